This is an optimization exercise on Yosys and OpenROAD, whose aim is a short achievable clock period and few clock cycles, not a production implementation. RTL that was checked went through simulation tests only; none was proved equivalent to the original. Runs are listed by start time; runs that overlapped did not see each other's results, and the first one shown may already differ from the original design. Some runs may be left out. An edit can pass the tests and still lose a function that they never use. No functional check of the RTL was part of runs 1, 2 and 5. Power and IR drop assume default switching activity.

==> design.v <==
module cpu (
  input  wire        clk,
  input  wire        rst,
  input  wire [15:0] rom_data,
  output reg  [11:0] contador,
  output wire        ram_we,
  output wire [7:0]  ram_waddr,
  output wire [7:0]  ram_wdata,
  output wire [5:0]  ram_rline,
  input  wire [31:0] ram_rdata,
  output reg         equal,
  output reg         halted,
  output reg         st_valid,
  output reg  [7:0]  st_addr,
  output reg  [7:0]  st_data
);
  localparam OP_LOAD  = 4'b0011;
  localparam OP_STORE = 4'b0100;
  localparam OP_ADD   = 4'b1001;
  localparam OP_SUB   = 4'b1010;
  localparam OP_OR    = 4'b0001;
  localparam OP_AND   = 4'b0010;
  localparam OP_EQUAL = 4'b0101;
  reg  [7:0] regA, regB;
  reg        x_valid;
  reg        x_load, x_store, x_add, x_sub, x_or, x_and;
  reg        x_r;
  reg  [7:0] x_ad;
  reg [31:0] x_line;
  wire [3:0] f_op = rom_data[15:12];
  wire [7:0] line_word = x_line[x_ad[1:0]*8 +: 8];
  wire       fwd       = st_valid && (st_addr == x_ad);
  wire [7:0] ld        = fwd ? st_data : line_word;
  wire [7:0] wdata   = x_r ? regB : regA;
  wire       x_st_go = x_valid & x_store;
  reg next_eq;
  always @(*) begin
    next_eq = (regA == regB);
    if (x_valid) begin
      if (x_load)
        next_eq = x_r ? (regA == ld) : (ld == regB);
      else if (x_add || x_sub)
        next_eq = (regB == 8'd0);
      else if (x_or)
        next_eq = ((regB & ~regA) == 8'd0);
      else if (x_and)
        next_eq = ((regA & ~regB) == 8'd0);
    end
  end
  wire f_is_eq  = ~halted & (f_op == OP_EQUAL);
  wire halt_now = f_is_eq & next_eq;
  assign ram_we    = x_st_go;
  assign ram_waddr = x_ad;
  assign ram_wdata = wdata;
  assign ram_rline = rom_data[7:2];
  always @(posedge clk) begin
    if (rst) begin
      contador <= 12'd0;
      halted   <= 1'b0;
      equal    <= 1'b0;
      x_valid  <= 1'b0;
      st_valid <= 1'b0;
      regA     <= 8'd0;
      regB     <= 8'd0;
    end else begin
      if (!halted && !halt_now)
        contador <= contador + 12'd1;
      if (f_is_eq)
        equal <= next_eq;
      if (halt_now)
        halted <= 1'b1;
      x_valid <= ~halted & ~halt_now;
      st_valid <= x_st_go;
      if (x_valid) begin
        if (x_load && !x_r) regA <= ld;
        if (x_load &&  x_r) regB <= ld;
        if (x_add) regB <= regA + regB;
        if (x_sub) regB <= regA - regB;
        if (x_or)  regB <= regA | regB;
        if (x_and) regB <= regA & regB;
      end
    end
  end
  always @(posedge clk) begin
    x_load  <= (f_op == OP_LOAD);
    x_store <= (f_op == OP_STORE);
    x_add   <= (f_op == OP_ADD);
    x_sub   <= (f_op == OP_SUB);
    x_or    <= (f_op == OP_OR);
    x_and   <= (f_op == OP_AND);
    x_r     <= rom_data[11];
    x_ad    <= rom_data[7:0];
    x_line  <= ram_rdata;
    st_addr <= x_ad;
    st_data <= wdata;
  end
endmodule
module ram (
  input  wire        clk,
  input  wire        rst_q,
  input  wire [15:0] carnet,
  input  wire        we,
  input  wire [7:0]  waddr,
  input  wire [7:0]  wdata,
  input  wire [5:0]  rline,
  output wire [31:0] rdata       
);
  reg [2047:0] mem;
  genvar i;
  generate
    for (i = 0; i < 256; i = i + 1) begin : g_word
      wire [7:0] init = (i == 0) ? {4'b0000, carnet[15:12]} :
                        (i == 1) ? {4'b0000, carnet[11:8]}  :
                        (i == 2) ? {4'b0000, carnet[7:4]}   :
                        (i == 3) ? {4'b0000, carnet[3:0]}   : 8'd0;
      always @(posedge clk) begin
        if (rst_q)
          mem[i*8 +: 8] <= init;
        else if (we && waddr == i)
          mem[i*8 +: 8] <= wdata;
      end
    end
  endgenerate
  assign rdata = mem[rline*32 +: 32];
endmodule
module cpu_sys (
  input  wire        clk,
  input  wire        rst,          
  input  wire [15:0] carnet,       
  input  wire [15:0] rom_data,     
  output wire [11:0] contador,     
  output wire        equal,        
  output wire        halted,       
  output wire        st_valid,     
  output wire [7:0]  st_addr,      
  output wire [7:0]  st_data       
);
  wire        ram_we;
  wire [7:0]  ram_waddr, ram_wdata;
  wire [5:0]  ram_rline;
  wire [31:0] ram_rdata;
  reg rst_q;
  always @(posedge clk) rst_q <= rst;
  cpu u_cpu (
    .clk(clk), .rst(rst), .rom_data(rom_data), .contador(contador),
    .ram_we(ram_we), .ram_waddr(ram_waddr), .ram_wdata(ram_wdata),
    .ram_rline(ram_rline), .ram_rdata(ram_rdata),
    .equal(equal), .halted(halted),
    .st_valid(st_valid), .st_addr(st_addr), .st_data(st_data)
  );
  ram u_ram (
    .clk(clk), .rst_q(rst_q), .carnet(carnet),
    .we(ram_we), .waddr(ram_waddr), .wdata(ram_wdata),
    .rline(ram_rline), .rdata(ram_rdata)
  );
endmodule
==> run.sh <==
#!/bin/bash
# synth_recipe.tcl (not shown) runs the flow's synth.tcl, then flattens the netlist and writes it again
# the make line also repeats each setting of config.mk as NAME=value (left out here)
make -C /OpenROAD-flow-scripts/flow DESIGN_CONFIG=/design/flow/config.mk WORK_HOME=/design/flow/orfs CLKGATE_MAP_FILE= SYNTH_SCRIPT=/design/flow/synth_recipe.tcl finish
==> config.mk <==
export PLATFORM = sky130hd
export DESIGN_NAME = cpu_sys
export DESIGN_NICKNAME = cpu_sys
export VERILOG_FILES = /design/flow/design.v
export SDC_FILE = /design/flow/constraint.sdc
export NUM_CORES = 4
export LEC_CHECK = 0
export CAP_MARGIN = 20
export CORE_MARGIN = 2
export CORE_UTILIZATION = 40
export PLACE_DENSITY = 0.6
export SLEW_MARGIN = 20
==> constraint.sdc <==
create_clock -name core_clock -period 5.0 [get_ports {clk}]
set_input_delay 1.0000 -clock core_clock [delete_from_list [all_inputs] [get_ports {clk}]]
set_output_delay 1.0000 -clock core_clock [all_outputs]
set_load 0.01 [all_outputs]
==> run summary, run 1 <==
* RSZ-0062 raised after global routing: false
* Final net count at roughly 8400
* Placer Congestion at 0.858
* Psw at 0.00789 W
* Final hold vios at 0
* Clock network power share at 0.464
* Mapped Area at 89000 sq um
* Final period util at 0.805
* Pin count of the biggest net entering global routing at 260
* Int Power at 0.0269 W
* Worst-path maximum fanout at 15
* Row count at 173
* Drt pass-1 iters at 5
* Reg power frac at 0.495
* Main synth FF type: dfxtp_1
* Seq cells post-synth at around 2100
* I/O pin cnt at 65
* Clock transition at path regs at 0.06 ns
* Main combinational cell family by area after synthesis: compound AO/OA/AOI/OAI gates
* Crit. End Element: flop
* Synth warnings at 3
* WS Path Type: reg -> reg
* Wire per inst at about 21 um
* Post-CTS setup buffers at 0
* Final Util at 0.454
* Slew Limit Fails at 0
* Vias at approximately 66000
* P per Cell Area at 346 nW/um^2
* Commonest cells post-synth: nor2_1 (2322), dfxtp_1 (2128), a211oi_1 (2042)
* Crit path DAT at about 4.8 ns
* Setup TNS Final at 0 ns
* CTS Root Cell: clkbuf_16
* First-pass GRT wire length at 384000 um
* Die area at 226000 sq um
* Synth top area cells: dfxtp_1 (48%), a211oi_1 (17%), mux4_2 (17%)
* Combinational fraction of design power at 0.041
* Initial antenna violation count at 11
* Layout area overhead at 13.0%
* Worst Skew at roughly 0.043 ns
* # H-tree levels at 4
* Top cell type's share of synthesized area at 0.479
* Max-cap viol count at 0
* Fmax at around 250 MHz
* Number of global-route vias before repair at 63100
* Die height at approximately 480 um
* Share of layout cells above drive strength 1 at 0.171
* Clk latency of the worst-skew pair at 0.87 ns
* Crit-path max cell delay at 0.65 ns
* Worst Path Required at 5.76 ns
* Post-synth EDFFs at 16
* Startpoint Class: flop
* Grt total ovfl at 0
* Post-Synth Simple-Gate Area at 0.109
* Sequential share of the synthesized area at 0.484
* WL final at 246000 um
* Buf+Inv Stages, Crit Path at 0
* Count leader, synth: nor2_1
* Buffers on Ports at a little over 60
* LEAKAGE at 30.9 nW
* Synth Net Count at 8664
* Net Sw Frac at 0.227
* Remaining antenna violation count after routing at 0
* CTS tree: yes
* Slew @ Worst Pin at 1.16 ns
* Worst path top cell family by delay: compound AO/OA/AOI/OAI gates
* Worst slew margin at 0.224
* Final Power at 0.0347 W
* Clk sink count at 2144
* Min-delay worst type: reg -> reg
* Tot GR Track Use at 0.215
* Peak VDD IR at 0.410 mV
* Ys async rst share at 0
* Post-synthesis xor/xnor area fraction at 0.00207
* Synth Area per Inst at 10.4 sq um
* CTS hold repair buffers at 0
* Core Box Area at 222000 sq um
* Cells after Synth at 8595
* HPWL after DPL at 153000 um
* Die Wd at 476 um
* Status: finished clean
* Final setup viols at 0
* Crit-path slowest cell: nand3_1
* Critical Path, Cell by Cell: xnor2_1 -> and3_1 -> nand3_1 -> o2111a_1 -> a2111oi_4 -> a31o_4 -> a21oi_2 -> nand2_1 -> mux2_2
* Final Critical Period at 4.02 ns
* Vias/cell at 5.71
* Cell taking the most area after synthesis: dfxtp_1
* Synth Area in Adders at 0.00509
* Clock buffer depth at 3
* Complex-gate fraction of the synthesized area at 0.182
* Cts bufs inserted at 220
* DRC violations left at 0
* Initial core utilization at 0.401
* Resized Gates After CTS at 0
* Post-synthesis cell type count at 60
* Post-synthesis mux area share at 0.175
* DRT iter0 DRCs at 5756
==> per-layer routing <==
| metal | GRT usage | part of all wire | up-vias |
|---|---|---|---|
| li1 | - | - | 31200 |
| met1 | 0.302 | 0.45 | 32200 |
| met2 | 0.345 | 0.47 | 1811 |
| met3 | 0.0288 | 0.052 | 334 |
| met4 | 0.0656 | 0.028 | 2 |
| met5 | 0 | 0.000061 | - |
==> placed cells by master (no fill, tap or decap), types with 33 or more instances in the layout <==
master | netlist | routed
a211oi_1 | 2042 | 2042
a21oi_1 | 43 | 43
buf_12 | 0 | 47
buf_4 | 0 | 324
clkbuf_1 | 846 | 67
clkbuf_16 | 0 | 221
clkbuf_8 | 0 | 49
clkdlybuf4s50_1 | 0 | 55
clkinv_2 | 0 | 34
dfxtp_1 | 2128 | 2127
ha_1 | 33 | 33
inv_1 | 56 | 56
mux4_2 | 667 | 667
nand2_1 | 72 | 72
nor2_1 | 2322 | 2308
==> final timing paths <==
kind / startpoint / slack (ns) / to / cells after the start
setup / recovery: u_cpu.x_ad[6]$_DFF_P_ / 0.98 / u_cpu.contador[7]$_SDFFE_PP0P_ / 9
hold / removal: u_cpu.x_ad[7]$_DFF_P_ / 0.47 / u_cpu.st_addr[7]$_DFF_P_ / 0
setup reg to reg: u_cpu.x_ad[6]$_DFF_P_ / 0.98 / u_cpu.contador[7]$_SDFFE_PP0P_ / 9
hold reg to reg: u_cpu.x_ad[7]$_DFF_P_ / 0.47 / u_cpu.st_addr[7]$_DFF_P_ / 0
==> cell type report <==
class	count	area [sq um]
Inverter	56	210
Timing Repair Buffer	434	4020
Antenna cell	6	15.0
Clock inverter	61	642
Clock buffer	337	6460
Tap cell	2975	3720
Fill cell	20300	121000
Sequential cell	2144	43100
Multi-Input combinational cell	5464	42400
==> flip-flops by register name, indices dropped and copies added, names as in the netlist <==
register / count
u_cpu.x_add: 1
u_ram.mem: 2048
u_cpu.st_valid: 1
u_cpu.halted: 1
u_cpu.st_data: 8
rst_q: 1
u_cpu.regB: 8
u_cpu.equal: 1
u_cpu.x_sub: 1
u_cpu.x_line: 32
u_cpu.x_and: 1
u_cpu.x_valid: 1
u_cpu.x_load: 1
u_cpu.contador: 12
u_cpu.x_ad: 8
u_cpu.st_addr: 8
u_cpu.x_or: 1
u_cpu.x_r: 1
u_cpu.x_store: 1
u_cpu.regA: 8
==> through the flow <==
stage          instances  hold WS [ns]  cell area, sq um  worst slack (ns)
2_1_floorplan       8595         0.326             89000              1.37
3_3_place_gp       11100         0.452             93300              1.03
3_5_place_dp       11100         0.457             93300              1.00
4_1_cts            11500         0.467            100000             0.985
5_1_grt            11500         0.484            101000             0.678
6_report           11500         0.475            101000             0.975
==> power by group through the flow <==
stage / combinational, W / clock, W / sequential (W)
floorplan: 0.000969 / 0 / 0.0175
global placement: 0.00141 / 0 / 0.0176
finish: 0.00142 / 0.0161 / 0.0172
detailed placement: 0.00142 / 0 / 0.0176
CTS: 0.00143 / 0.0164 / 0.0172
global route: 0.00151 / 0.0171 / 0.0172
==> cell families after synthesis <==
logic type                 after synthesis
adders and majority gates               35
and+or+nand+nor                       2520
DFF                                   2144
xor gates and xnor gates                21
muxes                                  716
buffers and inverters                  987
AOI/OAI and AO/OA                     2172
==> inputs of run 2 (changes only) <==
--- a/config.mk
+++ b/config.mk
@@ -5,8 +5,10 @@
 export SDC_FILE = /design/flow/constraint.sdc
 export NUM_CORES = 4
 export LEC_CHECK = 0
+export ABC_CLOCK_PERIOD_IN_PS = 2400
 export CAP_MARGIN = 20
 export CORE_MARGIN = 2
 export CORE_UTILIZATION = 40
 export PLACE_DENSITY = 0.6
+export SETUP_SLACK_MARGIN = 2.6
 export SLEW_MARGIN = 20
==> run 2 against run 1 <==
Compared with the run above: combinational power is 27% higher; setup slack better by 1.1 ns; still clean on timing, DRC and antenna; sequential power barely moved; largest cell class is now multi-input combinational cells; critical endpoint is now u_cpu.contador[10]$_SDFFE_PP0P_; hold slack got worse by 0.050 ns; total power up 1.2%; synthesized area is the same; die area unchanged; critical path depth is 1 higher; count of clock-buffer cells in the layout is 4 lower; highest routed layer unchanged.
==> run summary, run 2 <==
* Worst Skew at 0.0287 ns (-0.0146 ns)
* CTS tree: yes
* Peak VDD IR at 0.317 mV (-23%)
* Cells after Synth at 8595 (unchanged)
* Synth Area per Inst at 10.4 sq um (unchanged)
* Final hold vios at 0 (unchanged)
* Layout area overhead at 18.2%
* Synth Net Count at 8664 (unchanged)
* Final Util at 0.475 (+0.0210)
* Setup WS pre-CTS at 0.837 ns (-0.167 ns)
* Commonest cells post-synth: nor2_1 (2322), dfxtp_1 (2128), a211oi_1 (2042)
* Crit path DAT at 3.71 ns (-1.07 ns)
* Clock transition at path regs at 0.06 ns (about the same)
* I/O pin cnt at 65 (unchanged)
* Setup TNS Final at 0 ns (unchanged)
* Grt total ovfl at 0 (unchanged)
* Worst r2r dst: u_cpu.contador[10]$_SDFFE_PP0P_
* Area post-placement at 93200 sq um (-0.10%)
* Vias/cell at 5.74 (+0.50%)
* Crit path to: u_cpu.contador[10]$_SDFFE_PP0P_
* Clk latency of the worst-skew pair at 0.86 ns (about the same)
* Commonest non-fill, non-tap cell in the layout: nor2_1
* Final period util at 0.594 (-0.211)
* Buffers on Ports at 61 (unchanged)
* Pin count of the biggest net entering global routing at 230 (-12%)
* First-pass GRT wire length at 391000 um (+1.9%)
* Crit. End Element: flop
* Final Critical Period at 2.97 ns (-1.06 ns)
* P per Cell Area at 334 nW/um^2 (-3.3%)
* Post-synth EDFFs at 16 (unchanged)
* RSZ-0062 raised after global routing: true
* CTS Root Cell: clkbuf_16
* Initial antenna violation count at 5 (-6)
* Row count at 173 (unchanged)
* Slew Limit Fails at 0 (unchanged)
* LEAKAGE at 33.0 nW (+6.7%)
* FF-to-FF setup slack at 2.03 ns (+1.06 ns)
* HP Start: u_cpu.x_ad[6]$_DFF_P_
* Remaining antenna violation count after routing at 0 (unchanged)
* Status: finished clean
* Drt pass-1 iters at 6 (+1)
* Count leader, synth: nor2_1
* Initial core utilization at 0.401 (unchanged)
* Ys async rst share at 0 (unchanged)
* Synth warnings at 3 (unchanged)
* Synth top area cells: dfxtp_1 (48%), a211oi_1 (17%), mux4_2 (17%)
* R2R depth at 10 (+1)
* Setup ws final at 2.03 ns (+1.06 ns)
* Startpoint Class: flop
* Worst hold slack at 0.425 ns (-0.0498 ns)
* Tot GR Track Use at 0.221 (+0.00592)
* Clock buffer depth at 3 (unchanged)
* Die Wd at 476 um (unchanged)
* Wire per inst at 22.2 um (+3.5%)
* Cts bufs inserted at 214 (-2.7%)
* Clk sink count at 2144 (unchanged)
* Critical R2R Launch: u_cpu.x_ad[0]$_DFF_P_
* Sequential share of the synthesized area at 0.484 (unchanged)
* Worst-path maximum fanout at 5 (-10)
* DRT iter0 DRCs at 6600 (+15%)
* Fin area at 105000 sq um (+4.6%)
* Largest regs: u_ram.mem x2048, u_cpu.x_line x32, u_cpu.contador x12
* Die area at 226000 sq um (unchanged)
* Vias at 67000 (+2.1%)
* Share of layout cells above drive strength 1 at 0.219 (+0.0478)
* Mapped Area at 89000 sq um (unchanged)
* Min-delay worst type: reg -> reg
* Slew @ Worst Pin at 1.10 ns (-0.0596 ns)
* Number of global-route vias before repair at 63700 (+0.96%)
* # H-tree levels at 4 (unchanged)
* Top cell type's share of synthesized area at 0.479 (unchanged)
* HPWL after DPL at 153000 um (-0.37%)
* Final setup viols at 0 (unchanged)
* Main synth FF type: dfxtp_1
* Number of fill cells at 19900 (-1.9%)
* WL final at 259000 um (+5.2%)
* Core Box Area at 222000 sq um (unchanged)
* DRC violations left at 0 (unchanged)
* Worst slew margin at 0.265 (+0.0416)
* Post-synthesis cell type count at 60 (unchanged)
* WS Path Type: reg -> reg
* Die height at 476 um (unchanged)
* Seq cells post-synth at 2144 (unchanged)
* Register ranked first by flip-flop count: u_ram.mem
* Most frequent cells in the layout: nor2_1 (2242), dfxtp_1 (2075), a211oi_1 (2038), mux4_2 (667), buf_4 (357)
* Worst Path Required at 5.75 ns (about the same)
* Cell taking the most area after synthesis: dfxtp_1
* Crit path from: u_cpu.x_ad[0]$_DFF_P_
* Max-cap viol count at 0 (unchanged)
* Final net count at 8573 (+2.2%)
* Fmax at 337 MHz (+36%)
* Max reg flops at 2048 (unchanged)
* Placer Congestion at 0.852 (-0.65%)
run 2: changes by cell type in the layout (fill, tap and decap cells not counted), moves of 17 or more:
cell             change
buf_6               +58
dfxtp_1             -52
buf_4               +33
dfxtp_4             +26
dfxtp_2             +26
nor2_1              -66
o21ai_0             -17
buf_16              +49
buf_12              +38
nor2_4              +63
nand2_1             -19
clkdlybuf4s50_1     -31
run 2: worst min-delay path by stage:
| stage | endpoint | depth (start not counted) |
|---|---|---|
| 2_1_floorplan | u_cpu.st_addr[4]$_DFF_P_ | 0 |
| 3_3_place_gp | u_cpu.st_addr[6]$_DFF_P_ | 0 |
| 3_5_place_dp | u_cpu.st_addr[7]$_DFF_P_ | 0 |
| 4_1_cts | u_cpu.st_addr[7]$_DFF_P_ | 0 |
| 5_1_grt | u_cpu.st_addr[6]$_DFF_P_ | 0 |
| 6_report | u_cpu.st_addr[6]$_DFF_P_ | 0 |
run 2: logic make-up (layout without fill, tap and decap cells):
group,after synthesis,after routing,synth area share
flops,2144,2144,0.484
buf+inv,987,1072,0.0422
fa+ha+maj,35,35,0.00509
other cells,0,3,0
xor+xnor,21,21,0.00207
mux,716,716,0.175
simple gates,2520,2522,0.109
compound gates,2172,2176,0.182
run 2: report_power, final:
group | internal (W) | switching (W)
Combinational | 0.000673 | 0.00112
Clock | 0.00931 | 0.00687
Sequential | 0.0171 | 0.0000503
Total | 0.0271 | 0.00804
run 2: final cells by class:
class                           instances  area, sq um  share of cell area
Tap cell                             2975         3720              0.0354
Clock inverter                         65          724             0.00689
Multi-Input combinational cell       5470        43700               0.415
Sequential cell                      2144        43200               0.411
Timing Repair Buffer                  618         7220              0.0686
Inverter                               56          210             0.00200
Clock buffer                          333         6400              0.0608
Antenna cell                            3         7.51           0.0000714
run 2: what timing repair did:
action                     4_1_cts  5_1_grt
gates resized for setup        504      204
setup endpoints to repair     2154     1367
pin swaps                       31       53
cloned                          31       10
hold buffers                     0        0
buffers inserted                96       82
run 2: stage by stage:
stage,cells,total power [W]
floorplan,8595,0.0186
global placement,11000,0.0190
detailed placement,11000,0.0190
CTS,11600,0.0353
global route,11700,0.0362
finish,11700,0.0352
run 2: routing by layer:
metal,routed length (um),up-vias,share of wire,GRT usage
li1,-,31700,-,-
met2,120000,2034,0.46,0.349
met3,15700,396,0.060,0.0317
met4,8130,4,0.031,0.0688
met5,33,-,0.00013,0
met1,116000,32800,0.45,0.313
run 2: critical path, cell delays in order, from the launching register on:
cell and delay, ns:
dfxtp_4 0.39, buf_12 0.14, mux4_2 0.57, and2_4 0.18, o32ai_4 0.10, o211a_1 0.21
a31oi_1 0.06, a31o_4 0.31, a2111oi_4 0.36, and3_4 0.24, mux2_4 0.29
==> inputs of run 3 (changes only) <==
--- a/design.v
+++ b/design.v
@@ -22,75 +22,96 @@
   localparam OP_AND   = 4'b0010;
   localparam OP_EQUAL = 4'b0101;
   reg  [7:0] regA, regB;
-  reg        x_valid;
-  reg        x_load, x_store, x_add, x_sub, x_or, x_and;
+  reg        x_lA, x_lB, x_store, x_add, x_sub, x_or, x_and, x_keep;
   reg        x_r;
   reg  [7:0] x_ad;
   reg [31:0] x_line;
-  wire [3:0] f_op = rom_data[15:12];
-  wire [7:0] line_word = x_line[x_ad[1:0]*8 +: 8];
-  wire       fwd       = st_valid && (st_addr == x_ad);
-  wire [7:0] ld        = fwd ? st_data : line_word;
-  wire [7:0] wdata   = x_r ? regB : regA;
-  wire       x_st_go = x_valid & x_store;
-  reg next_eq;
-  always @(*) begin
-    next_eq = (regA == regB);
-    if (x_valid) begin
-      if (x_load)
-        next_eq = x_r ? (regA == ld) : (ld == regB);
-      else if (x_add || x_sub)
-        next_eq = (regB == 8'd0);
-      else if (x_or)
-        next_eq = ((regB & ~regA) == 8'd0);
-      else if (x_and)
-        next_eq = ((regA & ~regB) == 8'd0);
-    end
-  end
-  wire f_is_eq  = ~halted & (f_op == OP_EQUAL);
-  wire halt_now = f_is_eq & next_eq;
-  assign ram_we    = x_st_go;
+  reg  [4:0] x_src;       
+  reg  [7:0] x_fdata;
+  wire [3:0] f_op  = rom_data[15:12];
+  wire       f_r   = rom_data[11];
+  wire [7:0] f_ad  = rom_data[7:0];
+  wire       f_ok  = ~halted;
+  wire       f_load  = (f_op == OP_LOAD);
+  wire       f_store = (f_op == OP_STORE);
+  wire       f_add   = (f_op == OP_ADD);
+  wire       f_sub   = (f_op == OP_SUB);
+  wire       f_or    = (f_op == OP_OR);
+  wire       f_and   = (f_op == OP_AND);
+  wire       f_equal = (f_op == OP_EQUAL);
+  wire [7:0] wdata = x_r ? regB : regA;
+  wire       f_fwd = x_store && (x_ad == f_ad);
+  wire [7:0] w0 = x_line[7:0];
+  wire [7:0] w1 = x_line[15:8];
+  wire [7:0] w2 = x_line[23:16];
+  wire [7:0] w3 = x_line[31:24];
+  wire [7:0] ld = ({8{x_src[0]}} & w0) | ({8{x_src[1]}} & w1) |
+                  ({8{x_src[2]}} & w2) | ({8{x_src[3]}} & w3) |
+                  ({8{x_src[4]}} & x_fdata);
+  wire [4:0] eqA = {x_fdata == regA, w3 == regA, w2 == regA, w1 == regA, w0 == regA};
+  wire [4:0] eqB = {x_fdata == regB, w3 == regB, w2 == regB, w1 == regB, w0 == regB};
+  wire next_eq = (x_lA    & |(x_src & eqB)) |
+                 (x_lB    & |(x_src & eqA)) |
+                 ((x_add | x_sub) & (regB == 8'd0)) |
+                 (x_or    & ((regB & ~regA) == 8'd0)) |
+                 (x_and   & ((regA & ~regB) == 8'd0)) |
+                 (x_keep  & (regA == regB));
+  wire f_eq_ok  = f_ok & f_equal;
+  wire halt_now = f_eq_ok & next_eq;
+  wire [7:0] sum  = regA + regB;
+  wire [7:0] diff = regA - regB;
+  wire       x_holdB = ~(x_lB | x_add | x_sub | x_or | x_and);
+  assign ram_we    = x_store;
   assign ram_waddr = x_ad;
   assign ram_wdata = wdata;
-  assign ram_rline = rom_data[7:2];
+  assign ram_rline = f_ad[7:2];
   always @(posedge clk) begin
     if (rst) begin
       contador <= 12'd0;
       halted   <= 1'b0;
       equal    <= 1'b0;
-      x_valid  <= 1'b0;
+      x_lA     <= 1'b0;
+      x_lB     <= 1'b0;
+      x_store  <= 1'b0;
+      x_add    <= 1'b0;
+      x_sub    <= 1'b0;
+      x_or     <= 1'b0;
+      x_and    <= 1'b0;
+      x_keep   <= 1'b1;
       st_valid <= 1'b0;
       regA     <= 8'd0;
       regB     <= 8'd0;
     end else begin
       if (!halted && !halt_now)
         contador <= contador + 12'd1;
-      if (f_is_eq)
+      if (f_eq_ok)
         equal <= next_eq;
       if (halt_now)
         halted <= 1'b1;
-      x_valid <= ~halted & ~halt_now;
-      st_valid <= x_st_go;
-      if (x_valid) begin
-        if (x_load && !x_r) regA <= ld;
-        if (x_load &&  x_r) regB <= ld;
-        if (x_add) regB <= regA + regB;
-        if (x_sub) regB <= regA - regB;
-        if (x_or)  regB <= regA | regB;
-        if (x_and) regB <= regA & regB;
-      end
+      x_lA    <= f_ok & f_load & ~f_r;
+      x_lB    <= f_ok & f_load &  f_r;
+      x_store <= f_ok & f_store;
+      x_add   <= f_ok & f_add;
+      x_sub   <= f_ok & f_sub;
+      x_or    <= f_ok & f_or;
+      x_and   <= f_ok & f_and;
+      x_keep  <= ~(f_ok & (f_load | f_add | f_sub | f_or | f_and));
+      st_valid <= x_store;
+      if (x_lA) regA <= ld;
+      regB <= ({8{x_lB}}  & ld)   |
+              ({8{x_add}} & sum)  |
+              ({8{x_sub}} & diff) |
+              ({8{x_or}}  & (regA | regB)) |
+              ({8{x_and}} & (regA & regB)) |
+              ({8{x_holdB}} & regB);
     end
   end
   always @(posedge clk) begin
-    x_load  <= (f_op == OP_LOAD);
-    x_store <= (f_op == OP_STORE);
-    x_add   <= (f_op == OP_ADD);
-    x_sub   <= (f_op == OP_SUB);
-    x_or    <= (f_op == OP_OR);
-    x_and   <= (f_op == OP_AND);
-    x_r     <= rom_data[11];
-    x_ad    <= rom_data[7:0];
+    x_r     <= f_r;
+    x_ad    <= f_ad;
     x_line  <= ram_rdata;
+    x_src   <= f_fwd ? 5'b10000 : {1'b0, 4'b0001 << f_ad[1:0]};
+    x_fdata <= wdata;
     st_addr <= x_ad;
     st_data <= wdata;
   end
@@ -106,7 +127,7 @@
   output wire [31:0] rdata       
 );
   reg [2047:0] mem;
-  genvar i;
+  genvar i, j;
   generate
     for (i = 0; i < 256; i = i + 1) begin : g_word
       wire [7:0] init = (i == 0) ? {4'b0000, carnet[15:12]} :
@@ -121,7 +142,23 @@
       end
     end
   endgenerate
-  assign rdata = mem[rline*32 +: 32];
+  wire [7:0] hi = 8'd1 << rline[5:3];
+  wire [7:0] lo = 8'd1 << rline[2:0];
+  wire [31:0] grp [0:7];
+  wire [31:0] acc [0:8];
+  assign acc[0] = 32'd0;
+  generate
+    for (i = 0; i < 8; i = i + 1) begin : g_hi
+      wire [31:0] part [0:8];
+      assign part[0] = 32'd0;
+      for (j = 0; j < 8; j = j + 1) begin : g_lo
+        assign part[j+1] = part[j] | ({32{lo[j]}} & mem[(i*8+j)*32 +: 32]);
+      end
+      assign grp[i]   = part[8];
+      assign acc[i+1] = acc[i] | ({32{hi[i]}} & grp[i]);
+    end
+  endgenerate
+  assign rdata = acc[8];
 endmodule
 module cpu_sys (
   input  wire        clk,
--- a/config.mk
+++ b/config.mk
@@ -5,10 +5,10 @@
 export SDC_FILE = /design/flow/constraint.sdc
 export NUM_CORES = 4
 export LEC_CHECK = 0
-export ABC_CLOCK_PERIOD_IN_PS = 2400
+export ABC_CLOCK_PERIOD_IN_PS = 2000
 export CAP_MARGIN = 20
 export CORE_MARGIN = 2
 export CORE_UTILIZATION = 40
 export PLACE_DENSITY = 0.6
-export SETUP_SLACK_MARGIN = 2.6
+export SETUP_SLACK_MARGIN = 3.0
 export SLEW_MARGIN = 20
==> run 3 against run 2 <==
Compared with the run above: still clean; setup slack better by 0.50 ns; clock power is 4% higher; synthesized area is 3.5% lower; core utilization grew 5.4 points; sequential share of layout area fell by 2.7 points; routed wire length up 40%; critical path type unchanged.
==> run summary, run 3 <==
* Final setup viols at 0 (unchanged)
* Die height at 467 um (-1.7%)
* # H-tree levels at 4 (unchanged)
* Final period util at 0.494 (-0.0996)
* Tot GR Track Use at 0.287 (+0.0656)
* Main synth FF type: dfxtp_1
* Number of fill cells at 18500 (-7.2%)
* Register ranked first by flip-flop count: u_ram.mem
* HPWL after DPL at 174000 um (+14%)
* Commonest cells post-synth: nor2_1 (2206), dfxtp_1 (2134), a211oi_1 (2017)
* Peak VDD IR at 0.407 mV (+29%)
* Area of the multi-input gates at 43200 sq um (-1.0%)
* CTS tree: yes
* Startpoint Class: flop
* Met3 Use GR at 0.0500 (+0.0183)
* WS Path Type: reg -> reg
* Initial core utilization at 0.401 (about the same)
* Clock buffer depth at 3 (unchanged)
* Worst Skew at 0.0387 ns (+0.0100 ns)
* Layout area overhead at 31.7%
* Synth Net Count at 9594 (+11%)
* Core Box Area at 214000 sq um (-3.5%)
* Vias/cell at 6.34 (+10%)
* Mapped Area at 85900 sq um (-3.5%)
* Worst slew margin at 0.203 (-0.0620)
* Area post-placement at 89400 sq um (-4.0%)
* Die Wd at 467 um (-1.7%)
* Initial antenna violation count at 7 (+2)
* Wire per inst at 28.2 um (+27%)
* Synth warnings at 3 (unchanged)
* Synth Area per Inst at 9.02 sq um (-13%)
* Count leader, synth: nor2_1
* Reg area at 43400 sq um (+0.43%)
* Buffers on Ports at 61 (unchanged)
* Max reg flops at 2048 (unchanged)
* RSZ-0062 raised after global routing: true
* CTS hold repair buffers at 0 (unchanged)
* Clk latency of the worst-skew pair at 0.88 ns (+0.02 ns)
* First-pass GRT wire length at 479000 um (+23%)
* Commonest non-fill, non-tap cell in the layout: nor2_1
* I/O pin cnt at 65 (unchanged)
* Slew @ Worst Pin at 1.20 ns (+0.0930 ns)
* Worst Path Required at 5.80 ns (+0.05 ns)
* WL final at 363000 um (+40%)
* Cts bufs inserted at 218 (+1.9%)
* Status: finished clean
* Share of layout cells above drive strength 1 at 0.233 (+0.0136)
* Ys async rst share at 0 (unchanged)
* LEAKAGE at 35.8 nW (+8.6%)
* Met2 global-route usage at 0.446 (+0.0976)
* Top cell type's share of synthesized area at 0.497 (+0.0186)
* Layer with the highest usage: met2
* P per Cell Area at 317 nW/um^2 (-5.2%)
* DRT iter0 DRCs at 11000 (+66%)
* Worst hold slack at 0.375 ns (-0.0499 ns)
* Cell taking the most area after synthesis: dfxtp_1
* Slew Limit Fails at 0 (unchanged)
* Grt total ovfl at 0 (unchanged)
* Cells after Synth at 9525 (+11%)
* Fmax at 405 MHz (+20%)
* Number of global-route vias before repair at 72200 (+13%)
* Met1 GRT Util at 0.382 (+0.0697)
* Crit. End Element: flop
* Post-synthesis cell type count at 61 (+1.7%)
* Final net count at 9923 (+16%)
* Die area at 218000 sq um (-3.4%)
* Pin count of the biggest net entering global routing at 226 (-1.7%)
* Row count at 170 (-1.7%)
* CTS Root Cell: clkbuf_16
* Post-synth EDFFs at 16 (unchanged)
* Remaining antenna violation count after routing at 0 (unchanged)
* DRC violations left at 0 (unchanged)
* Synth top area cells: dfxtp_1 (50%), a211oi_1 (18%), nor2_1 (9.6%)
* Largest regs: u_ram.mem x2048, u_cpu.x_line x32, u_cpu.contador x12
* Vias at 81600 (+22%)
* Clk sink count at 2150 (+0.28%)
* Setup TNS Final at 0 ns (unchanged)
* Fin area at 113000 sq um (+7.5%)
* Placer Congestion at 0.894 (+4.9%)
* Min-delay worst type: in -> reg
* Worst-path maximum fanout at 13 (+8)
* Final Critical Period at 2.47 ns (-0.498 ns)
* Most frequent cells in the layout: nor2_1 (2109), dfxtp_1 (2064), a211oi_1 (1939), a22oi_1 (661), buf_4 (449)
* Final hold vios at 0 (unchanged)
* Drt pass-1 iters at 7 (+1)
* Sequential share of the synthesized area at 0.503 (+0.0188)
* Max-cap viol count at 0 (unchanged)
* Seq cells post-synth at 2150 (+0.28%)
* Clock transition at path regs at 0.07 ns (about the same)
* Crit path DAT at 3.27 ns (-0.44 ns)
-- run 3: worst paths after layout --
kind                                 start                        endpoint  slack [ns]  cells after the start
hold reg to reg      u_cpu.x_ad[0]$_DFF_P_        u_cpu.st_addr[0]$_DFF_P_        0.44                      0
setup reg to reg  u_cpu.x_line[23]$_DFF_P_  u_cpu.contador[8]$_SDFFE_PP0P_        2.53                      9
hold / removal                 rom_data[2]           u_cpu.x_ad[2]$_DFF_P_        0.38                      2
setup / recovery  u_cpu.x_line[23]$_DFF_P_  u_cpu.contador[8]$_SDFFE_PP0P_        2.53                      9
-- run 3: cell type report --
| class | instances | share of cell area |
|---|---|---|
| clock inverters | 55 | 0.00574 |
| repair buffers | 1133 | 0.136 |
| multi-input cells | 6301 | 0.382 |
| inverters | 50 | 0.00199 |
| well taps | 2838 | 0.0314 |
| flip-flops and latches | 2150 | 0.384 |
| clock buffers | 342 | 0.0587 |
| diodes | 4 | 0.0000885 |
-- run 3: worst max-delay path, cell delays in order (launching register included) --
cell	delay, ns
dfxtp_1	0.54
xor2_1	0.21
nor3_1	0.08
nand4_1	0.14
nand3_2	0.13
o21ai_4	0.33
a311oi_4	0.15
buf_12	0.17
or4_1	0.51
a21oi_2	0.14
-- run 3: timing repair --
action	in CTS	in global routing
setup endpoints to repair	2154	1710
pin swaps	260	324
hold endpoints to repair	0	0
gates resized for setup	964	664
setup buffers	351	269
gates cloned	56	101
-- run 3: routing by layer --
layer | up-vias | share of wire
li1 | 36100 | -
met5 | - | 0.00048
met3 | 1131 | 0.10
met1 | 39700 | 0.39
met4 | 6 | 0.064
met2 | 4604 | 0.44
-- run 3: kinds of logic (layout without fill, tap and decap cells) --
family / after synthesis / after routing / share of synthesized area
AO/OA/AOI/OAI: 3423 / 3435 / 0.298
other: 0 / 4 / 0
XOR/XNOR: 99 / 99 / 0.0101
flip-flops: 2150 / 2150 / 0.503
buffers and inverters: 1095 / 1580 / 0.0522
AND/OR/NAND/NOR: 2722 / 2731 / 0.131
multiplexers: 1 / 1 / 0.000131
adder cells (fa/ha/maj): 35 / 35 / 0.00527
-- run 3: where the power goes --
part           internal, W  total (W)  switching (W)
combinational     0.000607    0.00187        0.00126
clock              0.00969     0.0168        0.00706
sequential          0.0172     0.0172      0.0000424
total               0.0275     0.0358        0.00837
-- run 3: per-stage QoR --
step	total power [W]	instances	setup slack (ns)	util
floorplan	0.0182	9525	2.47	-
global placement	0.0187	11700	0.684	0.418
detailed placement	0.0187	11700	0.687	0.418
CTS	0.0355	12500	2.58	0.494
global route	0.0366	12900	2.45	0.528
finish	0.0358	12900	2.53	0.529
Testbench counts for the RTL of run 3, summed over its fixed seeds: cycles 13,928.
==> inputs of run 4 (changes only) <==
--- a/design.v
+++ b/design.v
@@ -27,6 +27,8 @@
   reg  [7:0] x_ad;
   reg [31:0] x_line;
   reg  [4:0] x_src;       
+  reg  [4:0] x_lAs;       
+  reg  [4:0] x_lBs;       
   reg  [7:0] x_fdata;
   wire [3:0] f_op  = rom_data[15:12];
   wire       f_r   = rom_data[11];
@@ -41,6 +43,7 @@
   wire       f_equal = (f_op == OP_EQUAL);
   wire [7:0] wdata = x_r ? regB : regA;
   wire       f_fwd = x_store && (x_ad == f_ad);
+  wire [4:0] f_src = f_fwd ? 5'b10000 : {1'b0, 4'b0001 << f_ad[1:0]};
   wire [7:0] w0 = x_line[7:0];
   wire [7:0] w1 = x_line[15:8];
   wire [7:0] w2 = x_line[23:16];
@@ -50,16 +53,18 @@
                   ({8{x_src[4]}} & x_fdata);
   wire [4:0] eqA = {x_fdata == regA, w3 == regA, w2 == regA, w1 == regA, w0 == regA};
   wire [4:0] eqB = {x_fdata == regB, w3 == regB, w2 == regB, w1 == regB, w0 == regB};
-  wire next_eq = (x_lA    & |(x_src & eqB)) |
-                 (x_lB    & |(x_src & eqA)) |
+  wire next_eq = (|(x_lAs & eqB)) |
+                 (|(x_lBs & eqA)) |
                  ((x_add | x_sub) & (regB == 8'd0)) |
                  (x_or    & ((regB & ~regA) == 8'd0)) |
                  (x_and   & ((regA & ~regB) == 8'd0)) |
                  (x_keep  & (regA == regB));
   wire f_eq_ok  = f_ok & f_equal;
   wire halt_now = f_eq_ok & next_eq;
-  wire [7:0] sum  = regA + regB;
-  wire [7:0] diff = regA - regB;
+  wire [11:0] c_run = halted ? contador : contador + 12'd1;
+  wire [7:0] sum, diff;
+  add8 u_add (.a(regA), .b(regB),  .cin(1'b0), .s(sum));
+  add8 u_sub (.a(regA), .b(~regB), .cin(1'b1), .s(diff));
   wire       x_holdB = ~(x_lB | x_add | x_sub | x_or | x_and);
   assign ram_we    = x_store;
   assign ram_waddr = x_ad;
@@ -71,6 +76,8 @@
       halted   <= 1'b0;
       equal    <= 1'b0;
       x_lA     <= 1'b0;
+      x_lAs    <= 5'd0;
+      x_lBs    <= 5'd0;
       x_lB     <= 1'b0;
       x_store  <= 1'b0;
       x_add    <= 1'b0;
@@ -82,13 +89,15 @@
       regA     <= 8'd0;
       regB     <= 8'd0;
     end else begin
-      if (!halted && !halt_now)
-        contador <= contador + 12'd1;
+      if (!halt_now)
+        contador <= c_run;
       if (f_eq_ok)
         equal <= next_eq;
       if (halt_now)
         halted <= 1'b1;
       x_lA    <= f_ok & f_load & ~f_r;
+      x_lAs   <= {5{f_ok & f_load & ~f_r}} & f_src;
+      x_lBs   <= {5{f_ok & f_load &  f_r}} & f_src;
       x_lB    <= f_ok & f_load &  f_r;
       x_store <= f_ok & f_store;
       x_add   <= f_ok & f_add;
@@ -110,11 +119,29 @@
     x_r     <= f_r;
     x_ad    <= f_ad;
     x_line  <= ram_rdata;
-    x_src   <= f_fwd ? 5'b10000 : {1'b0, 4'b0001 << f_ad[1:0]};
+    x_src   <= f_src;
     x_fdata <= wdata;
     st_addr <= x_ad;
     st_data <= wdata;
   end
+endmodule
+module add8 (
+  input  wire [7:0] a,
+  input  wire [7:0] b,
+  input  wire       cin,
+  output wire [7:0] s
+);
+  wire [7:0] p = a ^ b;
+  wire [7:0] g0 = a & b;
+  wire [7:0] gA = {g0[7:1], g0[0] | (p[0] & cin)};
+  wire [7:0] pA = p;
+  wire [7:0] gB = {gA[7:1] | (pA[7:1] & gA[6:0]), gA[0]};
+  wire [7:0] pB = {pA[7:1] & pA[6:0], pA[0]};
+  wire [7:0] gC = {gB[7:2] | (pB[7:2] & gB[5:0]), gB[1:0]};
+  wire [7:0] pC = {pB[7:2] & pB[5:0], pB[1:0]};
+  wire [7:0] gD = {gC[7:4] | (pC[7:4] & gC[3:0]), gC[3:0]};
+  wire [7:0] c = {gD[6:0], cin};
+  assign s = p ^ c;
 endmodule
 module ram (
   input  wire        clk,
--- a/config.mk
+++ b/config.mk
@@ -5,7 +5,7 @@
 export SDC_FILE = /design/flow/constraint.sdc
 export NUM_CORES = 4
 export LEC_CHECK = 0
-export ABC_CLOCK_PERIOD_IN_PS = 2000
+export ABC_CLOCK_PERIOD_IN_PS = 1200
 export CAP_MARGIN = 20
 export CORE_MARGIN = 2
 export CORE_UTILIZATION = 40
==> run 4 against run 3 <==
Compared with the run above: still clean; global-route usage decreased by 0.15 points; via count decreased by 1.7%; core utilization down 0.49 points; count of clock-buffer cells in the layout is 4 lower; register-to-register slack gained 0.05 ns; clock power about the same; cell count about the same; sequential share of layout area increased by 0.36 points; hold slack got worse by 0.051 ns; largest cell class unchanged.
==> run summary, run 4 <==
* Status: finished clean
* Post-synth EDFFs at 16 (unchanged)
* CTS tree: yes
* Count leader, synth: nor2_1
* I/O pin cnt at 65 (unchanged)
* Register ranked first by flip-flop count: u_ram.mem
* Clk latency of the worst-skew pair at 0.87 ns (about the same)
* Final Critical Period at 2.42 ns (-0.0519 ns)
* Area post-placement at 89100 sq um (-0.36%)
* Crit-path max cell delay at 0.39 ns (-0.15 ns)
* WS Path Type: reg -> reg
* DRT iter0 DRCs at 10700 (-2.7%)
* Worst Path Required at 5.76 ns (-0.04 ns)
* Largest regs: u_ram.mem x2048, u_cpu.x_line x32, u_cpu.contador x12
* Most frequent cells in the layout: nor2_1 (2119), dfxtp_1 (2084), a211oi_1 (1966), a22oi_1 (734), buf_4 (482)
* First-pass GRT wire length at 480000 um (+0.14%)
* Main synth FF type: dfxtp_1
* Pin count of the biggest net entering global routing at 237 (+4.9%)
* Fin area at 112000 sq um (-0.53%)
* CTS hold repair buffers at 0 (unchanged)
* Startpoint Class: flop
* # H-tree levels at 4 (unchanged)
* Ys async rst share at 0 (unchanged)
* Top cell type's share of synthesized area at 0.496 (-0.00133)
* Initial antenna violation count at 7 (unchanged)
* Crit. End Element: flop
* Worst Skew at 0.0555 ns (+0.0168 ns)
* Final net count at 9912 (-0.11%)
* Seq cells post-synth at 2160 (+0.47%)
* Crit path DAT at 3.18 ns (-0.09 ns)
* Core Box Area at 215000 sq um (+0.40%)
* Row count at 170 (unchanged)
* Worst slew margin at 0.350 (+0.147)
* Crit path top cell by count: nand4_1
* Die Wd at 469 um (+0.36%)
* RSZ-0062 raised after global routing: true
* Number of global-route vias before repair at 72700 (+0.80%)
* Initial core utilization at 0.403 (+0.00136)
* Setup TNS Final at 0 ns (unchanged)
* Share of layout cells above drive strength 1 at 0.222 (-0.0105)
* Commonest cells post-synth: nor2_1 (2161), dfxtp_1 (2144), a211oi_1 (2017)
* Remaining antenna violation count after routing at 0 (unchanged)
* Number of fill cells at 18500 (+0.36%)
* Buf+Inv Stages, Crit Path at 2 (+1)
* LEAKAGE at 35.3 nW (-1.5%)
* Slew @ Worst Pin at 0.975 ns (-0.220 ns)
* DRC violations left at 0 (unchanged)
* Clock buffer depth at 3 (unchanged)
* P per Cell Area at 321 nW/um^2 (+1.3%)
* HPWL after DPL at 172000 um (-1.6%)
* Wire per inst at 27.3 um (-3.0%)
* Clk sink count at 2160 (+0.47%)
* Worst-path maximum fanout at 8 (-5)
* Tot GR Track Use at 0.285 (-0.00149)
* Vias/cell at 6.23 (-1.7%)
* Final period util at 0.484 (-0.0104)
* Min-delay worst type: in -> reg
* Layout area overhead at 30.0%
* Sequential share of the synthesized area at 0.502 (-0.00137)
* Post-synthesis cell type count at 58 (-4.9%)
* Final hold vios at 0 (unchanged)
* Synth Net Count at 9632 (+0.40%)
* Cell taking the most area after synthesis: dfxtp_1
* Placer Congestion at 0.901 (+0.77%)
* Crit-path slowest cell: dfxtp_4
* Max-cap viol count at 0 (unchanged)
* Die height at 469 um (+0.36%)
* Grt total ovfl at 0 (unchanged)
* Fmax at 414 MHz (+2.1%)
* Final setup viols at 0 (unchanged)
* Slew Limit Fails at 0 (unchanged)
* Synth top area cells: dfxtp_1 (50%), a211oi_1 (18%), nor2_1 (9.4%)
* Max reg flops at 2048 (unchanged)
* Worst path top cell family by delay: simple AND/OR/NAND/NOR gates
* Clock transition at path regs at 0.06 ns (about the same)
* WL final at 352000 um (-3.0%)
* Peak VDD IR at 0.364 mV (-11%)
* CTS Root Cell: clkbuf_16
* Critical Path, Cell by Cell: inv_8 -> ha_4 -> nor4_4 -> nand3b_1 -> o41ai_4 -> nor3_2 -> nand4_1 -> buf_6 -> nand2_8 -> nand4_1 -> mux2_4
* Synth warnings at 3 (unchanged)
* Die area at 220000 sq um (+0.73%)
* Buffers on Ports at 61 (unchanged)
* Mapped Area at 86500 sq um (+0.74%)
* Commonest non-fill, non-tap cell in the layout: nor2_1
* Vias at 80200 (-1.7%)
* Synth Area per Inst at 9.05 sq um (+0.34%)
* Cells after Synth at 9563 (+0.40%)
* Drt pass-1 iters at 10 (+3)
* Cts bufs inserted at 217 (-0.46%)
[run 4: changes by cell type in the layout (fill, tap and decap cells not counted), moves of 33 or more]
cell,delta
a22oi_2,+41
buf_6,-42
nand4_1,+48
a22oi_1,+73
a31oi_2,-34
xnor2_1,+33
a22o_1,-37
buf_4,+33
[run 4: per-stage QoR]
step | total power, W | setup slack, ns | util | hold WS, ns | cells
5_1_grt | 0.0369 | 2.52 | 0.524 | 0.290 | 12900
3_5_place_dp | 0.0188 | 0.693 | 0.415 | 0.478 | 11600
6_report | 0.0361 | 2.58 | 0.524 | 0.324 | 12900
3_3_place_gp | 0.0188 | 0.699 | 0.415 | 0.471 | 11600
4_1_cts | 0.0358 | 2.61 | 0.499 | 0.268 | 12600
2_1_floorplan | 0.0183 | 2.54 | - | 0.326 | 9563
[run 4: final timing paths]
check | startpoint | to | slack, ns | cells after the start
setup / recovery | u_cpu.regA[5]$_SDFFE_PP0P_ | u_cpu.contador[7]$_SDFFE_PP0P_ | 2.58 | 11
hold / removal | rom_data[4] | u_cpu.x_ad[4]$_DFF_P_ | 0.32 | 1
setup reg to reg | u_cpu.regA[5]$_SDFFE_PP0P_ | u_cpu.contador[7]$_SDFFE_PP0P_ | 2.58 | 11
hold reg to reg | u_cpu.x_ad[4]$_DFF_P_ | u_cpu.st_addr[4]$_DFF_P_ | 0.49 | 0
[run 4: report_power, final]
| part | internal, W | switching [W] | total, W |
|---|---|---|---|
| logic | 0.000569 | 0.00124 | 0.00181 |
| registers | 0.0172 | 0.0000407 | 0.0173 |
| clock network | 0.00979 | 0.00721 | 0.0170 |
| total | 0.0276 | 0.00849 | 0.0361 |
[run 4: repair_timing]
| item | 4_1_cts | 5_1_grt |
|---|---|---|
| buffers inserted | 522 | 187 |
| cloned | 50 | 62 |
| setup endpoints to repair | 2165 | 1656 |
| gates resized for setup | 914 | 439 |
| pin swaps | 323 | 274 |
[run 4: layout make-up]
cell class | instances | area, sq um | area share
diodes | 2 | 5.00 | 0.0000445
clock buffers | 338 | 6640 | 0.0590
clock inverters | 66 | 825 | 0.00733
inverters | 57 | 260 | 0.00231
multi-input cells | 6328 | 43000 | 0.383
flip-flops and latches | 2160 | 43600 | 0.387
well taps | 2838 | 3550 | 0.0316
repair buffers | 1079 | 14600 | 0.130
[run 4: cell families (layout without fill, tap and decap cells)]
group	after synthesis	count (layout)	synth area share
compound gates	3368	3381	0.291
simple gates	2791	2803	0.137
flops	2160	2160	0.502
buf+inv	1100	1540	0.0536
xor+xnor	103	103	0.0104
fa+ha+maj	35	35	0.00524
mux	6	6	0.000781
other cells	0	2	0
[run 4: worst reg2reg max path: stages, from the launching register on]
cell      delay (ns)
dfxtp_4         0.39
inv_8           0.13
ha_4            0.24
nor4_4          0.25
nand3b_1        0.17
o41ai_4         0.27
nor3_2          0.09
nand4_1         0.11
buf_6           0.15
nand2_8         0.09
nand4_1         0.13
mux2_4          0.30
[run 4: metal layers]
metal  global-route usage  part of all wire
met1                0.378              0.40
met4                0.138             0.060
met3               0.0586             0.099
met2                0.442              0.44
met5                    0           0.00014
Testbench counts for the RTL of run 4, summed over its fixed seeds: cycles 13,928.
==> inputs of run 5 (changes only) <==
--- a/design.v
+++ b/design.v
@@ -30,6 +30,9 @@
   reg  [4:0] x_lAs;       
   reg  [4:0] x_lBs;       
   reg  [7:0] x_fdata;
+  reg        w_valid;
+  reg  [7:0] w_addr;
+  reg  [7:0] w_data;
   wire [3:0] f_op  = rom_data[15:12];
   wire       f_r   = rom_data[11];
   wire [7:0] f_ad  = rom_data[7:0];
@@ -42,8 +45,10 @@
   wire       f_and   = (f_op == OP_AND);
   wire       f_equal = (f_op == OP_EQUAL);
   wire [7:0] wdata = x_r ? regB : regA;
-  wire       f_fwd = x_store && (x_ad == f_ad);
-  wire [4:0] f_src = f_fwd ? 5'b10000 : {1'b0, 4'b0001 << f_ad[1:0]};
+  wire       f_fwd1 = x_store && (x_ad == f_ad);
+  wire       f_fwd2 = w_valid && (w_addr == f_ad);
+  wire       f_fwd  = f_fwd1 | f_fwd2;
+  wire [4:0] f_src  = f_fwd ? 5'b10000 : {1'b0, 4'b0001 << f_ad[1:0]};
   wire [7:0] w0 = x_line[7:0];
   wire [7:0] w1 = x_line[15:8];
   wire [7:0] w2 = x_line[23:16];
@@ -66,9 +71,9 @@
   add8 u_add (.a(regA), .b(regB),  .cin(1'b0), .s(sum));
   add8 u_sub (.a(regA), .b(~regB), .cin(1'b1), .s(diff));
   wire       x_holdB = ~(x_lB | x_add | x_sub | x_or | x_and);
-  assign ram_we    = x_store;
-  assign ram_waddr = x_ad;
-  assign ram_wdata = wdata;
+  assign ram_we    = w_valid;
+  assign ram_waddr = w_addr;
+  assign ram_wdata = w_data;
   assign ram_rline = f_ad[7:2];
   always @(posedge clk) begin
     if (rst) begin
@@ -120,7 +125,12 @@
     x_ad    <= f_ad;
     x_line  <= ram_rdata;
     x_src   <= f_src;
-    x_fdata <= wdata;
+    x_fdata <= f_fwd1 ? wdata : w_data;
+    w_valid <= x_store;
+    if (x_store) begin
+      w_addr <= x_ad;
+      w_data <= wdata;
+    end
     st_addr <= x_ad;
     st_data <= wdata;
   end
==> run 5 against run 4 <==
Compared with the run above: still clean; maximum frequency fell by 6.2%; synthesized cell count rose by 23%; non-clock buffer count rose by 179; hold slack got worse by 0.033 ns; via count rose by 26%; cell count rose by 21%; critical path depth rose by 1; clock power rose by 7%; highest routed layer unchanged.
==> run summary, run 5 <==
* WS Path Type: reg -> reg
* Max-cap viol count at 0 (unchanged)
* Initial core utilization at 0.401 (-0.00152)
* DRT iter0 DRCs at 16600 (+55%)
* Fmax at 388 MHz (-6.2%)
* Count leader, synth: nand2_1
* Placer Congestion at 0.942 (+4.6%)
* WHS Path Cells at 1 (unchanged)
* Worst path top cell family by delay: buffers and inverters
* I/O pin cnt at 65 (unchanged)
* Register ranked first by flip-flop count: u_ram.mem
* Die height at 478 um (+2.0%)
* Crit path DAT at 3.29 ns (+0.11 ns)
* Synth top area cells: dfxtp_1 (48%), nand2_1 (18%), a21oi_1 (12%)
* Worst hold slack at 0.291 ns (-0.0333 ns)
* Share of layout cells above drive strength 1 at 0.408 (+0.186)
* Initial antenna violation count at 22 (+15)
* CTS tree: yes
* Number of global-route vias before repair at 85500 (+18%)
* Core Box Area at 224000 sq um (+4.4%)
* FF-to-FF setup slack at 2.42 ns (-0.16 ns)
* Vias at 101000 (+26%)
* Synth Area per Inst at 7.68 sq um (-15%)
* WL final at 467000 um (+33%)
* Cts bufs inserted at 228 (+5.1%)
* CTS Root Cell: clkbuf_16
* Final period util at 0.516 (+0.0321)
* Crit path top cell by count: buf_6
* Most frequent cells in the layout: nand2_1 (2813), dfxtp_1 (2104), a21oi_2 (1122), a21oi_1 (1014), nand2_2 (615)
* Final Critical Period at 2.58 ns (+0.160 ns)
* Top cell type's share of synthesized area at 0.479 (-0.0170)
* Largest regs: u_ram.mem x2048, u_cpu.x_line x32, u_cpu.contador x12
* Min-delay worst type: in -> reg
* Slew Limit Fails at 0 (unchanged)
* Setup TNS Final at 0 ns (unchanged)
* Seq cells post-synth at 2185 (+1.2%)
* Final hold vios at 0 (unchanged)
* Layout area overhead at 51.8%
* Buffers on Ports at 61 (unchanged)
* Number of fill cells at 17000 (-8.2%)
* Peak VDD IR at 0.317 mV (-13%)
* Die Wd at 478 um (+2.0%)
* Status: finished clean
* Commonest cells post-synth: nand2_1 (4200), a21oi_1 (2158), dfxtp_1 (2153)
* Post-synthesis cell type count at 67 (+16%)
* Vias/cell at 6.52 (+4.7%)
* Ys async rst share at 0 (unchanged)
* Slew @ Worst Pin at 1.35 ns (+0.378 ns)
* DRC violations left at 0 (unchanged)
* Crit-path slowest cell: edfxtp_1
* # H-tree levels at 4 (unchanged)
* Cell taking the most area after synthesis: dfxtp_1
* Clock transition at path regs at 0.08 ns (+0.02 ns)
* Worst slew margin at 0.0981 (-0.252)
* Clk sink count at 2185 (+1.2%)
* Startpoint Class: flop
* Row count at 174 (+2.4%)
* Wire per inst at 30.1 um (+10%)
* Critical path depth in cells at 12 (+1)
* Worst-path maximum fanout at 8 (unchanged)
* Clk latency of the worst-skew pair at 0.94 ns (+0.07 ns)
* Mapped Area at 90000 sq um (+4.0%)
* Crit-path max cell delay at 0.50 ns (+0.11 ns)
* LEAKAGE at 42.0 nW (+19%)
* HPWL after DPL at 226000 um (+32%)
* Synth warnings at 3 (unchanged)
* Die area at 229000 sq um (+4.0%)
* RSZ-0062 raised after global routing: true
* Max reg flops at 2048 (unchanged)
* Pin count of the biggest net entering global routing at 207 (-13%)
* P per Cell Area at 277 nW/um^2 (-14%)
* Buf+Inv Stages, Crit Path at 7 (+5)
* Sequential share of the synthesized area at 0.490 (-0.0119)
* Final net count at 12400 (+25%)
* Cells after Synth at 11700 (+23%)
* Worst Skew at 0.0772 ns (+0.0217 ns)
* Drt pass-1 iters at 10 (unchanged)
* R2R depth at 12 (+1)
* Grt total ovfl at 0 (unchanged)
* Commonest non-fill, non-tap cell in the layout: nand2_1
* Final setup viols at 0 (unchanged)
* Remaining antenna violation count after routing at 0 (unchanged)
* Synth Net Count at 11800 (+22%)
* Post-synth EDFFs at 32 (+16)
* Main synth FF type: dfxtp_1
* Worst Path Required at 5.72 ns (-0.04 ns)
* Clock buffer depth at 3 (unchanged)
* Critical Path, Cell by Cell: buf_12 -> buf_6 -> buf_6 -> buf_6 -> nand2b_4 -> buf_6 -> nor2_4 -> clkbuf_16 -> buf_12 -> nand2_8 -> nand2_1 -> a21oi_1
* First-pass GRT wire length at 583000 um (+22%)
* Crit. End Element: flop
* Tot GR Track Use at 0.337 (+0.0516)
==> run 5: cell count changes after synthesis, moves of 61 or more <==
cell | previous run | this run
a21oi_1 | 132 | 2158
nor2_2 | 193 | 37
nand2_1 | 74 | 4200
nand3_1 | 71 | 313
nand4_1 | 177 | 116
buf_2 | 348 | 148
a211oi_1 | 2017 | 2
a31oi_1 | 85 | 150
a22oi_1 | 827 | 666
nor2_1 | 2161 | 275
==> run 5: repair_timing <==
item,CTS,global route
pin swaps,376,1999
buffers inserted,372,441
cloned,80,58
gates resized for setup,1670,3914
hold endpoints to repair,0,0
hold buffers,0,0
endpoints found under the setup margin,2163,2142
==> run 5: power by group <==
group | switching, W | internal [W] | total, W
Combinational | 0.00143 | 0.000640 | 0.00207
Clock | 0.00782 | 0.0104 | 0.0182
Sequential | 0.0000432 | 0.0175 | 0.0175
Total | 0.00929 | 0.0285 | 0.0378
==> run 5: per-stage QoR <==
step	util	instances	cell area, sq um	power (W)	worst slack (ns)
floorplan	-	11700	90900	0.0185	2.51
global placement	0.420	14200	94300	0.0190	0.620
detailed placement	0.420	14200	94300	0.0190	0.610
CTS	0.510	15000	114000	0.0372	2.57
global route	0.609	15500	137000	0.0384	2.42
finish	0.609	15500	137000	0.0378	2.42
==> run 5: final cells by class <==
type                    count  area (sq um)  share of cell area
clock inverters            83          1060             0.00779
repair buffers           1258         18300               0.134
multi-input cells        8636         62200               0.455
diodes                     13          32.5            0.000238
clock buffers             342          6960              0.0509
flip-flops and latches   2185         44200               0.324
well taps                2992          3740              0.0274
inverters                  34           135            0.000989
==> run 5: path summary, 6_finish.rpt <==
kind	to	startpoint
setup / recovery	u_ram.mem[894]$_SDFFE_PP0P_	u_cpu.w_addr[7]$_DFFE_PP_
hold / removal	u_cpu.x_ad[4]$_DFF_P_	rom_data[4]
setup reg to reg	u_ram.mem[894]$_SDFFE_PP0P_	u_cpu.w_addr[7]$_DFFE_PP_
hold reg to reg	u_cpu.st_addr[2]$_DFF_P_	u_cpu.x_ad[2]$_DFF_P_
==> run 5: kinds of logic (layout without fill, tap and decap cells) <==
| group | Yosys count | count (layout) | share of synthesized area |
|---|---|---|---|
| and+or+nand+nor | 5058 | 5067 | 0.224 |
| AOI/OAI and AO/OA | 3409 | 3409 | 0.228 |
| DFF | 2185 | 2185 | 0.490 |
| buffers and inverters | 907 | 1717 | 0.0407 |
| xor gates and xnor gates | 105 | 105 | 0.0102 |
| adders and majority gates | 35 | 35 | 0.00503 |
| muxes | 20 | 20 | 0.00248 |
| other | 0 | 13 | 0 |
==> run 5: routing by layer <==
metal,share of wire,up-vias,track usage,wire (um)
met3,0.15,2440,0.0867,70200
met5,0.00089,-,0,414
li1,-,41800,-,-
met4,0.086,24,0.186,40100
met1,0.35,49000,0.451,165000
met2,0.41,8085,0.492,191000
==> inputs of run 6 (changes only) <==
--- a/design.v
+++ b/design.v
@@ -30,9 +30,6 @@
   reg  [4:0] x_lAs;       
   reg  [4:0] x_lBs;       
   reg  [7:0] x_fdata;
-  reg        w_valid;
-  reg  [7:0] w_addr;
-  reg  [7:0] w_data;
   wire [3:0] f_op  = rom_data[15:12];
   wire       f_r   = rom_data[11];
   wire [7:0] f_ad  = rom_data[7:0];
@@ -45,10 +42,8 @@
   wire       f_and   = (f_op == OP_AND);
   wire       f_equal = (f_op == OP_EQUAL);
   wire [7:0] wdata = x_r ? regB : regA;
-  wire       f_fwd1 = x_store && (x_ad == f_ad);
-  wire       f_fwd2 = w_valid && (w_addr == f_ad);
-  wire       f_fwd  = f_fwd1 | f_fwd2;
-  wire [4:0] f_src  = f_fwd ? 5'b10000 : {1'b0, 4'b0001 << f_ad[1:0]};
+  wire       f_fwd = x_store && (x_ad == f_ad);
+  wire [4:0] f_src = f_fwd ? 5'b10000 : {1'b0, 4'b0001 << f_ad[1:0]};
   wire [7:0] w0 = x_line[7:0];
   wire [7:0] w1 = x_line[15:8];
   wire [7:0] w2 = x_line[23:16];
@@ -71,9 +66,9 @@
   add8 u_add (.a(regA), .b(regB),  .cin(1'b0), .s(sum));
   add8 u_sub (.a(regA), .b(~regB), .cin(1'b1), .s(diff));
   wire       x_holdB = ~(x_lB | x_add | x_sub | x_or | x_and);
-  assign ram_we    = w_valid;
-  assign ram_waddr = w_addr;
-  assign ram_wdata = w_data;
+  assign ram_we    = x_store;
+  assign ram_waddr = x_ad;
+  assign ram_wdata = wdata;
   assign ram_rline = f_ad[7:2];
   always @(posedge clk) begin
     if (rst) begin
@@ -125,12 +120,7 @@
     x_ad    <= f_ad;
     x_line  <= ram_rdata;
     x_src   <= f_src;
-    x_fdata <= f_fwd1 ? wdata : w_data;
-    w_valid <= x_store;
-    if (x_store) begin
-      w_addr <= x_ad;
-      w_data <= wdata;
-    end
+    x_fdata <= wdata;
     st_addr <= x_ad;
     st_data <= wdata;
   end
--- a/config.mk
+++ b/config.mk
@@ -5,7 +5,7 @@
 export SDC_FILE = /design/flow/constraint.sdc
 export NUM_CORES = 4
 export LEC_CHECK = 0
-export ABC_CLOCK_PERIOD_IN_PS = 1200
+export ABC_CLOCK_PERIOD_IN_PS = 800
 export CAP_MARGIN = 20
 export CORE_MARGIN = 2
 export CORE_UTILIZATION = 40
==> run 6 against run 5 <==
Compared with the run above: cell area decreased by 18%; clock power decreased by 7%; global-route usage decreased by 5.2 points; sequential share of layout area increased by 6.4 points; total power decreased by 4.5%.
==> run summary, run 6 <==
* Die area at 220000 sq um (-3.8%)
* Wire per inst at 27.3 um (-9.1%)
* Register ranked first by flip-flop count: u_ram.mem
* Row count at 170 (-2.3%)
* P per Cell Area at 321 nW/um^2 (+16%)
* Worst slew margin at 0.350 (+0.252)
* Seq cells post-synth at 2160 (-1.1%)
* Clock transition at path regs at 0.06 ns (-0.02 ns)
* Slew Limit Fails at 0 (unchanged)
* Commonest cells post-synth: nor2_1 (2161), dfxtp_1 (2144), a211oi_1 (2017)
* Top cell type's share of synthesized area at 0.496 (+0.0170)
* Finished Layout Cells at 12900 (-17%)
* Synth Net Count at 9632 (-18%)
* Crit-path max cell delay at 0.39 ns (-0.11 ns)
* Cells after Synth at 9563 (-18%)
* Layout area overhead at 30.0%
* Startpoint Class: flop
* DRC violations left at 0 (unchanged)
* Critical R2R Launch: u_cpu.regA[5]$_SDFFE_PP0P_
* Cell taking the most area after synthesis: dfxtp_1
* Initial core utilization at 0.403 (+0.00152)
* Crit path DAT at 3.18 ns (-0.11 ns)
* Slew @ Worst Pin at 0.975 ns (-0.378 ns)
* Status: finished clean
* Min-delay worst type: in -> reg
* Number of global-route vias before repair at 72700 (-15%)
* WS Path Type: reg -> reg
* Die height at 469 um (-1.9%)
* Commonest non-fill, non-tap cell in the layout: nor2_1
* Setup TNS Final at 0 ns (unchanged)
* Tot GR Track Use at 0.285 (-0.0516)
* Placed cell count at 11600 (-18%)
* Fin area at 112000 sq um (-18%)
* Remaining antenna violation count after routing at 0 (unchanged)
* Final hold vios at 0 (unchanged)
* Clk sink count at 2160 (-1.1%)
* First-pass GRT wire length at 480000 um (-18%)
* Synth Area per Inst at 9.05 sq um (+18%)
* Reg area at 43600 sq um (-1.4%)
* Pin count of the biggest net entering global routing at 237 (+14%)
* Final setup viols at 0 (unchanged)
* Critical Path, Cell by Cell: inv_8 -> ha_4 -> nor4_4 -> nand3b_1 -> o41ai_4 -> nor3_2 -> nand4_1 -> buf_6 -> nand2_8 -> nand4_1 -> mux2_4
* Cts bufs inserted at 217 (-4.8%)
* Ys async rst share at 0 (unchanged)
* Largest regs: u_ram.mem x2048, u_cpu.x_line x32, u_cpu.contador x12
* Max-cap viol count at 0 (unchanged)
* Drt pass-1 iters at 10 (unchanged)
* Worst Skew at 0.0555 ns (-0.0217 ns)
* Main synth FF type: dfxtp_1
* Clk latency of the worst-skew pair at 0.87 ns (-0.07 ns)
* Worst-path maximum fanout at 8 (unchanged)
* CTS Root Cell: clkbuf_16
* Post-synthesis cell type count at 58 (-13%)
* Share of layout cells above drive strength 1 at 0.222 (-0.186)
* Worst Path Required at 5.76 ns (+0.04 ns)
* Placer Congestion at 0.901 (-4.4%)
* Grt total ovfl at 0 (unchanged)
* Area post-placement at 89100 sq um (-5.5%)
* Final net count at 9912 (-20%)
* Crit-path slowest cell: dfxtp_4
* Die Wd at 469 um (-1.9%)
* Number of fill cells at 18500 (+8.9%)
* DRT iter0 DRCs at 10700 (-35%)
* Crit path top cell by count: nand4_1
* Clock buffer depth at 3 (unchanged)
* LEAKAGE at 35.3 nW (-16%)
* Area of the multi-input gates at 43000 sq um (-31%)
* R2R depth at 11 (-1)
* Most frequent cells in the layout: nor2_1 (2119), dfxtp_1 (2084), a211oi_1 (1966), a22oi_1 (734), buf_4 (482)
* Final Critical Period at 2.42 ns (-0.160 ns)
* RSZ-0062 raised after global routing: true
* Post-synth EDFFs at 16 (-50%)
* Vias/cell at 6.23 (-4.4%)
* # H-tree levels at 4 (unchanged)
* Mapped Area at 86500 sq um (-3.8%)
* Sequential share of the synthesized area at 0.502 (+0.0119)
* Synth top area cells: dfxtp_1 (50%), a211oi_1 (18%), nor2_1 (9.4%)
* CTS tree: yes
* WL final at 352000 um (-25%)
* Final period util at 0.484 (-0.0321)
* Crit. End Element: flop
* Worst hold slack at 0.324 ns (+0.0333 ns)
* Initial antenna violation count at 7 (-68%)
* I/O pin cnt at 65 (unchanged)
* Synth warnings at 3 (unchanged)
* Fmax at 414 MHz (+6.6%)
* Core Box Area at 215000 sq um (-4.2%)
* Crit path from: u_cpu.regA[5]$_SDFFE_PP0P_
* Peak VDD IR at 0.364 mV (+15%)
* HP Start: rom_data[4]
* Count leader, synth: nor2_1
* HPWL after DPL at 172000 um (-24%)
* WHS Path Cells at 1 (unchanged)
* Final Power at 0.0361 W (-4.5%)
* Vias at 80200 (-21%)
* Buffers on Ports at 61 (unchanged)
* Max reg flops at 2048 (unchanged)
-- run 6: cell count changes in the layout (fill, tap and decap cells not counted), sizes merged, moves of 65 or more --
cell and change:
a21oi -2026, nand3 -235, nand2 -4111, a31oi -65
a211oi +2015, buf -166, nor2 +2048, a22oi +161
-- run 6: metal layers --
layer | GRT usage | vias to the layer above | wire (um)
li1 | - | 36100 | -
met1 | 0.378 | 39000 | 141000
met2 | 0.442 | 4100 | 155000
met3 | 0.0586 | 956 | 34700
met4 | 0.138 | 6 | 21000
met5 | 0 | - | 49
-- run 6: worst max-delay path, delay by kind of cell, from the launching register on --
kind / cells / cell delay, ns
DFF: 1 / 0.39
adders and majority gates: 1 / 0.23
and+or+nand+nor: 6 / 0.84
muxes: 1 / 0.30
AOI/OAI and AO/OA: 1 / 0.27
buffers and inverters: 2 / 0.28
-- run 6: area by class of cell --
type / count / share of cell area
sequential: 2160 / 0.387
multi-input combinational: 6328 / 0.383
timing repair buffer: 1079 / 0.130
clock buffer: 338 / 0.0590
tap: 2838 / 0.0316
clock inverter: 66 / 0.00733
inverter: 57 / 0.00231
antenna: 2 / 0.0000445
-- run 6: cells by family after synthesis --
kind of cell / share of synthesized area
flip-flops: 0.502
AND/OR/NAND/NOR: 0.137
adder cells (fa/ha/maj): 0.00524
XOR/XNOR: 0.0104
buffers and inverters: 0.0536
multiplexers: 0.000781
AO/OA/AOI/OAI: 0.291
-- run 6: metrics by stage --
stage	worst slack (ns)	util
2_1_floorplan	2.54	-
5_1_grt	2.52	0.524
6_report	2.58	0.524
3_5_place_dp	0.693	0.415
4_1_cts	2.61	0.499
3_3_place_gp	0.699	0.415
-- run 6: power by group --
part	switching [W]	internal (W)	leakage [nW]	total [W]
combinational	0.00124	0.000569	14.1	0.00181
sequential	0.0000407	0.0172	17.5	0.0173
clock	0.00721	0.00979	3.69	0.0170
total	0.00849	0.0276	35.3	0.0361
-- run 6: final timing paths --
| path | endpoint | slack, ns |
|---|---|---|
| min | u_cpu.x_ad[4]$_DFF_P_ | 0.32 |
| max | u_cpu.contador[7]$_SDFFE_PP0P_ | 2.58 |
| max reg2reg | u_cpu.contador[7]$_SDFFE_PP0P_ | 2.58 |
| min reg2reg | u_cpu.st_addr[4]$_DFF_P_ | 0.49 |
-- run 6: repair_timing --
item                        CTS  global route
hold buffers                  0             0
setup endpoints to repair  2165          1656
resized for setup           914           439
gates cloned                 50            62
buffers inserted            522           187
hold endpoints to repair      0             0
pin swaps                   323           274
Testbench counts for the RTL of run 6, summed over its fixed seeds: cycles 13,928.

-- separate check: timing with driven ports --
In the flow no input, the clock included, has a driving cell. The finished layouts below were timed again as built, in two steps.
Step 1, drivers: a clkbuf_16 drives clk and a buf_2 each remaining input, both assumed.
Step 2 also shifts input and output timing later by t, the mid clock arrival at the registers, as if the neighbouring blocks saw the same clock.
Three values: ideal ports, drivers, drivers and shift; two values: the first two.
run | t (ns) | setup slack, ns | worst slew at a driven data input, ns
run 1 | 0.940 | 0.975 / 0.975 / 0.975 | 0.13
run 2 | 0.936 | 2.032 / 2.032 / 1.312 | 0.28
run 3 | 0.965 | 2.530 / 2.530 / 1.770 | 0.23
run 4 | 0.938 | 2.582 / 2.551 / 1.742 | 0.26
run 5 | 1.004 | 2.422 / 2.422 / 1.504 | 0.23
run 6 | 0.938 | 2.582 / 2.551 / 1.742 | 0.26
After both steps setup and hold are still met in every run listed. For run 5, which loses most, drivers alone change the setup slack by 0.000 ns; drivers and shift together by -0.918 ns.
